From an optimization exercise on the open Yosys and OpenROAD flow, aimed at small area; shortcuts taken in it are not production practice. RTL that was checked went through simulation tests only; none was proved equivalent to the original. Order is by start time. A run may have started before the one above it ended, and the first run may already hold edits. Some runs may be left out. An edit can pass the tests and still lose a function that they never use. Function not checked in runs 3 to 7: the RTL went through the layout flow alone. The flow treats the clock pin as an ideal source, which a real chip does not have. Power and IR drop assume default switching activity.

## config.mk

```make
export PLATFORM = sky130hd
export DESIGN_NAME = PL_Calculate
export DESIGN_NICKNAME = PL_Calculate
export VERILOG_FILES = /design/flow/design.v
export SDC_FILE = /design/flow/constraint.sdc
export NUM_CORES = 4
export LEC_CHECK = 0
export CAP_MARGIN = 20
export CORE_MARGIN = 2
export CORE_UTILIZATION = 40
export SLEW_MARGIN = 20
```

## run.sh

```bash
#!/bin/bash
# synth_recipe.tcl (not shown) runs the flow's synth.tcl, then flattens the netlist and writes it again
# the make line also repeats each setting of config.mk as NAME=value (left out here)
make -C /OpenROAD-flow-scripts/flow DESIGN_CONFIG=/design/flow/config.mk WORK_HOME=/design/flow/orfs CLKGATE_MAP_FILE= SYNTH_SCRIPT=/design/flow/synth_recipe.tcl finish
```

## constraint.sdc

```tcl
create_clock -name core_clock -period 5.0 [get_ports {clk}]
set_input_delay 1.0000 -clock core_clock [delete_from_list [all_inputs] [get_ports {clk}]]
set_output_delay 1.0000 -clock core_clock [all_outputs]
set_load 0.01 [all_outputs]
```

## design.v

```verilog
`timescale 1ns / 1ps
module PL_Calculate(
    clk,
    rst_n,
    ps_write_done,
    pl_cal_done,
    bram_addr_0b,
    bram_rddata_0b,
    bram_en_0b,
    bram_rst_0b,
    bram_we_0b,
    bram_addr_1a,
    bram_wrdata_1a,
    bram_en_1a,
    bram_rst_1a,
    bram_we_1a,
    phase_tdata,
    phase_tvalid,
    sin_tdata,
    sin_tvalid,
    cos_tdata,
    cos_tvalid
    );
    input clk;
    input rst_n;
    input ps_write_done;
    output pl_cal_done;
    output [11:0]bram_addr_0b;
    input [31:0]bram_rddata_0b;
    output bram_en_0b;
    output bram_rst_0b;
    output [3:0]bram_we_0b;
    output [11:0]bram_addr_1a;
    output [31:0]bram_wrdata_1a;
    output bram_en_1a;
    output bram_rst_1a;
    output [3:0]bram_we_1a;
    output [31:0]phase_tdata;
    output phase_tvalid;
    input [31:0]sin_tdata;
    input sin_tvalid;
    input [31:0]cos_tdata;
    input cos_tvalid;
	wire clk;
	wire rst_n;
	wire ps_write_done;
	wire pl_cal_done;
	wire [11:0]bram_addr_0b;
	wire [31:0]bram_rddata_0b;
	wire bram_en_0b;
	wire bram_rst_0b;
	wire [3:0]bram_we_0b;
	wire [11:0]bram_addr_1a;
	wire [31:0]bram_wrdata_1a;
	wire bram_en_1a;
	wire bram_rst_1a;
	wire [3:0]bram_we_1a;
	wire [31:0]phase_tdata;
	wire phase_tvalid;
	wire [31:0]sin_tdata;
	wire sin_tvalid;
	wire [31:0]cos_tdata;
	wire cos_tvalid;
	wire idle_s1_start;
	wire s1_s2_start;
	wire s2_s3_start;
	wire s3_s4_start;
	wire s4_s5_start;
	wire s4_idle_start;
	reg ps_write_done_reg_0;
	reg ps_write_done_reg_1;
	reg pl_cal_done_reg;
	reg [31:0]bram_addr_0b_reg;
	reg [31:0]bram_rddata_0b_reg;
	reg bram_en_0b_reg;
	reg [3:0]bram_we_0b_reg;
	reg [31:0]bram_addr_1a_reg;
	reg [31:0]bram_wrdata_1a_reg;
	reg bram_en_1a_reg;
	reg [3:0]bram_we_1a_reg;
	reg [2:0]state_current;
	reg [2:0]state_next;
	reg [1:0]subState1;
	reg [1:0]subState3;
	reg [31:0]phase_tdata_reg;
	reg phase_tvalid_reg;
	reg [31:0]sin_data_reg;
	reg [31:0]cos_data_reg;
	reg [1:0]phase_tvalid_cnt;
	reg phase_sincos_flag_reg;
	reg s4_idle_flag_reg;
	localparam  IDLE=3'b000,				 
				State1=3'b001,				 
				State2=3'b011,				 
				State3=3'b010,				 
				State4=3'b110,				 
				State5=3'b111;				 
	localparam	subState10=2'b00,
				subState11=2'b01,
				subState12=2'b11,
				subState13=2'b10;
	localparam	subState30=2'b00,
				subState31=2'b01,
				subState32=2'b11,
				subState33=2'b10;
	localparam  BRAM1_ADDRESS_HIGH = 32'd48 - 32'd4;
	assign pl_cal_done=pl_cal_done_reg;
	assign bram_rst_0b=~rst_n;
	assign bram_addr_0b=bram_addr_0b_reg[11:0];
	assign bram_en_0b=bram_en_0b_reg;
	assign bram_we_0b=bram_we_0b_reg;
	assign bram_rst_1a=~rst_n;
	assign bram_addr_1a=bram_addr_1a_reg[11:0];
	assign bram_wrdata_1a=bram_wrdata_1a_reg;
	assign bram_en_1a=bram_en_1a_reg;
	assign bram_we_1a=bram_we_1a_reg;
	assign phase_tdata=phase_tdata_reg;
	assign phase_tvalid=phase_tvalid_reg;
	always @ (posedge clk)
	begin
		if(!rst_n)
			ps_write_done_reg_0<=1'b0;
		else
			ps_write_done_reg_0<=ps_write_done;
	end
	always @ (posedge clk)
	begin
		if(!rst_n)
			ps_write_done_reg_1<=1'b0;
		else if ({ps_write_done_reg_0,ps_write_done}==2'b01)
			ps_write_done_reg_1<=1'b1;
		else
			ps_write_done_reg_1<=ps_write_done_reg_1;
	end	
	always@(posedge clk)
	begin
		if(!rst_n)
			state_current<=IDLE;
		else
			state_current<=state_next;
	end
	always@(*)
	begin
		case(state_current)
		IDLE:
			begin
				if(idle_s1_start)
					state_next = State1;
				else
					state_next = state_current;
			end
		State1:
			begin
				if(s1_s2_start)
					state_next = State2;
				else
					state_next = state_current;
			end
		State2:
			begin
				if(s2_s3_start)
					state_next = State3;
				else
					state_next = state_current;
			end
		State3:
			begin
				if(s3_s4_start)
					state_next = State4;
				else
					state_next = state_current;
			end
		State4:
			begin
				if(s4_s5_start)
					state_next = State5;
				else if(s4_idle_start)
					state_next = IDLE;
				else
					state_next = state_current;
			end
		State5:
			state_next = state_current;
		default:
			state_next = IDLE; 	
		endcase
	end
	assign idle_s1_start = (state_current==IDLE) && (ps_write_done_reg_1==1'b1);
	assign s1_s2_start = (state_current==State1) && (subState1==subState13);
	assign s2_s3_start = (state_current==State2) && (phase_sincos_flag_reg==1'b1);
	assign s3_s4_start = (state_current==State3) && (subState3==subState33);
	assign s4_s5_start = (state_current==State4) && (pl_cal_done_reg==1'b1);
	assign s4_idle_start = (state_current==State4) && (s4_idle_flag_reg==1'b1);
	always@(posedge clk)
	begin
		if(!rst_n)
		begin
			bram_addr_0b_reg<=32'd0;
			bram_en_0b_reg<=1'b0;
			bram_we_0b_reg<=4'd0;
			bram_rddata_0b_reg<=32'd0;
			bram_addr_1a_reg<=32'd0;
			bram_wrdata_1a_reg<=32'd0;
			bram_en_1a_reg<=1'b0;
			bram_we_1a_reg<=4'd0;
			pl_cal_done_reg<=1'b0;
			phase_sincos_flag_reg<=1'b0;
			subState1<=subState10;
			subState3<=subState30;
			phase_tvalid_cnt<=2'b0;
			s4_idle_flag_reg<=1'b0;
		end 
		else begin
			case(state_current)
			IDLE:
				begin
					subState1<=subState10;
					subState3<=subState30;
					phase_sincos_flag_reg<=1'b0;
					phase_tvalid_cnt<=2'b0;
					s4_idle_flag_reg<=1'b0;
					bram_en_0b_reg<=1'b0;
					bram_we_0b_reg<=4'd0;
				end
			State1:
				begin
					case(subState1)
					subState10:
						begin
							bram_en_0b_reg<=1'b1;
							bram_we_0b_reg<=4'd0;
							subState1 <= subState11;
						end
					subState11:
						begin
							bram_en_0b_reg<=1'b0;
							bram_we_0b_reg<=4'd0;
							subState1 <= subState12;
						end
					subState12:
						begin
							bram_rddata_0b_reg<=bram_rddata_0b;
							subState1 <= subState13;
						end
					default:
						subState1 <= subState10;
					endcase
				end
			State2:
				begin
					phase_tdata_reg <= bram_rddata_0b_reg;
					if(phase_tvalid_cnt < 2'b11)
					begin	
						phase_tvalid_reg <= 1'b1;
						phase_tvalid_cnt <= phase_tvalid_cnt+1'b1;
					end
					else
						phase_tvalid_reg <= 1'b0;
					if((sin_tvalid == 1'b1)&&(cos_tvalid == 1'b1))
					begin
						sin_data_reg <= sin_tdata;
						cos_data_reg <= cos_tdata;
						phase_sincos_flag_reg<=1'b1;
					end
				end
			State3:
				begin
					case(subState3)
					subState30: 
						begin
							bram_en_1a_reg<=1'b1;
							bram_we_1a_reg<=4'hf;
							bram_wrdata_1a_reg<=sin_data_reg;
							subState3<=subState31;
						end
					subState31:
						begin
							bram_en_1a_reg<=1'b0;
							bram_we_1a_reg<=4'h0;
							bram_addr_1a_reg<=bram_addr_1a_reg+32'd4;
							subState3<=subState32;
						end
					subState32:
						begin
							bram_en_1a_reg<=1'b1;
							bram_we_1a_reg<=4'hf;
							bram_wrdata_1a_reg<=cos_data_reg;
							subState3<=subState33;
						end
					subState33:
						begin
							bram_en_1a_reg<=1'b0;
							bram_we_1a_reg<=4'h0;
						end
					default:
						subState3<= subState30;
					endcase
				end
			State4:
				begin
					if(bram_addr_1a_reg==BRAM1_ADDRESS_HIGH)
					begin
						bram_addr_0b_reg<=32'd0;
						bram_addr_1a_reg<=32'd0;
						pl_cal_done_reg<=~pl_cal_done_reg;						
					end
					else if(s4_idle_flag_reg==1'b0)
					begin
						bram_addr_0b_reg<=bram_addr_0b_reg+32'd4;
						bram_addr_1a_reg<=bram_addr_1a_reg+32'd4;
						s4_idle_flag_reg<=1'b1;
 					end
				end
			default:;
			endcase
		end
	end
endmodule
```

==> results.ini, run 1 <==
[timing]
finalSetupViolations = 0
grt_setup_unrepaired = false
min_period_ps = 3447
worst_pin_slew_ps = 935.9
hold_viol_final = 0
max_freq_ghz = 0.2901
tns_ps = 0
fin_crit_sh = 0.6893
maxSlewViolCount = 0
finalClockSkew_ps = 9.658
slew_headroom = 0.3761
fin_ws_ps = 1553

[worst_setup_path]
required_ps = 4000
worstPathArrival_ps = 2450
setup.worst_path.end_class = output port
start_kind = primary input
critical_path_class = primary input to output port
path_max_fanout = 8

[routing]
viasPerCell = 4.896
highest_layer = met4
wl_met2_um = 8561
num_vias = 6027
drt_wl_total_um = 18820
dr_wl_met3_um = 1455
routedLengthMet1_um = 8432
first_pass_iters = 4
drt_iter0_drc = 224
remaining_drc_errors = 0
wl_per_cell_um = 15.29
ant_nets = 0

[place]
place_ws_ps = 1552
dp_hpwl_um = 12530
port_buffers = 194
gp_congestion = 0.7953

[floorplanning]
io_pins = 203
std_cell_rows = 53
start_util = 0.4057
die_w_um = 149.6
core-area_um2 = 20890
fp.dieH_um = 149.6
dieArea_um2 = 22370

[cts]
root_buffer = clkbuf_16
cts_buffer_depth = 3
hold_buffers = 0
cts_tree = yes
htree_levels = 1
cts_resized = 0
numCtsBuffers = 25
cts.reportedPaths.clkPinSlew_ps = 60
postCtsSetupRepairBufs = 0
cts_sinks = 217
insertion_delay_ps = 510

[outcome]
status = finished clean

[synth]
ys_seq_area_frac = 0.6272
netlist_area_um2 = 8474
synth-edff-count = 97
synth-seq-cells = 217
ys.flop_type = dfxtp_1
synth.distinct_cells = 53
syn-instance-count = 762
async_reset_ff_frac = 0
yosys_warnings = 1
syn_avg_cell_area_um2 = 11.12

[grt]
grt_max_degree = 83
grt_usage = 0.1645
antenna_found_initial = 0
overflow = 0
grt_pass1_vias = 5815
grt_pass1_wl_um = 29530

[layout]
synthToLayoutAreaGrowth_pct = 34.12
post_route_cells_drive_above_1_share = 0.06695
fin_nets = 1047
antenna_cells = 0
multi_input_area_um2 = 2834
n_fill_cell = 1853
seqCellArea_um2 = 5315

[power]
p_leak_nw = 3.760
cellPowerDensity_nw_per_um2 = 392.9
ir_drop_uv = 299.2

[worst_hold_path]
worstHoldPathType = flip-flop to flip-flop

[job]
maxCapViolations = 0

==> cells by family (layout without fill, tap and decap cells) <==
group / after synthesis / after routing / synth area share
buffers and inverters: 75 / 262 / 0.04415
XOR/XNOR: 20 / 20 / 0.02067
flip-flops: 217 / 217 / 0.6272
multiplexers: 35 / 35 / 0.04134
AO/OA/AOI/OAI: 136 / 136 / 0.09937
AND/OR/NAND/NOR: 270 / 270 / 0.1550
adder cells (fa/ha/maj): 8 / 8 / 0.01181
other: 1 / 8 / 0.0004425
==> power breakdown <==
group          internal [mW]  total [mW]  switching (mW)
combinational          0.353       0.664           0.311
sequential              1.96        2.05          0.0899
clock                   1.06        1.75           0.687
==> worst max-delay path: stages <==
cell and delay [ps]:
clkdlybuf4s50_1 700, inv_2 180, clkdlybuf4s50_1 560
==> layer usage <==
metal | track usage | vias up
li1 | - | 3055
met1 | 0.2121 | 2765
met2 | 0.2700 | 176
met3 | 0.05152 | 31
met4 | 0.04095 | 0
met5 | 0 | -
==> placed cells by master (no fill, tap or decap), types with 12 or more instances in the layout <==
cell,count
o21ai_0,20
clkbuf_16,25
and3_1,13
edfxtp_1,97
dfxtp_1,120
xor2_1,17
nand3_1,20
mux2i_1,35
nor2_1,72
a21oi_1,58
nand2_1,92
nand4_1,12
clkdlybuf4s50_1,194
a211oi_1,35
inv_1,13
==> metrics by stage <==
step	utilization	hold slack, ps	area, um2	power [mW]	std cells
after floorplan	-	408.1	8501	2.408	769
after global placement	0.5049	410.4	10550	2.760	1185
after detailed placement	0.5049	413.5	10550	2.762	1185
after CTS	0.5432	427.4	11350	4.529	1230
after global routing	0.5441	435.4	11370	4.671	1231
final	0.5441	426.5	11370	4.466	1231
==> synth_stat cells (all sizes together), types with 2 or more instances <==
master / number / area share
clkbuf: 32 / 0.014
o21ai: 21 / 0.013
nor4: 7 / 0.0074
or2: 3 / 0.0022
nand2: 93 / 0.041
and2: 5 / 0.0037
or3: 10 / 0.0074
nor3: 6 / 0.0035
mux2i: 35 / 0.041
ha: 8 / 0.012
a211oi: 35 / 0.031
a2bb2oi: 3 / 0.0031
a21oi: 58 / 0.034
a31oi: 6 / 0.0044
dfxtp: 120 / 0.28
nand2b: 6 / 0.0044
and3: 14 / 0.010
nand4: 14 / 0.012
nor4b: 2 / 0.0035
nor2: 75 / 0.034
inv: 14 / 0.0062
edfxtp: 97 / 0.34
nand4b: 2 / 0.0021
buf: 29 / 0.024
xor2: 17 / 0.018
nand3: 20 / 0.012
nand3b: 3 / 0.0027
nor2b: 3 / 0.0022
o211ai: 2 / 0.0024
and4: 3 / 0.0031
xnor2: 3 / 0.0031
o31ai: 5 / 0.0050
==> area by class of cell <==
type	count	area share
sequential	217	0.4676
multi-input combinational	477	0.2493
timing repair buffer	203	0.1779
clock buffer	32	0.06000
tap	275	0.03027
clock inverter	13	0.01024
inverter	14	0.004624
==> path summary, 6_finish.rpt <==
check                                      from                           endpoint  slack, ps  cells past startpoint
max                                       rst_n                        bram_rst_1a       1550                      3
min          bram_rddata_0b_reg[8]$_SDFFE_PN0P_       phase_tdata_reg[8]$_DFFE_PP_        430                      0
max reg2reg    bram_addr_1a_reg[2]$_SDFFE_PN0P_  bram_addr_1a_reg[16]$_SDFFE_PN0P_       2260                      7
min reg2reg  bram_rddata_0b_reg[8]$_SDFFE_PN0P_       phase_tdata_reg[8]$_DFFE_PP_        430                      0
==> run 2, diff against run 1 <==
==> design.v (replaced) <==
`timescale 1ns / 1ps
module PL_Calculate(
    clk,
    rst_n,
    ps_write_done,
    pl_cal_done,
    bram_addr_0b,
    bram_rddata_0b,
    bram_en_0b,
    bram_rst_0b,
    bram_we_0b,
    bram_addr_1a,
    bram_wrdata_1a,
    bram_en_1a,
    bram_rst_1a,
    bram_we_1a,
    phase_tdata,
    phase_tvalid,
    sin_tdata,
    sin_tvalid,
    cos_tdata,
    cos_tvalid
    );
    input clk;
    input rst_n;
    input ps_write_done;
    output pl_cal_done;
    output [11:0]bram_addr_0b;
    input [31:0]bram_rddata_0b;
    output bram_en_0b;
    output bram_rst_0b;
    output [3:0]bram_we_0b;
    output [11:0]bram_addr_1a;
    output [31:0]bram_wrdata_1a;
    output bram_en_1a;
    output bram_rst_1a;
    output [3:0]bram_we_1a;
    output [31:0]phase_tdata;
    output phase_tvalid;
    input [31:0]sin_tdata;
    input sin_tvalid;
    input [31:0]cos_tdata;
    input cos_tvalid;
    localparam [3:0] WAIT = 4'd0,
                     IDLE = 4'd1,
                     R0   = 4'd2,
                     R1   = 4'd3,
                     R2   = 4'd4,
                     R3   = 4'd5,
                     CW   = 4'd6,
                     CF   = 4'd7,
                     W0   = 4'd8,
                     W1   = 4'd9,
                     W2   = 4'd10,
                     W3   = 4'd11,
                     U0   = 4'd12,
                     U1   = 4'd13,
                     DONE = 4'd14;
    reg [3:0] st;
    reg [2:0] idx;           
    reg [1:0] cnt;           
    reg       tvalid;
    reg [31:0] x_reg;        
    reg [31:0] c_reg;        
    reg [31:0] p_reg;        
    reg [31:0] w_reg;        
    wire cap = sin_tvalid & cos_tvalid;
    wire in_wait = (st == CW) | (st == CF);
    wire last = (idx == 3'd5);
    always @(posedge clk) begin
        if (!rst_n)
            st <= WAIT;
        else begin
            case (st)
            WAIT: if (ps_write_done) st <= IDLE;
            CW:   if (cap) st <= CF;
            U1:   st <= (idx == 3'd0) ? DONE : IDLE;
            DONE: st <= DONE;
            default: st <= st + 4'd1;
            endcase
        end
    end
    always @(posedge clk) begin
        if (!rst_n)
            idx <= 3'd0;
        else if (st == U0)
            idx <= last ? 3'd0 : idx + 3'd1;
    end
    always @(posedge clk) begin
        if (st == IDLE)
            cnt <= 2'd0;
        else if (in_wait && cnt != 2'd3)
            cnt <= cnt + 2'd1;
    end
    always @(posedge clk) begin
        if (in_wait)
            tvalid <= (cnt != 2'd3);
    end
    always @(posedge clk) begin
        if (st == R2)
            x_reg <= bram_rddata_0b;
        else if (in_wait && cap)
            x_reg <= sin_tdata;
    end
    always @(posedge clk) begin
        if (in_wait && cap)
            c_reg <= cos_tdata;
    end
    always @(posedge clk) begin
        if (st == CW && cnt == 2'd0)
            p_reg <= x_reg;
    end
    always @(posedge clk) begin
        if (!rst_n)
            w_reg <= 32'd0;
        else if (st == W0)
            w_reg <= x_reg;
        else if (st == W2)
            w_reg <= c_reg;
    end
    wire odd = (st == W2) | (st == W3) | (st == U0) | (st == DONE);
    assign pl_cal_done    = (st == DONE) | ((st == U1) & (idx == 3'd0));
    assign bram_rst_0b    = ~rst_n;
    assign bram_addr_0b   = {7'd0, idx[2:1], idx[0] | (st == DONE), 2'b00};
    assign bram_en_0b     = (st == R1);
    assign bram_we_0b     = 4'd0;
    assign bram_rst_1a    = ~rst_n;
    assign bram_addr_1a   = {6'd0, idx, odd, 2'b00};
    assign bram_wrdata_1a = w_reg;
    assign bram_en_1a     = (st == W1) | (st == W3);
    assign bram_we_1a     = {4{bram_en_1a}};
    assign phase_tdata    = p_reg;
    assign phase_tvalid   = tvalid;
endmodule
==> results.ini, run 2 <==
[worst_setup_path]
worstPathArrival_ps = 2560
critical_path_class = primary input to output port
r2r_slack_ps = 2140
required_ps = 4000
start_kind = primary input
path_max_fanout = 37
setup.worst_path.end_class = output port

[timing]
slew_headroom = 0.3489
worst_pin_slew_ps = 974.4
hold_viol_final = 0
whs_ps = 447.5
finalSetupViolations = 0
fin_crit_sh = 0.7117
maxSlewViolCount = 0
fin_ws_ps = 1441
tns_ps = 0
min_period_ps = 3559
finalClockSkew_ps = 15.49
grt_setup_unrepaired = false
max_freq_ghz = 0.2810

[synth]
syn_avg_cell_area_um2 = 14.13
synth-seq-cells = 138
yosysMostFrequentCell = edfxtp_1
synth_common_cells = edfxtp_1 (97), dfxtp_1 (41), a21oi_1 (40)
synth_top_area_share = 0.5128
synth-edff-count = 97
netlist_area_um2 = 5680
synth_top_family_by_area = multiplexers
synth.area.mux_share = 0.1198
yosys_warnings = 1
async_reset_ff_frac = 0
syn-instance-count = 402
yosysTopAreaCell = edfxtp_1
synth_compound_area_frac = 0.1020
synthSimpleGateAreaFrac = 0.04097
yosys-top-cells-area = edfxtp_1 (51%), dfxtp_1 (14%), mux2_2 (6.3%), mux2i_1 (5.6%), a211oi_1 (4.4%)
synth.distinct_cells = 44
ys_seq_area_frac = 0.6573
ys.flop_type = edfxtp_1
synthAdderAreaFrac = 0.01322
synth-xor-area-share = 0.001542

[routing]
drt_wl_total_um = 13570
first_pass_iters = 4
wl_per_cell_um = 17.73
remaining_drc_errors = 0
viasPerCell = 5.000
ant_nets = 0
num_vias = 3825
drt_iter0_drc = 215

[cts]
cts_resized = 0
cts_tree = yes
cts_buffer_depth = 2
insertion_delay_ps = 420
root_buffer = clkbuf_16
numCtsBuffers = 17
hold_buffers = 0
postCtsSetupRepairBufs = 0
cts.reportedPaths.clkPinSlew_ps = 60
cts_sinks = 138
htree_levels = 4

[floorplanning]
std_cell_rows = 43
dieArea_um2 = 15170
die_w_um = 123.2
start_util = 0.4092
io_pins = 203
fp.dieH_um = 123.2
core-area_um2 = 13880

[place]
place_ws_ps = 1424
dp_hpwl_um = 9141
port_buffers = 181
gp_congestion = 0.8318
postPlaceCellArea_um2 = 7536

[layout]
post_route_cells_drive_above_1_share = 0.1301
n_fill_cell = 1133
synthToLayoutAreaGrowth_pct = 43.06
seqCellArea_um2 = 3734
fin_area_um2 = 8127
multi_input_area_um2 = 1682
layout_commonest_cell = clkdlybuf4s50_1
final_cell_mix = clkdlybuf4s50_1 (181), edfxtp_1 (97), dfxtp_1 (41), a21oi_1 (40), a211oi_1 (33)
fin_nets = 678

[power]
totalPowerFinal_mw = 2.757
p_leak_nw = 2.822
ir_drop_uv = 257.6
cellPowerDensity_nw_per_um2 = 339.3

[worst_hold_path]
worstHoldPathType = flip-flop to flip-flop

[grt]
grt_max_degree = 38
grt_usage = 0.1787
grt_pass1_wl_um = 19900
grt_pass1_vias = 3718
overflow = 0
antenna_found_initial = 1

[job]
maxCapViolations = 0

[outcome]
status = finished clean

run 2: critical path: stages:
cell and delay, ps:
clkdlybuf4s50_1 470, clkinv_1 70, buf_4 380, clkdlybuf4s50_1 630
run 2: final cells by class:
type	count	share of cell area
sequential	138	0.4594
tap	180	0.02771
timing repair buffer	186	0.2300
inverter	7	0.003233
clock inverter	13	0.01786
antenna	1	0.0003079
multi-input combinational	221	0.2069
clock buffer	19	0.05450
run 2: routing by layer:
| metal | share of wire | vias up | GRT usage |
|---|---|---|---|
| met1 | 0.38 | 1848 | 0.2110 |
| li1 | - | 1811 | - |
| met2 | 0.51 | 154 | 0.2964 |
| met5 | 0 | - | 0 |
| met3 | 0.094 | 12 | 0.07380 |
| met4 | 0.013 | 0 | 0.05753 |
run 2: report_power, final:
part           switching, mW  leakage (nW)  internal, mW
Clock                  0.478         0.280         0.751
Sequential            0.0114          1.20          1.23
Combinational          0.136          1.34         0.149
Total                  0.626          2.82          2.13
run 2: final timing paths:
check	from	to	depth (start not counted)
min reg2reg	x_reg[21]$_DFFE_PP_	p_reg[21]$_DFFE_PP_	0
max reg2reg	st[0]$_SDFFE_PN0P_	x_reg[30]$_DFFE_PP_	5
max	rst_n	bram_rst_0b	4
min	x_reg[21]$_DFFE_PP_	p_reg[21]$_DFFE_PP_	0
run 2: logic make-up (layout without fill, tap and decap cells):
family / count (synthesis) / in the layout
DFF: 138 / 138
AOI/OAI and AO/OA: 91 / 91
muxes: 64 / 64
buffers and inverters: 63 / 225
and+or+nand+nor: 38 / 38
adders and majority gates: 6 / 6
other: 1 / 22
xor gates and xnor gates: 1 / 1
run 2: per-stage QoR:
| stage | cells | util |
|---|---|---|
| 2_1_floorplan | 422 | - |
| 3_3_place_gp | 731 | 0.5408 |
| 3_5_place_dp | 732 | 0.5429 |
| 4_1_cts | 764 | 0.5853 |
| 5_1_grt | 764 | 0.5853 |
| 6_report | 765 | 0.5855 |
==> run 3, diff against run 2 <==
--- a/design.v
+++ b/design.v
@@ -96,27 +96,19 @@
         if (in_wait)
             tvalid <= (cnt != 2'd3);
     end
+    wire        s_rd  = (st == R2);
+    wire        s_cap = in_wait & cap;
+    wire        s_ph  = (st == CW) & (cnt == 2'd0);
+    wire        s_ws  = rst_n & (st == W0);
+    wire        s_wc  = rst_n & (st == W2);
+    wire        h_x   = ~(s_rd | s_cap);
+    wire        h_w   = rst_n & ~((st == W0) | (st == W2));
     always @(posedge clk) begin
-        if (st == R2)
-            x_reg <= bram_rddata_0b;
-        else if (in_wait && cap)
-            x_reg <= sin_tdata;
-    end
-    always @(posedge clk) begin
-        if (in_wait && cap)
-            c_reg <= cos_tdata;
-    end
-    always @(posedge clk) begin
-        if (st == CW && cnt == 2'd0)
-            p_reg <= x_reg;
-    end
-    always @(posedge clk) begin
-        if (!rst_n)
-            w_reg <= 32'd0;
-        else if (st == W0)
-            w_reg <= x_reg;
-        else if (st == W2)
-            w_reg <= c_reg;
+        x_reg <= ({32{s_rd}} & bram_rddata_0b) | ({32{s_cap}} & sin_tdata) |
+                 ({32{h_x}} & x_reg);
+        c_reg <= ({32{s_cap}} & cos_tdata) | ({32{~s_cap}} & c_reg);
+        p_reg <= ({32{s_ph}} & x_reg) | ({32{~s_ph}} & p_reg);
+        w_reg <= ({32{s_ws}} & x_reg) | ({32{s_wc}} & c_reg) | ({32{h_w}} & w_reg);
     end
     wire odd = (st == W2) | (st == W3) | (st == U0) | (st == DONE);
     assign pl_cal_done    = (st == DONE) | ((st == U1) & (idx == 3'd0));
==> flow/run.sh (new file) <==
#!/bin/bash
set -euo pipefail
bash standard.sh BUFFER_PORTS_ARGS="-buffer_cell sky130_fd_sc_hd__buf_1" finish > standard.log 2>&1
==> standard.sh (new file) <==
#!/bin/bash
# synth_recipe.tcl (not shown) runs the flow's synth.tcl, then flattens the netlist and writes it again
# the make line also repeats each setting of config.mk as NAME=value (left out here)
make -C /OpenROAD-flow-scripts/flow DESIGN_CONFIG=/design/flow/config.mk WORK_HOME=/design/flow/orfs CLKGATE_MAP_FILE= SYNTH_SCRIPT=/design/flow/synth_recipe.tcl "${@:-finish}"
--- a/config.mk
+++ b/config.mk
@@ -8,4 +8,6 @@
 export CAP_MARGIN = 20
 export CORE_MARGIN = 2
 export CORE_UTILIZATION = 40
+export CTS_BUF_LIST = sky130_fd_sc_hd__clkbuf_4
+export CTS_CLUSTER_SIZE = 30
 export SLEW_MARGIN = 20
removed: run.sh
==> results.ini, run 3 <==
[layout]
fin_area_um2 = 6231
antenna_cells = 0
fin_nets = 705
synthToLayoutAreaGrowth_pct = 14.51
n_fill_cell = 1264
final_cell_mix = buf_1 (181), dfxtp_1 (73), nand2_1 (70), edfxtp_1 (65), a21o_1 (33)
post_route_cells_drive_above_1_share = 0.08020
seqCellArea_um2 = 3413
layout_commonest_cell = buf_1
multi_input_area_um2 = 1627

[routing]
first_pass_iters = 5
remaining_drc_errors = 0
drt_wl_total_um = 12190
viasPerCell = 4.836
wl_per_cell_um = 15.49
num_vias = 3806
ant_nets = 0
drt_iter0_drc = 205

[power]
switching_share = 0.3048
ir_drop_uv = 206.4
cellPowerDensity_nw_per_um2 = 419.5
seq_power_share = 0.579
p_int_mw = 1.817
p_sw_uw = 796.6
pwr-share-comb = 0.195
p_leak_nw = 2.491
power_frac_clock = 0.226

[worst_setup_path]
path_max_fanout = 9
critical_path_class = flip-flop to output port
path_buf_inv = 2
setup.worst_path.end_class = output port
worstPathArrival_ps = 1940
required_ps = 4000
cp_slowest_cell = dfxtp_1
start_kind = flip-flop
crit_chain = inv_1, ha_1, mux2_2, o21a_1, buf_1
crit_path_max_incr_delay_ps = 430
critPathTopFamily = flip-flops

[synth]
synth_compound_area_frac = 0.1729
yosysMostFrequentCell = dfxtp_1
synth_top_area_share = 0.3587
synth-xor-area-share = 0.006438
yosysTopAreaCell = edfxtp_1
synth-seq-cells = 138
synthAdderAreaFrac = 0.01380
ys.flop_type = dfxtp_1
netlist_area_um2 = 5441
async_reset_ff_frac = 0
syn-instance-count = 429
synth.area.mux_share = 0.003909
synth_common_cells = dfxtp_1 (73), nand2_1 (70), edfxtp_1 (65)
synth-edff-count = 65
synth.distinct_cells = 43
synth_top_family_by_area = compound AO/OA/AOI/OAI gates
yosys_warnings = 1
synthSimpleGateAreaFrac = 0.08692
ys_seq_area_frac = 0.6273
syn_avg_cell_area_um2 = 12.68
yosys-top-cells-area = edfxtp_1 (36%), dfxtp_1 (27%), a22o_1 (5.2%), buf_4 (5.0%), nand2_1 (4.8%)

[cts]
insertion_delay_ps = 510
htree_levels = 4
cts_tree = yes
cts_resized = 0
cts.reportedPaths.clkPinSlew_ps = 110
hold_buffers = 0
postCtsSetupRepairBufs = 0
cts_sinks = 138
numCtsBuffers = 17
cts_buffer_depth = 2
root_buffer = clkbuf_4

[timing]
hold_viol_final = 0
grt_setup_unrepaired = false
fin_crit_sh = 0.5889
max_freq_ghz = 0.3396
tns_ps = 0
finalClockSkew_ps = 17.16
finalSetupViolations = 0
maxSlewViolCount = 0
slew_headroom = 0.3968
worst_pin_slew_ps = 904.8
min_period_ps = 2945

[grt]
grt_pass1_vias = 3592
grt_max_degree = 65
antenna_found_initial = 0
grt_usage = 0.1672
overflow = 0
grt_pass1_wl_um = 18240

[floorplanning]
die_w_um = 120.6
io_pins = 203
start_util = 0.4109
std_cell_rows = 42
fp.dieH_um = 120.6
dieArea_um2 = 14550
core-area_um2 = 13240

[place]
gp_congestion = 0.7986
port_buffers = 181
dp_hpwl_um = 7940
postPlaceCellArea_um2 = 5981

[outcome]
status = finished clean

[job]
maxCapViolations = 0

[worst_hold_path]
worstHoldPathType = flip-flop to flip-flop

## run 3: cell types whose count changed in the layout (fill, tap and decap cells not counted), moves of 17 or more
| cell | before | now |
|---|---|---|
| mux2_2 | 32 | 1 |
| mux2i_1 | 32 | 1 |
| buf_1 | 0 | 181 |
| edfxtp_1 | 97 | 65 |
| dfxtp_1 | 41 | 73 |
| nand2_1 | 6 | 70 |
| a22o_1 | 0 | 32 |
| a21oi_1 | 40 | 8 |
| a22oi_1 | 0 | 25 |
| a211oi_1 | 33 | 0 |
| clkbuf_4 | 0 | 19 |
| clkdlybuf4s50_1 | 181 | 0 |
| clkbuf_16 | 17 | 0 |
| a21o_1 | 2 | 33 |
## run 3: power by group through the flow
stage	registers, mW	logic [mW]	clock network [mW]
after floorplan	1.50	0.428	0
after global placement	1.53	0.496	0
after detailed placement	1.54	0.510	0
after CTS	1.51	0.516	0.615
after global routing	1.53	0.569	0.662
final	1.51	0.511	0.590
## run 3: per-stage QoR
stage          power, mW  hold WS (ps)  worst slack (ps)  cells  utilization
6_report           2.614         429.9              2056    787       0.4705
3_5_place_dp       2.047         415.7              2322    754       0.4516
2_1_floorplan      1.931         408.1              2630    449            -
3_3_place_gp       2.024         410.9              2395    754       0.4516
4_1_cts            2.642         431.1              1988    786       0.4684
5_1_grt            2.764         452.6              1898    787       0.4705
## run 3: worst paths after layout
check | depth (start not counted) | endpoint | start | slack (ps)
max | 5 | bram_addr_1a[2] | st[0]$_SDFFE_PN0P_ | 2060
min | 2 | w_reg[30]$_DFF_P_ | flip-flop | 430
max reg2reg | 7 | x_reg[10]$_DFF_P_ | st[0]$_SDFFE_PN0P_ | 2590
min reg2reg | 2 | w_reg[30]$_DFF_P_ | flip-flop | 430
## run 3: cells by family after synthesis
group	count (synthesis)
DFF	138
AOI/OAI and AO/OA	117
and+or+nand+nor	100
buffers and inverters	61
adders and majority gates	6
xor gates and xnor gates	4
muxes	2
other	1
## run 3: area by class of cell
class,instances,share of cell area
tap,176,0.03534
sequential,138,0.5478
multi-input combinational,250,0.2610
inverter,7,0.004217
clock buffer,19,0.02289
clock inverter,13,0.01285
timing repair buffer,184,0.1159
## run 3: worst min-delay path, stage by stage (launching register included)
cell      delay, ps
edfxtp_1        330
nand2_1          40
nand2_1          40
## run 3: metal layers
layer / share of wire / vias up / GRT usage
met3: 0.078 / 5 / 0.05802
li1: - / 1846 / -
met4: 0.0066 / 0 / 0.05669
met1: 0.42 / 1800 / 0.2004
met2: 0.49 / 155 / 0.2800
met5: 0 / - / 0
==> run 4, diff against run 3 <==
--- a/config.mk
+++ b/config.mk
@@ -8,6 +8,4 @@
 export CAP_MARGIN = 20
 export CORE_MARGIN = 2
 export CORE_UTILIZATION = 40
-export CTS_BUF_LIST = sky130_fd_sc_hd__clkbuf_4
-export CTS_CLUSTER_SIZE = 30
 export SLEW_MARGIN = 20
==> results.ini, run 4 <==
[power]
pwr-share-comb = 0.162
p_int_mw = 2.291
cellPowerDensity_nw_per_um2 = 482.2
switching_share = 0.2748
power_frac_clock = 0.359
p_sw_uw = 868.0
seq_power_share = 0.479
p_leak_nw = 2.633
ir_drop_uv = 220.5

[floorplanning]
io_pins = 203
start_util = 0.4109
std_cell_rows = 42
dieArea_um2 = 14550
die_w_um = 120.6
core-area_um2 = 13240
fp.dieH_um = 120.6

[synth]
synth-xor-area-share = 0.006438
yosysTopAreaCell = edfxtp_1
synth_top_family_by_area = compound AO/OA/AOI/OAI gates
synth.distinct_cells = 43
syn_avg_cell_area_um2 = 12.68
synthAdderAreaFrac = 0.01380
synth-seq-cells = 138
yosysMostFrequentCell = dfxtp_1
netlist_area_um2 = 5441
synth_common_cells = dfxtp_1 (73), nand2_1 (70), edfxtp_1 (65)
async_reset_ff_frac = 0
synth.area.mux_share = 0.003909
ys_seq_area_frac = 0.6273
synthSimpleGateAreaFrac = 0.08692
yosys_warnings = 1
yosys-top-cells-area = edfxtp_1 (36%), dfxtp_1 (27%), a22o_1 (5.2%), buf_4 (5.0%), nand2_1 (4.8%)
synth_compound_area_frac = 0.1729
ys.flop_type = dfxtp_1
synth-edff-count = 65
synth_top_area_share = 0.3587
syn-instance-count = 429

[timing]
fin_ws_ps = 2173
fin_crit_sh = 0.5653
grt_setup_unrepaired = false
worst_pin_slew_ps = 896.7
finalSetupViolations = 0
min_period_ps = 2827
tns_ps = 0
maxSlewViolCount = 0
hold_viol_final = 0
finalClockSkew_ps = 8.598
max_freq_ghz = 0.3538
slew_headroom = 0.4022

[worst_setup_path]
r2r-end = x_reg[10]$_DFF_P_
critPathLaunch = st[0]$_SDFFE_PN0P_
path_depth = 5
critical_path_class = flip-flop to output port
start_kind = flip-flop
path_max_fanout = 9
worstPathArrival_ps = 1830
r2r_slack_ps = 2610
setup.worst_path.end_class = output port
cp-endpoint = bram_addr_1a[2]
r2r-start = st[0]$_SDFFE_PN0P_
ff2ff_path_depth = 7
path_buf_inv = 2
crit_chain = inv_1, ha_1, mux2_2, o21a_1, buf_1
crit_path_max_incr_delay_ps = 410
critPathTopFamily = flip-flops
required_ps = 4000
cp_slowest_cell = dfxtp_1

[layout]
layout_commonest_cell = buf_1
final_cell_mix = buf_1 (181), dfxtp_1 (73), nand2_1 (70), edfxtp_1 (65), a21o_1 (33)
synthToLayoutAreaGrowth_pct = 20.40
multi_input_area_um2 = 1627
fin_nets = 705
n_fill_cell = 1227
antenna_cells = 0
seqCellArea_um2 = 3413
post_route_cells_drive_above_1_share = 0.08183

[routing]
drt_wl_total_um = 12260
first_pass_iters = 4
viasPerCell = 4.846
remaining_drc_errors = 0
ant_nets = 0
wl_per_cell_um = 15.57
drt_iter0_drc = 196
num_vias = 3814

[job]
maxCapViolations = 0

[cts]
insertion_delay_ps = 410
hold_buffers = 0
cts_buffer_depth = 2
cts_sinks = 138
numCtsBuffers = 17
cts_resized = 0
postCtsSetupRepairBufs = 0
cts.reportedPaths.clkPinSlew_ps = 60
cts_tree = yes
htree_levels = 4
root_buffer = clkbuf_16

[place]
place_ws_ps = 2322
dp_hpwl_um = 7940
gp_congestion = 0.7986
port_buffers = 181

[worst_hold_path]
worstHoldPathType = flip-flop to flip-flop
whs_path_depth = 2

[grt]
grt_pass1_wl_um = 18410
grt_max_degree = 65
overflow = 0
grt_usage = 0.1690
grt_pass1_vias = 3615
antenna_found_initial = 0

[outcome]
status = finished clean

[run 4: cell counts after synthesis]
Identical to the previous run, type by type.
[run 4: power by group through the flow]
stage | clock (mW) | sequential [mW] | combinational, mW
after floorplan | 0 | 1.50 | 0.428
after global placement | 0 | 1.53 | 0.496
after detailed placement | 0 | 1.54 | 0.510
after CTS | 1.15 | 1.51 | 0.517
after global routing | 1.21 | 1.53 | 0.570
final | 1.13 | 1.51 | 0.511
[run 4: how the worst min path moves through the flow]
stage | startpoint | endpoint | slack, ps
after global placement | flip-flop | w_reg[15]$_DFF_P_ | 410
final | flip-flop | w_reg[30]$_DFF_P_ | 430
after global routing | flip-flop | w_reg[15]$_DFF_P_ | 440
after detailed placement | flip-flop | w_reg[30]$_DFF_P_ | 420
after CTS | flip-flop | w_reg[30]$_DFF_P_ | 430
after floorplan | flip-flop | w_reg[0]$_DFF_P_ | 410
[run 4: kinds of logic after synthesis]
logic type | Yosys count
flops | 138
compound gates | 117
xor+xnor | 4
fa+ha+maj | 6
buf+inv | 61
simple gates | 100
other cells | 1
mux | 2
[run 4: stage by stage]
stage	total power, mW	cell area [um2]	hold slack [ps]	cells	utilization
final	3.159	6551	426.5	787	0.4947
after global routing	3.310	6551	442.8	787	0.4947
after CTS	3.183	6524	425.3	786	0.4926
after detailed placement	2.047	5981	415.7	754	0.4516
after global placement	2.024	5981	410.9	754	0.4516
after floorplan	1.931	5517	408.1	449	-
[run 4: layout make-up]
class / instances / share of cell area
Clock buffer: 22 / 0.07238
Tap cell: 176 / 0.03361
Inverter: 7 / 0.004011
Sequential cell: 138 / 0.5210
Multi-Input combinational cell: 250 / 0.2483
Clock inverter: 10 / 0.01050
Timing Repair Buffer: 184 / 0.1102
[run 4: routing by layer]
metal / global-route usage / up-vias / routed length [um]
met5: 0 / - / 0
met4: 0.05887 / 0 / 131
met3: 0.05660 / 15 / 891
met2: 0.2839 / 147 / 5959
met1: 0.2026 / 1808 / 5274
li1: - / 1844 / -
[run 4: tightest hold or removal path: cells and delay by family, from the launching register on]
kind,cells,cell delay [ps]
flip-flops,1,310
AND/OR/NAND/NOR,2,80
==> run 5, diff against run 4 <==
--- a/config.mk
+++ b/config.mk
@@ -7,5 +7,8 @@
 export LEC_CHECK = 0
 export CAP_MARGIN = 20
 export CORE_MARGIN = 2
-export CORE_UTILIZATION = 40
+export CORE_UTILIZATION = 60
+export CTS_BUF_LIST = sky130_fd_sc_hd__clkbuf_2 sky130_fd_sc_hd__clkbuf_4 sky130_fd_sc_hd__clkbuf_8
+export CTS_CLUSTER_DIAMETER = 200
+export CTS_CLUSTER_SIZE = 40
 export SLEW_MARGIN = 20
==> results.ini, run 5 <==
[worst_setup_path]
r2r-start = st[0]$_SDFFE_PN0P_
path_max_fanout = 9
required_ps = 4000
start_kind = flip-flop
critical_path_class = flip-flop to output port
worstPathArrival_ps = 1850
critPathLaunch = st[0]$_SDFFE_PN0P_
setup.worst_path.end_class = output port

[routing]
ant_nets = 0
viasPerCell = 5.255
wl_per_cell_um = 16.16
first_pass_iters = 4
num_vias = 3778
remaining_drc_errors = 0
drt_wl_total_um = 11620
drt_iter0_drc = 133

[floorplanning]
start_util = 0.6209
io_pins = 203
std_cell_rows = 34
die_w_um = 99.23
dieArea_um2 = 9847
fp.dieH_um = 99.23
core-area_um2 = 8763

[grt]
grt_pass1_wl_um = 17910
grt_pass1_vias = 3716
grt_usage = 0.2361
antenna_found_initial = 0
grt_max_degree = 66
overflow = 0

[place]
dp_hpwl_um = 7634
gp_congestion = 0.8039
port_buffers = 181

[cts]
cts_resized = 0
postCtsSetupRepairBufs = 0
cts_tree = yes
cts_buffer_depth = 2
htree_levels = 4
cts_sinks = 138
hold_buffers = 0
numCtsBuffers = 17
cts.reportedPaths.clkPinSlew_ps = 80
insertion_delay_ps = 410
root_buffer = clkbuf_8

[layout]
synthToLayoutAreaGrowth_pct = 15.73
post_route_cells_drive_above_1_share = 0.08347
antenna_cells = 0
n_fill_cell = 694
fin_nets = 705
final_cell_mix = buf_1 (181), dfxtp_1 (73), nand2_1 (70), edfxtp_1 (65), a21o_1 (33)
finish.utilization = 0.7186
layout_commonest_cell = buf_1

[synth]
syn-instance-count = 429
yosysTopAreaCell = edfxtp_1
yosysMostFrequentCell = dfxtp_1
synth_top_area_share = 0.3587
synth-edff-count = 65
netlist_area_um2 = 5441
yosys-top-cells-area = edfxtp_1 (36%), dfxtp_1 (27%), a22o_1 (5.2%), buf_4 (5.0%), nand2_1 (4.8%)
synth_common_cells = dfxtp_1 (73), nand2_1 (70), edfxtp_1 (65)
syn_avg_cell_area_um2 = 12.68
yosys_warnings = 1
synth.distinct_cells = 43
synth-seq-cells = 138
async_reset_ff_frac = 0
ys_seq_area_frac = 0.6273
ys.flop_type = dfxtp_1

[power]
p_sw_uw = 850.6
pwr-share-comb = 0.175
switching_share = 0.2934
p_int_mw = 2.049
power_frac_clock = 0.304
ir_drop_uv = 229.4
p_leak_nw = 2.554
cellPowerDensity_nw_per_um2 = 460.4
seq_power_share = 0.522

[timing]
whs_ps = 418.9
slew_headroom = 0.2757
finalSetupViolations = 0
min_period_ps = 2847
fin_crit_sh = 0.5694
worst_pin_slew_ps = 1084
finalClockSkew_ps = 13.62
grt_setup_unrepaired = false
hold_viol_final = 0
maxSlewViolCount = 0
tns_ps = 0
max_freq_ghz = 0.3512

[worst_hold_path]
worstHoldPathType = flip-flop to flip-flop

[outcome]
status = finished clean

[job]
maxCapViolations = 0

-- run 5: critical path, stage by stage (launching register included) --
cell and delay, ps:
dfxtp_1 400, inv_1 100, ha_1 330, mux2_2 310, o21a_1 160, buf_1 120
-- run 5: power by group through the flow --
stage                     combinational (mW)  sequential (mW)  clock (mW)
after floorplan                        0.428             1.50           0
after global placement                 0.483             1.52           0
after detailed placement               0.508             1.54           0
after CTS                              0.512             1.51       0.891
after global routing                   0.562             1.53       0.940
final                                  0.507             1.51       0.880
-- run 5: per-stage QoR --
stage | cells | area, um2 | power (mW) | worst slack (ps)
finish | 719 | 6297 | 2.899 | 2153
global route | 719 | 6297 | 3.034 | 2068
CTS | 719 | 6297 | 2.913 | 2132
detailed placement | 687 | 5902 | 2.044 | 2309
global placement | 687 | 5902 | 2.008 | 2348
floorplan | 449 | 5517 | 1.931 | 2630
-- run 5: path summary, 6_finish.rpt --
| kind | slack, ps | cells after the start | end |
|---|---|---|---|
| worst max-delay path | 2150 | 5 | bram_addr_1a[2] |
| worst min-delay path | 420 | 2 | w_reg[11]$_DFF_P_ |
| worst max register to register | 2380 | 7 | x_reg[24]$_DFF_P_ |
| worst min register to register | 420 | 2 | w_reg[11]$_DFF_P_ |
-- run 5: logic make-up (layout without fill, tap and decap cells) --
kind of cell,after synthesis,after routing,synth area share
buffers and inverters,61,223,0.08807
DFF,138,138,0.6273
adders and majority gates,6,6,0.01380
muxes,2,2,0.003909
xor gates and xnor gates,4,4,0.006439
other,1,21,0.0006892
AOI/OAI and AO/OA,117,117,0.1729
and+or+nand+nor,100,100,0.08692
-- run 5: per-layer routing --
metal	vias to the layer above	share of wire	GRT usage
met3	18	0.073	0.07098
met4	0	0.024	0.09694
met1	1770	0.40	0.2801
met5	-	0	0
met2	156	0.51	0.4023
li1	1834	-	-
-- run 5: final cells by class --
| cell class | count | area, um2 | area share |
|---|---|---|---|
| Multi-Input combinational cell | 250 | 1625 | 0.2581 |
| Sequential cell | 138 | 3413 | 0.5420 |
| Tap cell | 108 | 135.1 | 0.02146 |
| Clock inverter | 13 | 133.9 | 0.02126 |
| Inverter | 7 | 26.28 | 0.004172 |
| Timing Repair Buffer | 184 | 701.9 | 0.1115 |
| Clock buffer | 19 | 261.5 | 0.04153 |
==> run 6, diff against run 5 <==
==> flow/run.sh (replaced) <==
#!/bin/bash
# Layout flow: the standard flow (standard.sh) with three changes:
#  - synthesis maps logic with ABC's area mapper (flow/area.abc) instead of
#    ORFS's speed script; everything else in synth_recipe.tcl is unchanged;
#  - ports are buffered with sky130_fd_sc_hd__buf_1;
#  - clock tree: clkbuf_4 buffers, no dummy loads.
set -euo pipefail
here=$PWD
{
  head -n 1 synth_recipe.tcl
  cat <<EOT
proc abc {args} {
  set i [lsearch -exact \$args -script]
  if {\$i >= 0} { lset args [expr {\$i + 1}] $here/flow/area.abc }
  yosys abc {*}\$args
}
EOT
  tail -n +2 synth_recipe.tcl
} > my_synth.tcl
bash standard.sh SYNTH_SCRIPT=$here/my_synth.tcl \
  BUFFER_PORTS_ARGS="-buffer_cell sky130_fd_sc_hd__buf_1" \
  CTS_ARGS="-sink_clustering_enable -repair_clock_nets -dont_use_dummy_load -buf_list sky130_fd_sc_hd__clkbuf_4" \
  finish > standard.log 2>&1
==> flow/area.abc (new file) <==
strash
dch
amap
topo
==> config.mk (replaced) <==
export PLATFORM = sky130hd
export DESIGN_NAME = PL_Calculate
export DESIGN_NICKNAME = PL_Calculate
export VERILOG_FILES = /design/flow/design.v
export SDC_FILE = /design/flow/constraint.sdc
export NUM_CORES = 4
export LEC_CHECK = 0
export CAP_MARGIN = 20
export CORE_MARGIN = 2
export CORE_UTILIZATION = 40
export SLEW_MARGIN = 20
==> results.ini, run 6 <==
[outcome]
status = finished clean

[timing]
max_freq_ghz = 0.3495
worst_pin_slew_ps = 1011
min_period_ps = 2861
maxSlewViolCount = 0
tns_ps = 0
finalClockSkew_ps = 21.66
finalSetupViolations = 0
slew_headroom = 0.3241
fin_crit_sh = 0.5723
grt_setup_unrepaired = false
hold_viol_final = 0

[synth]
yosysMostFrequentCell = clkinv_1
synth_top_area_share = 0.3945
yosys-top-cells-area = edfxtp_1 (39%), dfxtp_1 (30%), a222oi_1 (13%), clkinv_1 (6.4%), buf_4 (4.4%)
synth-edff-count = 65
syn_avg_cell_area_um2 = 13.02
ys.flop_type = dfxtp_1
synth-seq-cells = 138
syn-instance-count = 380
synth.distinct_cells = 21
yosysTopAreaCell = edfxtp_1
netlist_area_um2 = 4947
ys_seq_area_frac = 0.6899
synth_common_cells = clkinv_1 (85), dfxtp_1 (73), edfxtp_1 (65)
async_reset_ff_frac = 0
yosys_warnings = 1

[worst_setup_path]
r2r-start = st[2]$_SDFFE_PN0P_
setup.worst_path.end_class = flip-flop
required_ps = 5390
path_buf_inv = 3
cp_slowest_cell = nor2_4
r2r-end = x_reg[10]$_DFF_P_
r2r_slack_ps = 2140
path_max_fanout = 33
cpMostUsedCell = clkinv_1
start_kind = flip-flop
critical_path_class = flip-flop to flip-flop
crit_chain = clkinv_1, nor2_1, clkinv_1, nor2_4, nor2_4, a222oi_1, clkinv_1
critPathTopFamily = simple AND/OR/NAND/NOR gates
crit_path_max_incr_delay_ps = 780
cp-endpoint = x_reg[10]$_DFF_P_
path_depth = 7
critPathLaunch = st[2]$_SDFFE_PN0P_
ff2ff_path_depth = 7
worstPathArrival_ps = 3250

[layout]
final_cells = 741
synthToLayoutAreaGrowth_pct = 19.09
final_cell_mix = buf_1 (181), clkinv_1 (85), dfxtp_1 (73), edfxtp_1 (65), a222oi_1 (64)
fin_nets = 681
n_fill_cell = 1161
post_route_cells_drive_above_1_share = 0.04720
layout_commonest_cell = buf_1

[routing]
first_pass_iters = 8
ant_nets = 0
remaining_drc_errors = 0
viasPerCell = 5.136
num_vias = 3806
drt_wl_total_um = 12270
wl_per_cell_um = 16.56
drt_iter0_drc = 545

[grt]
antenna_found_initial = 1
grt_pass1_wl_um = 18490
grt_pass1_vias = 3657
grt_max_degree = 65
overflow = 0
grt_usage = 0.1862

[worst_hold_path]
whs_path_depth = 2
worstHoldPathType = flip-flop to flip-flop

[cts]
cts_resized = 0
cts_tree = yes
htree_levels = 4
cts_buffer_depth = 2
insertion_delay_ps = 520
postCtsSetupRepairBufs = 0
hold_buffers = 0
numCtsBuffers = 17
cts_sinks = 138
root_buffer = clkbuf_4
cts.reportedPaths.clkPinSlew_ps = 100

[floorplanning]
dieArea_um2 = 13270
start_util = 0.4102
die_w_um = 115.2
io_pins = 203
core-area_um2 = 12060
fp.dieH_um = 115.2
std_cell_rows = 40

[power]
p_leak_nw = 1.994
ir_drop_uv = 201.3
cellPowerDensity_nw_per_um2 = 376.6

[place]
gp_congestion = 0.8025
place_inst = 723
dp_hpwl_um = 7958
port_buffers = 181

[job]
maxCapViolations = 0

## run 6: cell count changes after synthesis, moves of 12 or more
| cell | before | now |
|---|---|---|
| a22oi_1 | 25 | 1 |
| buf_6 | 15 | 0 |
| a21o_1 | 33 | 0 |
| nor2_1 | 8 | 20 |
| a222oi_1 | 0 | 64 |
| clkinv_1 | 0 | 85 |
| a22o_1 | 32 | 0 |
| nand2_1 | 70 | 6 |
## run 6: through the flow
step           area [um2]  worst slack [ps]  power (mW)  hold slack (ps)  utilization
5_1_grt              5892              1830       2.336            467.7       0.4885
3_3_place_gp         5762              2209       1.741            424.9       0.4777
2_1_floorplan        5034             996.4       1.660            424.1            -
6_report             5892              2139       2.219            432.9       0.4885
4_1_cts              5889              2098       2.241            433.8       0.4883
3_5_place_dp         5762              2159       1.760            434.3       0.4777
## run 6: power breakdown
group / internal [mW] / switching, mW
registers: 1.33 / 0.0913
clock network: 0.155 / 0.329
logic: 0.149 / 0.167
## run 6: metal layers
layer | global-route usage | vias up | part of all wire
li1 | - | 1773 | -
met1 | 0.2212 | 1798 | 0.41
met2 | 0.3094 | 229 | 0.47
met3 | 0.07011 | 6 | 0.11
met4 | 0.06827 | 0 | 0.0063
met5 | 0 | - | 0
## run 6: how the worst min path moves through the flow
stage                    from  slack (ps)                 to
floorplan           flip-flop         420   w_reg[0]$_DFF_P_
global placement    flip-flop         420  w_reg[23]$_DFF_P_
detailed placement  flip-flop         430  w_reg[29]$_DFF_P_
CTS                 flip-flop         430  w_reg[29]$_DFF_P_
global route        flip-flop         470  w_reg[29]$_DFF_P_
finish              flip-flop         430  w_reg[29]$_DFF_P_
## run 6: cells by family (layout without fill, tap and decap cells)
logic type | Yosys count | count (layout) | synth area share
adder cells (fa/ha/maj) | 6 | 6 | 0.01517
other | 1 | 22 | 0.0007580
flip-flops | 138 | 138 | 0.6899
AO/OA/AOI/OAI | 82 | 82 | 0.1523
AND/OR/NAND/NOR | 39 | 39 | 0.03338
buffers and inverters | 114 | 286 | 0.1085
## run 6: area by class of cell
| class | count | area, um2 | area share |
|---|---|---|---|
| sequential | 138 | 3413 | 0.5793 |
| multi-input combinational | 148 | 1117 | 0.1896 |
| timing repair buffer | 184 | 701.9 | 0.1191 |
| inverter | 85 | 319.1 | 0.05415 |
| tap | 168 | 210.2 | 0.03568 |
| clock buffer | 17 | 127.6 | 0.02166 |
| antenna | 1 | 2.502 | 0.0004247 |
## run 6: tightest hold or removal path: cells and delay by family, from the launching register on
| kind | cells | cell delay, ps |
|---|---|---|
| DFF | 1 | 330 |
| buffers and inverters | 1 | 40 |
| AOI/OAI and AO/OA | 1 | 60 |
==> run 7, diff against run 6 <==
--- a/flow/run.sh
+++ b/flow/run.sh
@@ -3,7 +3,7 @@
 #  - synthesis maps logic with ABC's area mapper (flow/area.abc) instead of
 #    ORFS's speed script; everything else in synth_recipe.tcl is unchanged;
 #  - ports are buffered with sky130_fd_sc_hd__buf_1;
-#  - clock tree: clkbuf_4 buffers, no dummy loads.
+#  - clock tree: clkbuf_8 buffers, no dummy loads.
 set -euo pipefail
 here=$PWD
 {
@@ -19,5 +19,5 @@
 } > my_synth.tcl
 bash standard.sh SYNTH_SCRIPT=$here/my_synth.tcl \
   BUFFER_PORTS_ARGS="-buffer_cell sky130_fd_sc_hd__buf_1" \
-  CTS_ARGS="-sink_clustering_enable -repair_clock_nets -dont_use_dummy_load -buf_list sky130_fd_sc_hd__clkbuf_4" \
+  CTS_ARGS="-sink_clustering_enable -repair_clock_nets -dont_use_dummy_load -buf_list sky130_fd_sc_hd__clkbuf_8" \
   finish > standard.log 2>&1
==> results.ini, run 7 <==
[synth]
yosys-top-cells-area = edfxtp_1 (39%), dfxtp_1 (30%), a222oi_1 (13%), clkinv_1 (6.4%), buf_4 (4.4%)
netlist_area_um2 = 4947
synth-edff-count = 65
synth_top_area_share = 0.3945
synth_common_cells = clkinv_1 (85), dfxtp_1 (73), edfxtp_1 (65)
ys_seq_area_frac = 0.6899
ys.flop_type = dfxtp_1
synth.distinct_cells = 21
syn-instance-count = 380
synth-seq-cells = 138
yosys_warnings = 1
yosysTopAreaCell = edfxtp_1
yosysMostFrequentCell = clkinv_1
syn_avg_cell_area_um2 = 13.02
async_reset_ff_frac = 0

[cts]
postCtsSetupRepairBufs = 0
cts_sinks = 138
htree_levels = 4
cts_buffer_depth = 2
cts.reportedPaths.clkPinSlew_ps = 70
cts_resized = 0
root_buffer = clkbuf_8
hold_buffers = 0
numCtsBuffers = 17
cts_tree = yes
insertion_delay_ps = 430

[grt]
grt_pass1_vias = 3686
antenna_found_initial = 0
grt_max_degree = 65
grt_pass1_wl_um = 18460
grt_usage = 0.1854
overflow = 0

[timing]
grt_setup_unrepaired = false
finalSetupViolations = 0
maxSlewViolCount = 0
finalClockSkew_ps = 14.30
max_freq_ghz = 0.3472
min_period_ps = 2880
worst_pin_slew_ps = 1049
tns_ps = 0
fin_ws_ps = 2120
slew_headroom = 0.2991
hold_viol_final = 0
fin_crit_sh = 0.5760

[layout]
seqCellArea_um2 = 3413
post_route_cells_drive_above_1_share = 0.04720
antenna_cells = 0
final_cell_mix = buf_1 (181), clkinv_1 (85), dfxtp_1 (73), edfxtp_1 (65), a222oi_1 (64)
multi_input_area_um2 = 1117
layout_commonest_cell = buf_1
n_fill_cell = 1143
finish.utilization = 0.4971
fin_nets = 681
synthToLayoutAreaGrowth_pct = 21.19

[power]
cellPowerDensity_nw_per_um2 = 397.4
p_leak_nw = 2.038
ir_drop_uv = 205.6

[floorplanning]
io_pins = 203
core-area_um2 = 12060
fp.dieH_um = 115.2
dieArea_um2 = 13270
std_cell_rows = 40
die_w_um = 115.2
start_util = 0.4102

[place]
gp_congestion = 0.8025
place_ws_ps = 2159
port_buffers = 181
dp_hpwl_um = 7958

[job]
maxCapViolations = 0

[worst_setup_path]
worstPathArrival_ps = 3180
critical_path_class = flip-flop to flip-flop
setup.worst_path.end_class = flip-flop
start_kind = flip-flop
path_max_fanout = 33
required_ps = 5300

[worst_hold_path]
worstHoldPathType = flip-flop to flip-flop

[outcome]
status = finished clean

[routing]
viasPerCell = 5.122
first_pass_iters = 7
wl_per_cell_um = 16.55
remaining_drc_errors = 0
num_vias = 3790
drt_wl_total_um = 12250
ant_nets = 0
drt_iter0_drc = 506

[run 7: cell counts after synthesis]
No cell type changed its count.
[run 7: cell families after synthesis]
kind of cell               share of synthesized area
other                                      0.0007580
adders and majority gates                    0.01517
AOI/OAI and AO/OA                             0.1523
DFF                                           0.6899
and+or+nand+nor                              0.03338
buffers and inverters                         0.1085
[run 7: through the flow]
| step | hold slack, ps | std cells | cell area [um2] | power (mW) |
|---|---|---|---|---|
| floorplan | 424.1 | 400 | 5034 | 1.660 |
| global placement | 424.9 | 723 | 5762 | 1.741 |
| detailed placement | 434.3 | 723 | 5762 | 1.760 |
| CTS | 436.2 | 740 | 5996 | 2.407 |
| global route | 468.2 | 740 | 5996 | 2.498 |
| finish | 435.9 | 740 | 5996 | 2.382 |
[run 7: path summary, 6_finish.rpt]
check	end	slack [ps]	cells after the start	start
max	x_reg[3]$_DFF_P_	2120	7	st[2]$_SDFFE_PN0P_
min	w_reg[29]$_DFF_P_	440	2	flip-flop
max reg2reg	x_reg[3]$_DFF_P_	2120	7	st[2]$_SDFFE_PN0P_
min reg2reg	w_reg[29]$_DFF_P_	440	2	flip-flop
[run 7: final cells by class]
cell class / count / share of cell area
Sequential cell: 138 / 0.5693
Multi-Input combinational cell: 148 / 0.1864
Timing Repair Buffer: 184 / 0.1171
Inverter: 85 / 0.05321
Clock buffer: 17 / 0.03902
Tap cell: 168 / 0.03506
[run 7: report_power, final]
part	internal, mW	switching [mW]	leakage [nW]
Sequential	1.33	0.0917	1.18
Combinational	0.149	0.167	0.732
Clock	0.299	0.347	0.122
[run 7: routing by layer]
layer / global-route usage / share of wire / vias up
met1: 0.2208 / 0.41 / 1789
li1: - / - / 1771
met5: 0 / 0 / -
met4: 0.07550 / 0.017 / 0
met3: 0.06062 / 0.10 / 18
met2: 0.3106 / 0.47 / 212
[run 7: worst max-delay path, stage by stage, from the launching register on]
cell	delay, ps
dfxtp_1	410
clkinv_1	170
nor2_1	210
clkinv_1	150
nor2_4	810
nor2_4	380
a222oi_1	480
clkinv_1	120
==> run 8, diff against run 7 <==
==> design.v (replaced) <==
`timescale 1ns / 1ps
module PL_Calculate(
    clk, rst_n, ps_write_done, pl_cal_done,
    bram_addr_0b, bram_rddata_0b, bram_en_0b, bram_rst_0b, bram_we_0b,
    bram_addr_1a, bram_wrdata_1a, bram_en_1a, bram_rst_1a, bram_we_1a,
    phase_tdata, phase_tvalid, sin_tdata, sin_tvalid, cos_tdata, cos_tvalid
    );
    input clk;
    input rst_n;
    input ps_write_done;
    output pl_cal_done;
    output [11:0]bram_addr_0b;
    input [31:0]bram_rddata_0b;
    output bram_en_0b;
    output bram_rst_0b;
    output [3:0]bram_we_0b;
    output [11:0]bram_addr_1a;
    output [31:0]bram_wrdata_1a;
    output bram_en_1a;
    output bram_rst_1a;
    output [3:0]bram_we_1a;
    output [31:0]phase_tdata;
    output phase_tvalid;
    input [31:0]sin_tdata;
    input sin_tvalid;
    input [31:0]cos_tdata;
    input cos_tvalid;
    localparam [3:0] WAIT = 4'd8,
                     IDLE = 4'd4,
                     R0   = 4'd11,
                     R1   = 4'd3,
                     R2   = 4'd6,
                     R3   = 4'd2,
                     CW   = 4'd10,
                     CF   = 4'd14,
                     W0   = 4'd12,
                     W1   = 4'd7,
                     W2   = 4'd15,
                     W3   = 4'd5,
                     U0   = 4'd0,
                     U1   = 4'd9,
                     DONE = 4'd13;
    reg [3:0] st;
    reg [2:0] idx;           
    reg [1:0] cnt;           
    reg       tvalid;        
    reg [31:0] x_reg;        
    reg [31:0] c_reg;        
    reg [31:0] p_reg;        
    reg [31:0] w_reg;        
    wire cap = sin_tvalid & cos_tvalid;
    wire in_wait = (st == CW) | (st == CF);
    always @(posedge clk) begin
        if (!rst_n)
            st <= WAIT;
        else begin
            case (st)
            WAIT: st <= ps_write_done ? IDLE : WAIT;
            IDLE: st <= R0;
            R0:   st <= R1;
            R1:   st <= R2;
            R2:   st <= R3;
            R3:   st <= CW;
            CW:   st <= cap ? CF : CW;
            CF:   st <= W0;
            W0:   st <= W1;
            W1:   st <= W2;
            W2:   st <= W3;
            W3:   st <= U0;
            U0:   st <= U1;
            U1:   st <= (idx == 3'd0) ? DONE : IDLE;
            DONE: st <= DONE;
            default: st <= WAIT;
            endcase
        end
    end
    always @(posedge clk) begin
        if (!rst_n)
            idx <= 3'd0;
        else if (st == U0)
            idx <= (idx == 3'd5) ? 3'd0 : idx + 3'd1;
    end
    always @(posedge clk) begin
        if (!in_wait)
            cnt <= 2'd0;
        else if (cnt != 2'd3)
            cnt <= cnt + 2'd1;
    end
    always @(posedge clk) begin
        if (in_wait)
            tvalid <= (cnt != 2'd3);
    end
    wire        s_rd  = (st == R2);
    wire        s_cap = in_wait & cap;
    wire        s_ph  = (st == CW) & (cnt == 2'd0);
    wire        s_ws  = rst_n & (st == W0);
    wire        s_wc  = rst_n & (st == W2);
    wire        h_x   = ~(s_rd | s_cap);
    wire        unused = (st == 4'd1);
    wire        h_c   = ~(s_cap | unused);
    wire        h_p   = ~(s_ph | unused);
    wire        h_w   = rst_n & ~((st == W0) | (st == W2));
    always @(posedge clk) begin
        x_reg <= ({32{s_rd}} & bram_rddata_0b) | ({32{s_cap}} & sin_tdata) |
                 ({32{h_x}} & x_reg);
        c_reg <= ({32{s_cap}} & cos_tdata) | ({32{h_c}} & c_reg);
        p_reg <= ({32{s_ph}} & x_reg) | ({32{h_p}} & p_reg);
        w_reg <= ({32{s_ws}} & x_reg) | ({32{s_wc}} & c_reg) | ({32{h_w}} & w_reg);
    end
    wire odd = (st == W2) | (st == W3) | (st == U0) | (st == DONE);
    assign pl_cal_done    = (st == DONE) | ((st == U1) & (idx == 3'd0));
    assign bram_rst_0b    = ~rst_n;
    assign bram_addr_0b   = {7'd0, idx[2:1], idx[0] | (st == DONE), 2'b00};
    assign bram_en_0b     = (st == R1);
    assign bram_we_0b     = 4'd0;
    assign bram_rst_1a    = ~rst_n;
    assign bram_addr_1a   = {6'd0, idx, odd, 2'b00};
    assign bram_wrdata_1a = w_reg;
    assign bram_en_1a     = (st == W1) | (st == W3);
    assign bram_we_1a     = {4{bram_en_1a}};
    assign phase_tdata    = p_reg;
    assign phase_tvalid   = tvalid;
endmodule
==> flow/run.sh (replaced) <==
#!/bin/bash
# Layout flow: the standard flow (standard.sh) with these changes:
#  - synthesis maps logic with ABC's area mapper (flow/area.abc) instead of
#    ORFS's speed script; everything else in synth_recipe.tcl is unchanged;
#  - ports are buffered with sky130_fd_sc_hd__buf_1;
#  - clock tree: clkbuf_4 buffers, no dummy loads;
#  - one tie cell drives all constant outputs (no tie fanout repair).
set -euo pipefail
here=$PWD
{
  head -n 1 synth_recipe.tcl
  cat <<EOT
proc abc {args} {
  set i [lsearch -exact \$args -script]
  if {\$i >= 0} { lset args [expr {\$i + 1}] $here/flow/area.abc }
  yosys abc {*}\$args
}
EOT
  tail -n +2 synth_recipe.tcl
} > my_synth.tcl
bash standard.sh SYNTH_SCRIPT=$here/my_synth.tcl \
  BUFFER_PORTS_ARGS="-buffer_cell sky130_fd_sc_hd__buf_1" \
  SKIP_REPAIR_TIE_FANOUT=1 \
  CTS_ARGS="-sink_clustering_enable -repair_clock_nets -dont_use_dummy_load -buf_list sky130_fd_sc_hd__clkbuf_4" \
  finish > standard.log 2>&1
==> results.ini, run 8 <==
[timing]
finalSetupViolations = 0
fin_crit_sh = 0.6312
max_freq_ghz = 0.3168
grt_setup_unrepaired = false
slew_headroom = 0.2475
hold_viol_final = 0
tns_ps = 0
worst_pin_slew_ps = 1124
maxSlewViolCount = 0
finalClockSkew_ps = 37.15
min_period_ps = 3156

[layout]
fin_area_um2 = 5866
synthToLayoutAreaGrowth_pct = 18.15
finish.utilization = 0.4863
final_cell_mix = buf_1 (181), clkinv_1 (145), dfxtp_1 (137), a222oi_1 (64), o22ai_1 (33)
final_cells = 840
post_route_cells_drive_above_1_share = 0.04471
fin_nets = 776
layout_commonest_cell = buf_1
n_fill_cell = 1192

[synth]
yosysMostFrequentCell = clkinv_1
async_reset_ff_frac = 0
ys.flop_type = dfxtp_1
syn_avg_cell_area_um2 = 9.969
yosys_warnings = 1
synth_common_cells = clkinv_1 (145), dfxtp_1 (137), a222oi_1 (64)
synth.distinct_cells = 25
synth_top_area_share = 0.5524
netlist_area_um2 = 4965
ys_seq_area_frac = 0.5585
synth-edff-count = 1
syn-instance-count = 498
yosysTopAreaCell = dfxtp_1
yosys-top-cells-area = dfxtp_1 (55%), a222oi_1 (13%), clkinv_1 (11%), a22o_1 (5.6%), buf_4 (4.4%)
synth-seq-cells = 138

[worst_setup_path]
path_max_fanout = 7
setup.worst_path.end_class = output port
worstPathArrival_ps = 2160
r2r-start = st[1]$_SDFF_PN0_
required_ps = 4000
critical_path_class = flip-flop to output port
r2r_slack_ps = 2100
start_kind = flip-flop
ff2ff_path_depth = 8
r2r-end = x_reg[15]$_DFF_P_

[place]
gp_congestion = 0.7908
postPlaceCellArea_um2 = 5736
dp_hpwl_um = 8453
place_inst = 822
port_buffers = 181

[routing]
wl_per_cell_um = 15.78
drt_iter0_drc = 536
first_pass_iters = 6
drt_wl_total_um = 13250
viasPerCell = 5.204
remaining_drc_errors = 0
num_vias = 4371
ant_nets = 0

[floorplanning]
die_w_um = 115.4
fp.dieH_um = 115.4
core-area_um2 = 12060
io_pins = 203
dieArea_um2 = 13320
std_cell_rows = 40
start_util = 0.4116

[power]
totalPowerFinal_mw = 3.307
cellPowerDensity_nw_per_um2 = 563.9
p_leak_nw = 2.043
ir_drop_uv = 234.3

[cts]
numCtsBuffers = 17
cts.reportedPaths.clkPinSlew_ps = 110
cts_sinks = 138
cts_tree = yes
cts_resized = 0
hold_buffers = 0
postCtsSetupRepairBufs = 0
root_buffer = clkbuf_4
insertion_delay_ps = 530
htree_levels = 4
cts_buffer_depth = 2

[worst_hold_path]
min_to = p_reg[15]$_DFF_P_
whs_path_depth = 2
worstHoldPathType = flip-flop to flip-flop
hp-start = x_reg[15]$_DFF_P_

[grt]
grt_pass1_wl_um = 20290
grt_usage = 0.1975
grt_pass1_vias = 4137
overflow = 0
antenna_found_initial = 0
grt_max_degree = 67

[outcome]
status = finished clean

[job]
maxCapViolations = 0

run 8: critical path, stage by stage, from the launching register on:
cell and delay [ps]:
dfxtp_1 400, nor2_1 320, clkinv_1 230, nor2_1 260, clkinv_1 150, o221ai_1 90
buf_1 170
run 8: cell type report:
class | count | area, um2 | share of cell area
well taps | 168 | 210.2 | 0.03584
repair buffers | 185 | 709.4 | 0.1209
inverters | 145 | 544.3 | 0.09279
diodes | 1 | 2.502 | 0.0004266
flip-flops and latches | 138 | 2773 | 0.4727
clock buffers | 17 | 127.6 | 0.02176
multi-input cells | 186 | 1499 | 0.2555
run 8: kinds of logic (layout without fill, tap and decap cells):
group | after synthesis | in the layout | share of synthesized area
other cells | 1 | 2 | 0.0007553
flops | 138 | 138 | 0.5585
compound gates | 146 | 146 | 0.2505
buf+inv | 174 | 347 | 0.1535
fa+ha+maj | 2 | 2 | 0.005040
simple gates | 37 | 37 | 0.03175
run 8: through the flow:
step	worst slack (ps)	hold slack, ps
finish	1844	442.9
global route	1572	465.3
CTS	1778	439.3
detailed placement	1918	449.3
global placement	1992	444.1
floorplan	306.4	432.3
run 8: per-layer routing:
layer  track usage  up-vias  part of all wire
met4       0.06988        0            0.0093
met1        0.2488     2063              0.44
li1              -     2123                 -
met5             0        -                 0
met2        0.3212      175              0.48
met3       0.06119       10             0.080
run 8: worst max path at each step:
stage,startpoint,end,cells past startpoint
finish,st[2]$_SDFF_PN0_,bram_addr_1a[2],6
global route,st[2]$_SDFF_PN0_,bram_addr_1a[2],6
CTS,st[2]$_SDFF_PN0_,bram_addr_1a[2],6
detailed placement,cos_tvalid,x_reg[27]$_DFF_P_,7
global placement,cos_tvalid,x_reg[23]$_DFF_P_,7
floorplan,cos_tvalid,x_reg[0]$_DFF_P_,5
run 8: report_power, final:
group          internal [mW]  switching, mW  total (mW)
Clock                  0.155          0.324       0.479
Combinational          0.468          0.598        1.07
Sequential              1.51          0.256        1.76
==> run 9, diff against run 8 <==
--- a/design.v
+++ b/design.v
@@ -41,13 +41,11 @@
                      U1   = 4'd9,
                      DONE = 4'd13;
     reg [3:0] st;
-    reg [2:0] idx;           
-    reg [1:0] cnt;           
-    reg       tvalid;        
-    reg [31:0] x_reg;        
-    reg [31:0] c_reg;        
-    reg [31:0] p_reg;        
-    reg [31:0] w_reg;        
+    reg [2:0] idx;
+    reg [1:0] cnt;
+    reg       tvalid;
+    wire [31:0] p_reg;
+    wire [31:0] w_reg;
     wire cap = sin_tvalid & cos_tvalid;
     wire in_wait = (st == CW) | (st == CF);
     always @(posedge clk) begin
@@ -96,17 +94,13 @@
     wire        s_ws  = rst_n & (st == W0);
     wire        s_wc  = rst_n & (st == W2);
     wire        h_x   = ~(s_rd | s_cap);
-    wire        unused = (st == 4'd1);
-    wire        h_c   = ~(s_cap | unused);
-    wire        h_p   = ~(s_ph | unused);
     wire        h_w   = rst_n & ~((st == W0) | (st == W2));
-    always @(posedge clk) begin
-        x_reg <= ({32{s_rd}} & bram_rddata_0b) | ({32{s_cap}} & sin_tdata) |
-                 ({32{h_x}} & x_reg);
-        c_reg <= ({32{s_cap}} & cos_tdata) | ({32{h_c}} & c_reg);
-        p_reg <= ({32{s_ph}} & x_reg) | ({32{h_p}} & p_reg);
-        w_reg <= ({32{s_ws}} & x_reg) | ({32{s_wc}} & c_reg) | ({32{h_w}} & w_reg);
-    end
+    PL_Calculate_data u_data (
+        .clk(clk),
+        .s_rd(s_rd), .s_cap(s_cap), .s_ph(s_ph), .s_ws(s_ws), .s_wc(s_wc),
+        .h_x(h_x), .h_c(~s_cap), .h_p(~s_ph), .h_w(h_w),
+        .rddata(bram_rddata_0b), .sin(sin_tdata), .cos(cos_tdata),
+        .p(p_reg), .w(w_reg));
     wire odd = (st == W2) | (st == W3) | (st == U0) | (st == DONE);
     assign pl_cal_done    = (st == DONE) | ((st == U1) & (idx == 3'd0));
     assign bram_rst_0b    = ~rst_n;
@@ -121,3 +115,19 @@
     assign phase_tdata    = p_reg;
     assign phase_tvalid   = tvalid;
 endmodule
+module PL_Calculate_data(
+    input clk,
+    input s_rd, input s_cap, input s_ph, input s_ws, input s_wc,
+    input h_x, input h_c, input h_p, input h_w,
+    input [31:0] rddata, input [31:0] sin, input [31:0] cos,
+    output reg [31:0] p, output reg [31:0] w
+    );
+    reg [31:0] x;    
+    reg [31:0] c;    
+    always @(posedge clk) begin
+        x <= ({32{s_rd}} & rddata) | ({32{s_cap}} & sin) | ({32{h_x}} & x);
+        c <= ({32{s_cap}} & cos) | ({32{h_c}} & c);
+        p <= ({32{s_ph}} & x) | ({32{h_p}} & p);
+        w <= ({32{s_ws}} & x) | ({32{s_wc}} & c) | ({32{h_w}} & w);
+    end
+endmodule
--- a/config.mk
+++ b/config.mk
@@ -9,3 +9,4 @@
 export CORE_MARGIN = 2
 export CORE_UTILIZATION = 40
 export SLEW_MARGIN = 20
+export SYNTH_HIERARCHICAL = 1
==> results.ini, run 9 <==
[cts]
root_buffer = clkbuf_4
cts.reportedPaths.clkPinSlew_ps = 120
htree_levels = 4
cts_tree = yes
cts_buffer_depth = 2
cts_resized = 0
insertion_delay_ps = 500
cts_sinks = 138
hold_buffers = 0
postCtsSetupRepairBufs = 0
numCtsBuffers = 17

[routing]
first_pass_iters = 6
remaining_drc_errors = 0
ant_nets = 0
drt_iter0_drc = 387
drt_wl_total_um = 12910
num_vias = 4167
wl_per_cell_um = 17.30
viasPerCell = 5.586

[timing]
fin_ws_ps = 1954
max_freq_ghz = 0.3283
fin_crit_sh = 0.6092
worst_pin_slew_ps = 935.1
min_period_ps = 3046
finalClockSkew_ps = 35.22
maxSlewViolCount = 0
hold_viol_final = 0
slew_headroom = 0.3751
grt_setup_unrepaired = false
finalSetupViolations = 0
tns_ps = 0

[worst_setup_path]
start_kind = flip-flop
r2r-start = st[1]$_SDFF_PN0_
critical_path_class = flip-flop to flip-flop
cp-endpoint = u_data.x[11]$_DFF_P_
critPathLaunch = st[1]$_SDFF_PN0_
r2r_slack_ps = 1950
path_max_fanout = 65
required_ps = 5410
setup.worst_path.end_class = flip-flop
r2r-end = u_data.x[11]$_DFF_P_
ff2ff_path_depth = 9
worstPathArrival_ps = 3460

[synth]
synth_common_cells = dfxtp_1 (137), clkinv_1 (82), a222oi_1 (64), a22o_1 (64), buf_4 (29)
synth-edff-count = 1
synth_top_area_share = 0.5738
yosysTopAreaCell = dfxtp_1
yosys-top-cells-area = dfxtp_1 (57%), a222oi_1 (13%), a22o_1 (12%), clkinv_1 (6.4%), buf_4 (4.6%)
ys.flop_type = dfxtp_1
yosys_warnings = 8
syn-instance-count = 428
netlist_area_um2 = 4780
ys_seq_area_frac = 0.5801
async_reset_ff_frac = 0
syn_avg_cell_area_um2 = 11.17
synth-seq-cells = 138
synth.distinct_cells = 24
yosysMostFrequentCell = dfxtp_1

[outcome]
status = finished clean

[layout]
antenna_cells = 0
n_fill_cell = 1126
layout_commonest_cell = buf_1
final_cell_mix = buf_1 (181), dfxtp_1 (137), clkinv_1 (80), a222oi_1 (64), a22o_1 (64)
post_route_cells_drive_above_1_share = 0.05141
synthToLayoutAreaGrowth_pct = 17.83
fin_nets = 708

[grt]
met3_usage = 0.07177
grt_pass1_wl_um = 20690
antenna_found_initial = 0
grt_usage = 0.2027
grt_pass1_vias = 4057
grt_max_degree = 66
grt-busiest-layer = met2
use_met1 = 0.2593
use_met2 = 0.3257
overflow = 0

[floorplanning]
die_w_um = 113.3
start_util = 0.4150
core-area_um2 = 11520
io_pins = 203
fp.dieH_um = 113.3
dieArea_um2 = 12840
std_cell_rows = 39

[power]
switching_share = 0.3453
p_int_mw = 2.174
cellPowerDensity_nw_per_um2 = 589.7
p_leak_nw = 2.050
p_sw_mw = 1.147
ir_drop_uv = 283.2
power_frac_clock = 0.144
seq_power_share = 0.544
pwr-share-comb = 0.312

[worst_hold_path]
worstHoldPathType = flip-flop to flip-flop

[place]
gp_congestion = 0.9016
port_buffers = 181
place_ws_ps = 1900
dp_hpwl_um = 8600

[job]
maxCapViolations = 0

[run 9: cell count changes after synthesis, moves of 2 or more]
cell / previous run / this run
a22o_1: 32 / 64
clkinv_1: 145 / 82
nor2_1: 20 / 17
o21a_1: 3 / 1
a21oi_1: 4 / 2
o22ai_1: 33 / 2
[run 9: how the worst min path moves through the flow]
stage | end | slack, ps | start | cells after the start
after floorplan | u_data.w[29]$_DFF_P_ | 430 | u_data.c[29]$_DFF_P_ | 2
after global placement | u_data.w[17]$_DFF_P_ | 440 | u_data.c[17]$_DFF_P_ | 2
after detailed placement | u_data.w[4]$_DFF_P_ | 450 | u_data.c[4]$_DFF_P_ | 2
after CTS | u_data.w[2]$_DFF_P_ | 440 | u_data.c[2]$_DFF_P_ | 2
after global routing | u_data.w[2]$_DFF_P_ | 470 | u_data.c[2]$_DFF_P_ | 2
final | u_data.w[2]$_DFF_P_ | 440 | u_data.c[2]$_DFF_P_ | 2
[run 9: kinds of logic (layout without fill, tap and decap cells)]
logic type	count (synthesis)	after routing	share of synthesized area
flip-flops	138	138	0.5801
other	1	1	0.0007846
AO/OA/AOI/OAI	143	143	0.2741
AND/OR/NAND/NOR	33	33	0.02984
adder cells (fa/ha/maj)	2	2	0.005235
buffers and inverters	111	286	0.1099
[run 9: metal layers]
metal | wire (um) | vias to the layer above
met2 | 6041 | 187
met5 | 0 | -
met1 | 5597 | 1988
met3 | 1153 | 11
met4 | 114 | 0
li1 | - | 1981
[run 9: critical path, cell delays in order, from the launching register on]
cell and delay, ps:
dfxtp_1 410, clkinv_1 130, nor2_1 150, clkinv_1 190, nor2_1 230, nand3_2 660
inv_2 290, buf_4 590, a222oi_1 160, clkinv_1 80
[run 9: layout make-up]
class | count | area [um2] | area share
Timing Repair Buffer | 187 | 724.4 | 0.1286
Tap cell | 143 | 178.9 | 0.03177
Sequential cell | 138 | 2773 | 0.4923
Inverter | 82 | 307.8 | 0.05465
Multi-Input combinational cell | 179 | 1520 | 0.2699
Clock buffer | 17 | 127.6 | 0.02266
[run 9: metrics by stage]
step                      total power, mW  hold slack [ps]  cells  area, um2    util
after floorplan                     2.508            432.3    428       4780       -
after global placement              2.823            442.1    728       5490  0.4767
after detailed placement            2.864            450.8    729       5498  0.4774
after CTS                           3.348            439.2    746       5625  0.4885
after global routing                3.555            466.7    746       5632  0.4890
final                               3.321            439.5    746       5632  0.4890
[run 9: power groups by stage]
stage               Combinational, mW  Sequential (mW)  Clock [mW]
finish                           1.04             1.81       0.479
CTS                              1.04             1.80       0.501
detailed placement               1.04             1.82           0
global route                     1.16             1.86       0.539
floorplan                       0.690             1.82           0
global placement                 1.01             1.81           0
[run 9: modules after synthesis (local to each module, per instance)]
module / cell area, um2 / copies in the design
PL_Calculate: 775.7 / 1
PL_Calculate_data: 4004 / 1
==> run 10, diff against run 9 <==
--- a/config.mk
+++ b/config.mk
@@ -5,8 +5,8 @@
 export SDC_FILE = /design/flow/constraint.sdc
 export NUM_CORES = 4
 export LEC_CHECK = 0
-export CAP_MARGIN = 20
+export CAP_MARGIN = 0
 export CORE_MARGIN = 2
 export CORE_UTILIZATION = 40
-export SLEW_MARGIN = 20
+export SLEW_MARGIN = 0
 export SYNTH_HIERARCHICAL = 1
==> results.ini, run 10 <==
[outcome]
status = finished clean

[floorplanning]
core-area_um2 = 11520
std_cell_rows = 39
start_util = 0.4150
io_pins = 203
die_w_um = 113.3
dieArea_um2 = 12840
fp.dieH_um = 113.3

[layout]
finish.utilization = 0.4878
final_cell_mix = buf_1 (181), dfxtp_1 (137), clkinv_1 (81), a222oi_1 (64), a22o_1 (64)
post_route_cells_drive_above_1_share = 0.04817
layout_commonest_cell = buf_1
antenna_cells = 0
synthToLayoutAreaGrowth_pct = 17.54
fin_nets = 707

[power]
p_sw_mw = 1.148
cellPowerDensity_nw_per_um2 = 591.4
p_leak_nw = 2.038
power_frac_clock = 0.145
p_int_mw = 2.174
seq_power_share = 0.543
switching_share = 0.3455
ir_drop_uv = 277.2
pwr-share-comb = 0.312

[worst_setup_path]
worstPathArrival_ps = 3480
start_kind = flip-flop
setup.worst_path.end_class = flip-flop
cp_slowest_cell = nand3_2
crit_chain = clkinv_1, nor2_1, clkinv_1, nor2_1, nand3_2, inv_2, buf_4, a221oi_1, nor2_1
crit_path_max_incr_delay_ps = 660
critical_path_class = flip-flop to flip-flop
required_ps = 5420
cpMostUsedCell = nor2_1
path_max_fanout = 65

[synth]
synth_common_cells = dfxtp_1 (137), clkinv_1 (82), a222oi_1 (64), a22o_1 (64), buf_4 (29)
yosysTopAreaCell = dfxtp_1
ys_seq_area_frac = 0.5801
async_reset_ff_frac = 0
synth-seq-cells = 138
yosys_warnings = 8
syn-instance-count = 428
synth-edff-count = 1
synth_top_area_share = 0.5738
ys.flop_type = dfxtp_1
synth.distinct_cells = 24
yosys-top-cells-area = dfxtp_1 (57%), a222oi_1 (13%), a22o_1 (12%), clkinv_1 (6.4%), buf_4 (4.6%)
yosysMostFrequentCell = dfxtp_1
netlist_area_um2 = 4780
syn_avg_cell_area_um2 = 11.17

[cts]
cts_buffer_depth = 2
postCtsSetupRepairBufs = 0
cts_resized = 0
cts_sinks = 138
hold_buffers = 0
insertion_delay_ps = 500
htree_levels = 4
cts.reportedPaths.clkPinSlew_ps = 100
root_buffer = clkbuf_4
cts_tree = yes
numCtsBuffers = 17

[timing]
worst_pin_slew_ps = 1205
finalClockSkew_ps = 31.41
tns_ps = 0
finalSetupViolations = 0
whs_ps = 455.2
maxSlewViolCount = 0
fin_ws_ps = 1938
fin_crit_sh = 0.6124
min_period_ps = 3062
max_freq_ghz = 0.3266
hold_viol_final = 0
slew_headroom = 0.1923
grt_setup_unrepaired = false

[grt]
overflow = 0
grt_pass1_wl_um = 20620
grt_usage = 0.2023
antenna_found_initial = 0
grt_max_degree = 66
grt_pass1_vias = 4072

[job]
maxCapViolations = 0

[place]
place_ws_ps = 1888
port_buffers = 181
gp_congestion = 0.9016
dp_hpwl_um = 8561

[routing]
drt_wl_total_um = 12990
first_pass_iters = 7
num_vias = 4148
remaining_drc_errors = 0
wl_per_cell_um = 17.44
drt_iter0_drc = 487
viasPerCell = 5.568
ant_nets = 0

[worst_hold_path]
worstHoldPathType = flip-flop to flip-flop

-- run 10: changes by cell type in the layout (fill, tap and decap cells not counted) --
| cell | previous run | this run |
|---|---|---|
| clkinv_1 | 80 | 81 |
| inv_2 | 2 | 1 |
| nor3_2 | 1 | 2 |
| buf_4 | 6 | 5 |
| nor3_4 | 1 | 0 |
-- run 10: metrics by stage --
| stage | total power, mW | instances | cell area [um2] |
|---|---|---|---|
| floorplan | 2.508 | 428 | 4780 |
| global placement | 2.823 | 728 | 5490 |
| detailed placement | 2.868 | 728 | 5490 |
| CTS | 3.346 | 745 | 5618 |
| global route | 3.552 | 745 | 5618 |
| finish | 3.322 | 745 | 5618 |
-- run 10: path summary, 6_finish.rpt --
| check | startpoint | cells past startpoint | slack [ps] | end |
|---|---|---|---|---|
| worst max register to register | st[1]$_SDFF_PN0_ | 9 | 1940 | st[2]$_SDFF_PN0_ |
| worst min register to register | u_data.c[29]$_DFF_P_ | 2 | 460 | u_data.w[29]$_DFF_P_ |
| worst min-delay path | u_data.c[29]$_DFF_P_ | 2 | 460 | u_data.w[29]$_DFF_P_ |
| worst max-delay path | st[1]$_SDFF_PN0_ | 9 | 1940 | st[2]$_SDFF_PN0_ |
-- run 10: per-layer routing --
| metal | wire [um] | GRT usage | share of wire | up-vias |
|---|---|---|---|---|
| li1 | - | - | - | 1973 |
| met1 | 5620 | 0.2494 | 0.43 | 1984 |
| met2 | 6120 | 0.3357 | 0.47 | 183 |
| met3 | 1160 | 0.06856 | 0.089 | 8 |
| met4 | 91 | 0.06179 | 0.0070 | 0 |
| met5 | 0 | 0 | 0 | - |
-- run 10: modules after synthesis, one instance, submodules excluded --
module	times used	cell area, um2	cells	flip-flops and latches
PL_Calculate_data	1	4004	320	128
PL_Calculate	1	775.7	108	10
-- run 10: layout make-up --
| cell class | instances | area, um2 |
|---|---|---|
| repair buffers | 186 | 716.9 |
| fillers | 1126 | 5898 |
| inverters | 82 | 307.8 |
| clock buffers | 17 | 127.6 |
| flip-flops and latches | 138 | 2773 |
| multi-input cells | 179 | 1514 |
| well taps | 143 | 178.9 |
-- run 10: critical path, delay by kind of cell, from the launching register on --
kind                   cells  cell delay (ps)
buffers and inverters      4             1210
AND/OR/NAND/NOR            4             1160
flip-flops                 1              410
AO/OA/AOI/OAI              1              210
-- run 10: cells by family after synthesis --
group           Yosys count  synth area share
compound gates          143            0.2741
fa+ha+maj                 2          0.005235
buf+inv                 111            0.1099
flops                   138            0.5801
other cells               1         0.0007846
simple gates             33           0.02984
-- run 10: power by group through the flow --
| stage | clock [mW] | sequential, mW | combinational, mW |
|---|---|---|---|
| after global routing | 0.538 | 1.85 | 1.16 |
| after global placement | 0 | 1.81 | 1.01 |
| after detailed placement | 0 | 1.82 | 1.05 |
| after CTS | 0.498 | 1.80 | 1.05 |
| final | 0.482 | 1.80 | 1.04 |
| after floorplan | 0 | 1.82 | 0.690 |
==> run 11, diff against run 10 <==
--- a/config.mk
+++ b/config.mk
@@ -7,6 +7,6 @@
 export LEC_CHECK = 0
 export CAP_MARGIN = 0
 export CORE_MARGIN = 2
-export CORE_UTILIZATION = 40
+export CORE_UTILIZATION = 55
 export SLEW_MARGIN = 0
 export SYNTH_HIERARCHICAL = 1
==> results.ini, run 11 <==
[timing]
whs_ps = 444.2
tns_ps = 0
slew_headroom = 0.2496
min_period_ps = 3127
hold_viol_final = 0
grt_setup_unrepaired = false
maxSlewViolCount = 0
finalSetupViolations = 0
fin_crit_sh = 0.6253
max_freq_ghz = 0.3198
worst_pin_slew_ps = 1119
finalClockSkew_ps = 46.60

[cts]
cts_tree = yes
cts.reportedPaths.clkPinSlew_ps = 100
postCtsSetupRepairBufs = 0
numCtsBuffers = 17
root_buffer = clkbuf_4
cts_resized = 0
hold_buffers = 0
insertion_delay_ps = 490
cts_sinks = 138
cts_buffer_depth = 2
htree_levels = 4

[synth]
syn_avg_cell_area_um2 = 11.17
async_reset_ff_frac = 0
syn-instance-count = 428
synth_top_area_share = 0.5738
synth-edff-count = 1
synth.distinct_cells = 24
yosysTopAreaCell = dfxtp_1
synth-seq-cells = 138
ys_seq_area_frac = 0.5801
yosysMostFrequentCell = dfxtp_1
yosys_warnings = 8
ys.flop_type = dfxtp_1
yosys-top-cells-area = dfxtp_1 (57%), a222oi_1 (13%), a22o_1 (12%), clkinv_1 (6.4%), buf_4 (4.6%)
netlist_area_um2 = 4780
synth_common_cells = dfxtp_1 (137), clkinv_1 (82), a222oi_1 (64), a22o_1 (64), buf_4 (29)

[worst_hold_path]
whs_path_depth = 2
worstHoldPathType = flip-flop to flip-flop
min_to = u_data.w[6]$_DFF_P_
hp-start = u_data.c[6]$_DFF_P_

[layout]
fin_area_um2 = 5577
layout_commonest_cell = buf_1
final_cell_mix = buf_1 (181), dfxtp_1 (137), clkinv_1 (81), a222oi_1 (64), a22o_1 (64)
fin_nets = 708
synthToLayoutAreaGrowth_pct = 16.68
post_route_cells_drive_above_1_share = 0.04975
antenna_cells = 0
finish.utilization = 0.6490

[floorplanning]
io_pins = 203
fp.dieH_um = 97.22
dieArea_um2 = 9452
start_util = 0.5562
die_w_um = 97.22
std_cell_rows = 34
core-area_um2 = 8593

[place]
dp_hpwl_um = 8186
postPlaceCellArea_um2 = 5449
port_buffers = 181
gp_congestion = 0.7915

[routing]
ant_nets = 0
first_pass_iters = 10
wl_per_cell_um = 17.33
num_vias = 4163
remaining_drc_errors = 0
drt_iter0_drc = 444
drt_wl_total_um = 12320
viasPerCell = 5.855

[power]
p_leak_nw = 2.040
ir_drop_uv = 313.9
totalPowerFinal_mw = 3.308
cellPowerDensity_nw_per_um2 = 593.1

[outcome]
status = finished clean

[worst_setup_path]
worstPathArrival_ps = 3470
r2r-end = u_data.x[17]$_DFF_P_
start_kind = flip-flop
ff2ff_path_depth = 10
r2r-start = st[1]$_SDFF_PN0_
r2r_slack_ps = 1870
path_max_fanout = 33
setup.worst_path.end_class = flip-flop
required_ps = 5350
critical_path_class = flip-flop to flip-flop

[grt]
grt_pass1_vias = 3978
antenna_found_initial = 0
grt_usage = 0.2642
overflow = 0
grt_pass1_wl_um = 19950
grt_max_degree = 66

[job]
maxCapViolations = 0

run 11: per-module statistics from Yosys, one instance, submodules excluded:
module / times used / flip-flops and latches / cell area (um2) / cells inside
PL_Calculate: 1 / 10 / 775.7 / 108
PL_Calculate_data: 1 / 128 / 4004 / 320
run 11: layout make-up:
| cell class | count | area (um2) |
|---|---|---|
| Clock buffer | 17 | 127.6 |
| Fill cell | 741 | 3017 |
| Inverter | 82 | 307.8 |
| Multi-Input combinational cell | 179 | 1509 |
| Sequential cell | 138 | 2773 |
| Tap cell | 108 | 135.1 |
| Timing Repair Buffer | 187 | 724.4 |
run 11: where the power goes:
part	switching (mW)	internal, mW	leakage [nW]
Combinational	0.543	0.494	0.822
Sequential	0.272	1.53	1.14
Clock	0.317	0.156	0.0782
Total	1.13	2.18	2.04
run 11: stage by stage:
step | setup slack [ps] | std cells
CTS | 1907 | 711
finish | 1873 | 711
detailed placement | 1944 | 694
global placement | 2013 | 694
floorplan | 368.7 | 428
global route | 1571 | 711
run 11: kinds of logic (layout without fill, tap and decap cells):
logic type      Yosys count  after routing  synth area share
compound gates          143            143            0.2741
simple gates             33             33           0.02984
other cells               1              1         0.0007846
flops                   138            138            0.5801
buf+inv                 111            286            0.1099
fa+ha+maj                 2              2          0.005235
run 11: critical path, stage by stage, from the launching register on:
cell and delay (ps):
dfxtp_1 410, clkinv_1 130, nor2_1 160, clkinv_1 210
nor2_1 220, nand3_2 640, inv_2 230, nor2_2 150
buf_4 320, a222oi_1 400, clkinv_1 110
run 11: worst max-delay path by stage:
stage                     slack [ps]              from                   end  cells past startpoint
after global placement          2010        sin_tvalid  u_data.x[26]$_DFF_P_                      7
after CTS                       1910  st[1]$_SDFF_PN0_   u_data.x[1]$_DFF_P_                     10
after detailed placement        1940        sin_tvalid  u_data.x[17]$_DFF_P_                      7
final                           1870  st[1]$_SDFF_PN0_  u_data.x[17]$_DFF_P_                     10
after floorplan                  370        sin_tvalid   u_data.x[0]$_DFF_P_                      5
after global routing            1570  st[1]$_SDFF_PN0_  u_data.x[17]$_DFF_P_                     10
run 11: routing by layer:
layer,GRT usage,share of wire
met5,0,0
met4,0.1004,0.014
met3,0.08201,0.096
met2,0.4231,0.48
met1,0.3374,0.41
==> run 12, diff against run 11 <==
--- a/design.v
+++ b/design.v
@@ -25,25 +25,25 @@
     input sin_tvalid;
     input [31:0]cos_tdata;
     input cos_tvalid;
-    localparam [3:0] WAIT = 4'd8,
-                     IDLE = 4'd4,
+    localparam [3:0] WAIT = 4'd5,
+                     IDLE = 4'd0,
                      R0   = 4'd11,
-                     R1   = 4'd3,
-                     R2   = 4'd6,
-                     R3   = 4'd2,
-                     CW   = 4'd10,
-                     CF   = 4'd14,
-                     W0   = 4'd12,
-                     W1   = 4'd7,
-                     W2   = 4'd15,
-                     W3   = 4'd5,
-                     U0   = 4'd0,
-                     U1   = 4'd9,
-                     DONE = 4'd13;
+                     R1   = 4'd15,
+                     R2   = 4'd7,
+                     R3   = 4'd13,
+                     CW   = 4'd2,
+                     CF   = 4'd10,
+                     W0   = 4'd14,
+                     W1   = 4'd9,
+                     W2   = 4'd12,
+                     W3   = 4'd8,
+                     U0   = 4'd1,
+                     U1   = 4'd6,
+                     DONE = 4'd4;
     reg [3:0] st;
-    reg [2:0] idx;
-    reg [1:0] cnt;
-    reg       tvalid;
+    reg [2:0] idx;           
+    reg [1:0] cnt;           
+    reg       tvalid;        
     wire [31:0] p_reg;
     wire [31:0] w_reg;
     wire cap = sin_tvalid & cos_tvalid;
--- a/flow/run.sh
+++ b/flow/run.sh
@@ -4,7 +4,9 @@
 #    ORFS's speed script; everything else in synth_recipe.tcl is unchanged;
 #  - ports are buffered with sky130_fd_sc_hd__buf_1;
 #  - clock tree: clkbuf_4 buffers, no dummy loads;
-#  - one tie cell drives all constant outputs (no tie fanout repair).
+#  - one tie cell drives all constant outputs (no tie fanout repair);
+#  - after CTS, clock leaf buffers whose flip-flops see a slew above
+#    115 ps are upsized to clkbuf_8 (flow/clk_fix.tcl).
 set -euo pipefail
 here=$PWD
 {
@@ -21,5 +23,6 @@
 bash standard.sh SYNTH_SCRIPT=$here/my_synth.tcl \
   BUFFER_PORTS_ARGS="-buffer_cell sky130_fd_sc_hd__buf_1" \
   SKIP_REPAIR_TIE_FANOUT=1 \
+  POST_CTS_TCL=$here/flow/clk_fix.tcl \
   CTS_ARGS="-sink_clustering_enable -repair_clock_nets -dont_use_dummy_load -buf_list sky130_fd_sc_hd__clkbuf_4" \
   finish > standard.log 2>&1
==> flow/clk_fix.tcl (new file) <==
set clk_slew_limit 0.115
estimate_parasitics -placement
foreach inst [get_cells clkbuf_*] {
  set worst 0
  foreach pin [get_pins -of_objects [get_nets -of_objects [get_pins [get_full_name $inst]/X]]] {
    if {[get_property $pin direction] ne "input" || [get_property $pin lib_pin_name] ne "CLK"} continue
    set s [get_property $pin slew_max]
    if {$s > $worst} { set worst $s }
  }
  if {$worst > $clk_slew_limit && [get_property $inst ref_name] ne "sky130_fd_sc_hd__clkbuf_8"} {
    puts "clk_fix: [get_full_name $inst] load slew $worst, upsized to clkbuf_8"
    replace_cell $inst sky130_fd_sc_hd__clkbuf_8
  }
}
estimate_parasitics -placement
set ms 0
foreach pin [get_pins -hierarchical */CLK] { set s [get_property $pin slew_max]; if {$s > $ms} { set ms $s } }
puts "clk_fix: max flip-flop clock slew $ms"
--- a/config.mk
+++ b/config.mk
@@ -7,6 +7,6 @@
 export LEC_CHECK = 0
 export CAP_MARGIN = 0
 export CORE_MARGIN = 2
-export CORE_UTILIZATION = 55
+export CORE_UTILIZATION = 45
 export SLEW_MARGIN = 0
 export SYNTH_HIERARCHICAL = 1
==> results.ini, run 12 <==
[outcome]
status = finished clean

[layout]
antenna_cells = 0
fin_nets = 702
final_cells = 733
post_route_cells_drive_above_1_share = 0.05025
n_fill_cell = 1013
final_cell_mix = buf_1 (181), dfxtp_1 (137), clkinv_1 (76), a222oi_1 (64), a22o_1 (64)
synthToLayoutAreaGrowth_pct = 17.97
layout_commonest_cell = buf_1
fin_area_um2 = 5610

[synth]
yosysMostFrequentCell = dfxtp_1
async_reset_ff_frac = 0
yosys-top-cells-area = dfxtp_1 (58%), a222oi_1 (13%), a22o_1 (12%), clkinv_1 (6.1%), buf_4 (4.6%)
ys.flop_type = dfxtp_1
synth-xor-area-share = 0
synth_common_cells = dfxtp_1 (137), clkinv_1 (77), a222oi_1 (64), a22o_1 (64), buf_4 (29)
synthSimpleGateAreaFrac = 0.03210
yosys_warnings = 8
syn_avg_cell_area_um2 = 11.27
yosysTopAreaCell = dfxtp_1
synth_top_family_by_area = compound AO/OA/AOI/OAI gates
syn-instance-count = 422
ys_seq_area_frac = 0.5830
synth_top_area_share = 0.5767
synthAdderAreaFrac = 0.005262
synth.area.mux_share = 0
synth.distinct_cells = 25
synth_compound_area_frac = 0.2723
netlist_area_um2 = 4756
synth-seq-cells = 138
synth-edff-count = 1

[floorplanning]
core-area_um2 = 10280
dieArea_um2 = 11410
start_util = 0.4627
die_w_um = 106.8
std_cell_rows = 37
io_pins = 203
fp.dieH_um = 106.8

[worst_setup_path]
cp_slowest_cell = nor2_4
required_ps = 5340
worstPathArrival_ps = 3520
path_max_fanout = 33
start_kind = flip-flop
setup.worst_path.end_class = flip-flop
crit_path_max_incr_delay_ps = 810
crit_chain = clkinv_1, or2_0, nor2_4, nor2_2, buf_4, a222oi_1, clkinv_1
critical_path_class = flip-flop to flip-flop
cpMostUsedCell = clkinv_1
critPathTopFamily = simple AND/OR/NAND/NOR gates
path_buf_inv = 3

[power]
p_leak_nw = 2.018
ir_drop_uv = 221.3
cellPowerDensity_nw_per_um2 = 483.5

[timing]
fin_crit_sh = 0.6348
grt_setup_unrepaired = false
tns_ps = 0
worst_pin_slew_ps = 1091
max_freq_ghz = 0.3150
finalClockSkew_ps = 33.44
slew_headroom = 0.2684
hold_viol_final = 0
maxSlewViolCount = 0
finalSetupViolations = 0
min_period_ps = 3174

[place]
postPlaceCellArea_um2 = 5470
port_buffers = 181
dp_hpwl_um = 8501
place_inst = 716
gp_congestion = 0.8535

[routing]
wl_per_cell_um = 17.88
remaining_drc_errors = 0
first_pass_iters = 9
ant_nets = 0
num_vias = 4183
viasPerCell = 5.707
drt_iter0_drc = 480
drt_wl_total_um = 13110

[cts]
cts_tree = yes
cts_sinks = 138
cts.reportedPaths.clkPinSlew_ps = 100
insertion_delay_ps = 480

[grt]
grt_usage = 0.2280
antenna_found_initial = 0
overflow = 0
grt_pass1_wl_um = 20240
grt_pass1_vias = 4030
grt_max_degree = 65

[worst_hold_path]
worstHoldPathType = flip-flop to flip-flop

[job]
maxCapViolations = 0

[run 12: cell types whose count changed after synthesis, moves of 2 or more]
cell	before	now
o221ai_1	2	0
nor2_1	17	15
or2_0	0	3
clkinv_1	82	77
nor3_1	8	4
o22ai_1	2	4
nor4_1	0	2
[run 12: path summary, 6_finish.rpt]
kind | from | endpoint | slack, ps | cells after the start
max | st[2]$_SDFF_PN1_ | u_data.x[0]$_DFF_P_ | 1830 | 7
min | u_data.c[27]$_DFF_P_ | u_data.w[27]$_DFF_P_ | 450 | 2
max reg2reg | st[2]$_SDFF_PN1_ | u_data.x[0]$_DFF_P_ | 1830 | 7
min reg2reg | u_data.c[27]$_DFF_P_ | u_data.w[27]$_DFF_P_ | 450 | 2
[run 12: per-stage QoR]
step / power [mW] / setup WS [ps] / utilization / hold WS, ps
2_1_floorplan: 2.019 / 360.5 / - / 432.3
3_3_place_gp: 2.217 / 1896 / 0.5323 / 443.4
3_5_place_dp: 2.246 / 1806 / 0.5323 / 448.5
5_1_grt: 2.887 / 1655 / 0.5459 / 488.2
6_report: 2.712 / 1826 / 0.5459 / 451.4
[run 12: layout make-up]
cell class	instances	area, um2	share of cell area
inverters	77	289.0	0.05152
repair buffers	187	724.4	0.1291
well taps	136	170.2	0.03033
flip-flops and latches	138	2773	0.4942
clock buffers	17	140.1	0.02498
multi-input cells	178	1514	0.2698
[run 12: worst reg2reg max path, cell delays in order, from the launching register on]
cell and delay, ps:
dfxtp_1 540, clkinv_1 130, or2_0 330, nor2_4 810, nor2_2 390, buf_4 330
a222oi_1 400, clkinv_1 100
[run 12: cell families after synthesis]
family          count (synthesis)
other cells                     1
buf+inv                       106
fa+ha+maj                       2
simple gates                   33
compound gates                142
flops                         138
[run 12: Yosys stat by module (local to each module, per instance)]
module,cells inside,copies in the design,flops+latches,area [um2]
PL_Calculate,102,1,10,752.0
PL_Calculate_data,320,1,128,4004
[run 12: power breakdown]
group / switching (mW) / internal [mW] / leakage [nW]
Clock: 0.315 / 0.173 / 0.0834
Sequential: 0.190 / 1.37 / 1.12
Combinational: 0.347 / 0.318 / 0.810
[run 12: per-layer routing]
metal | global-route usage | wire length [um]
met3 | 0.07295 | 1177
met2 | 0.3712 | 6385
met4 | 0.07978 | 124
met1 | 0.2851 | 5417
met5 | 0 | 0
==> run 13, diff against run 12 <==
--- a/design.v
+++ b/design.v
@@ -81,8 +81,8 @@
     always @(posedge clk) begin
         if (!in_wait)
             cnt <= 2'd0;
-        else if (cnt != 2'd3)
-            cnt <= cnt + 2'd1;
+        else
+            cnt <= {cnt[1] | cnt[0], cnt[1] | ~cnt[0]};    
     end
     always @(posedge clk) begin
         if (in_wait)
==> results.ini, run 13 <==
[cts]
insertion_delay_ps = 500
cts.reportedPaths.clkPinSlew_ps = 100
cts_tree = yes
cts_sinks = 138

[synth]
syn_avg_cell_area_um2 = 11.22
ys_seq_area_frac = 0.5870
ys.flop_type = dfxtp_1
yosys_warnings = 8
yosysTopAreaCell = dfxtp_1
synth_common_cells = dfxtp_1 (137), clkinv_1 (76), a222oi_1 (64), a22o_1 (64), buf_4 (29)
async_reset_ff_frac = 0
synth-edff-count = 1
yosys-top-cells-area = dfxtp_1 (58%), a222oi_1 (14%), a22o_1 (12%), clkinv_1 (6.0%), buf_4 (4.6%)
synth-seq-cells = 138
synth.distinct_cells = 23
netlist_area_um2 = 4723
syn-instance-count = 421
synth_top_area_share = 0.5807
yosysMostFrequentCell = dfxtp_1

[timing]
finalClockSkew_ps = 36.80
grt_setup_unrepaired = false
whs_ps = 459.6
slew_headroom = 0.2066
maxSlewViolCount = 0
hold_viol_final = 0
worst_pin_slew_ps = 1183
tns_ps = 0
min_period_ps = 2950
finalSetupViolations = 0
max_freq_ghz = 0.3390
fin_crit_sh = 0.5900

[layout]
final_cells = 733
final_cell_mix = buf_1 (181), dfxtp_1 (137), clkinv_1 (75), a222oi_1 (64), a22o_1 (64)
fin_nets = 700
synthToLayoutAreaGrowth_pct = 17.99
post_route_cells_drive_above_1_share = 0.05193
layout_commonest_cell = buf_1
finish.utilization = 0.5422
antenna_cells = 0

[routing]
drt_iter0_drc = 455
wl_per_cell_um = 17.51
first_pass_iters = 7
num_vias = 4112
drt_wl_total_um = 12840
remaining_drc_errors = 0
viasPerCell = 5.610
ant_nets = 0

[power]
ir_drop_uv = 225.5
totalPowerFinal_mw = 2.927
p_leak_nw = 1.999
cellPowerDensity_nw_per_um2 = 525.3

[floorplanning]
die_w_um = 106.5
std_cell_rows = 37
start_util = 0.4596
dieArea_um2 = 11330
fp.dieH_um = 106.5
io_pins = 203
core-area_um2 = 10280

[job]
maxCapViolations = 0

[worst_setup_path]
path_max_fanout = 34
critical_path_class = flip-flop to flip-flop
r2r-end = u_data.x[22]$_DFF_P_
setup.worst_path.end_class = flip-flop
worstPathArrival_ps = 3300
required_ps = 5350
ff2ff_path_depth = 8
start_kind = flip-flop
r2r_slack_ps = 2050
r2r-start = st[2]$_SDFF_PN1_

[outcome]
status = finished clean

[worst_hold_path]
min_to = u_data.w[17]$_DFF_P_
hp-start = u_data.c[17]$_DFF_P_
worstHoldPathType = flip-flop to flip-flop
whs_path_depth = 2

[grt]
grt_pass1_wl_um = 19880
grt_pass1_vias = 3941
grt_usage = 0.2255
antenna_found_initial = 0
grt_max_degree = 65
overflow = 0

[place]
port_buffers = 181
gp_congestion = 0.8363
place_inst = 716
dp_hpwl_um = 8254

[run 13: worst max-delay path by stage]
| stage | start | end | slack (ps) | depth (start not counted) |
|---|---|---|---|---|
| 2_1_floorplan | sin_tvalid | u_data.x[0]$_DFF_P_ | 360 | 5 |
| 3_3_place_gp | sin_tvalid | u_data.x[27]$_DFF_P_ | 2130 | 8 |
| 3_5_place_dp | sin_tvalid | u_data.x[9]$_DFF_P_ | 2100 | 8 |
| 5_1_grt | st[2]$_SDFF_PN1_ | u_data.x[11]$_DFF_P_ | 1790 | 8 |
| 6_report | st[2]$_SDFF_PN1_ | u_data.x[22]$_DFF_P_ | 2050 | 8 |
[run 13: per-stage QoR]
stage               area (um2)  setup WS [ps]
global placement          5433           2126
detailed placement        5433           2097
floorplan                 4723          358.7
finish                    5573           2050
global route              5573           1791
[run 13: modules after synthesis, one instance, submodules excluded]
module	flip-flops and latches	cell area, um2	cells
PL_Calculate	10	719.4	101
PL_Calculate_data	128	4004	320
[run 13: cell families (layout without fill, tap and decap cells)]
| family | after synthesis | count (layout) | share of synthesized area |
|---|---|---|---|
| flip-flops | 138 | 138 | 0.5870 |
| AND/OR/NAND/NOR | 35 | 35 | 0.03152 |
| other | 1 | 1 | 0.0007939 |
| buffers and inverters | 105 | 281 | 0.1065 |
| AO/OA/AOI/OAI | 142 | 142 | 0.2742 |
[run 13: where the power goes]
part / switching [mW] / internal [mW]
clock network: 0.322 / 0.173
registers: 0.215 / 1.43
logic: 0.400 / 0.388
[run 13: final cells by class]
type	instances	area [um2]
repair buffers	188	732.0
clock buffers	17	140.1
fillers	977	4705
flip-flops and latches	138	2773
inverters	76	285.3
well taps	136	170.2
multi-input cells	178	1473
[run 13: per-layer routing]
layer | track usage | share of wire
met3 | 0.06990 | 0.089
met4 | 0.06494 | 0.0043
met1 | 0.2966 | 0.43
met2 | 0.3585 | 0.48
met5 | 0 | 0
[run 13: critical path, cell delays in order (launching register included)]
cell and delay (ps):
dfxtp_1 440, clkinv_1 110, nor2_1 150, clkinv_1 160
nor2_4 760, nor2_2 380, buf_4 320, a222oi_1 360
clkinv_1 110
==> run 14, diff against run 13 <==
--- a/config.mk
+++ b/config.mk
@@ -7,6 +7,6 @@
 export LEC_CHECK = 0
 export CAP_MARGIN = 0
 export CORE_MARGIN = 2
-export CORE_UTILIZATION = 45
+export CORE_UTILIZATION = 40
 export SLEW_MARGIN = 0
 export SYNTH_HIERARCHICAL = 1
==> results.ini, run 14 <==
[worst_hold_path]
worstHoldPathType = flip-flop to flip-flop
whs_path_depth = 2
hp-start = u_data.c[24]$_DFF_P_
min_to = u_data.w[24]$_DFF_P_

[cts]
cts_sinks = 138
cts_tree = yes
cts.reportedPaths.clkPinSlew_ps = 100
insertion_delay_ps = 540

[routing]
first_pass_iters = 11
remaining_drc_errors = 0
viasPerCell = 5.559
drt_wl_total_um = 12930
highest_layer = met4
routedLengthMet1_um = 5542
num_vias = 4097
drt_iter0_drc = 459
dr_wl_met3_um = 1037
wl_per_cell_um = 17.55
ant_nets = 0
wl_met2_um = 6148

[synth]
yosysTopAreaCell = dfxtp_1
netlist_area_um2 = 4723
syn-instance-count = 421
syn_avg_cell_area_um2 = 11.22
yosys_warnings = 8
ys.flop_type = dfxtp_1
yosys-top-cells-area = dfxtp_1 (58%), a222oi_1 (14%), a22o_1 (12%), clkinv_1 (6.0%), buf_4 (4.6%)
synth_top_area_share = 0.5807
yosysMostFrequentCell = dfxtp_1
synth.distinct_cells = 23
synth_common_cells = dfxtp_1 (137), clkinv_1 (76), a222oi_1 (64), a22o_1 (64), buf_4 (29)
ys_seq_area_frac = 0.5870
synth-seq-cells = 138
async_reset_ff_frac = 0
synth-edff-count = 1

[timing]
maxSlewViolCount = 0
fin_crit_sh = 0.5808
max_freq_ghz = 0.3443
grt_setup_unrepaired = false
worst_pin_slew_ps = 1178
hold_viol_final = 0
tns_ps = 0
finalSetupViolations = 0
finalClockSkew_ps = 29.31
slew_headroom = 0.2096
min_period_ps = 2904

[place]
postPlaceCellArea_um2 = 5429
gp_congestion = 0.8424
dp_hpwl_um = 8209
port_buffers = 181

[floorplanning]
core-area_um2 = 11470
dieArea_um2 = 12690
start_util = 0.4119
die_w_um = 112.7
io_pins = 203
std_cell_rows = 39
fp.dieH_um = 112.7

[worst_setup_path]
start_kind = flip-flop
critical_path_class = flip-flop to output port
required_ps = 4000
worstPathArrival_ps = 1900
ff2ff_path_depth = 7
crit_chain = nor2_1, clkinv_1, nor2_1, clkinv_1, o21ai_0, buf_1
r2r-start = st[1]$_SDFF_PN0_
path_max_fanout = 6
cp_slowest_cell = dfxtp_1
setup.worst_path.end_class = output port
r2r-end = u_data.x[27]$_DFF_P_
crit_path_max_incr_delay_ps = 370
r2r_slack_ps = 2200

[grt]
overflow = 0
grt_pass1_vias = 4122
grt_pass1_wl_um = 20950
grt_usage = 0.2103
grt_max_degree = 65
antenna_found_initial = 0

[power]
power_frac_clock = 0.171
totalPowerFinal_mw = 2.934
seq_power_share = 0.560
p_sw_uw = 947.1
switching_share = 0.3228
p_leak_nw = 1.988
pwr-share-comb = 0.268
p_int_mw = 1.987
ir_drop_uv = 216.6
cellPowerDensity_nw_per_um2 = 526.9

[layout]
final_cell_mix = buf_1 (181), dfxtp_1 (137), clkinv_1 (75), a222oi_1 (64), a22o_1 (64)
n_fill_cell = 1122
layout_commonest_cell = buf_1
synthToLayoutAreaGrowth_pct = 17.91
post_route_cells_drive_above_1_share = 0.04714
antenna_cells = 0
finish.utilization = 0.4857
fin_nets = 697
fin_area_um2 = 5569

[job]
maxCapViolations = 0

[outcome]
status = finished clean

run 14: cell counts after synthesis:
No cell type changed its count.
run 14: worst max-delay path by stage:
| stage | startpoint | endpoint | slack (ps) | cells past startpoint |
|---|---|---|---|---|
| floorplan | sin_tvalid | u_data.x[0]$_DFF_P_ | 360 | 5 |
| global placement | sin_tvalid | u_data.x[22]$_DFF_P_ | 2030 | 6 |
| detailed placement | sin_tvalid | u_data.x[3]$_DFF_P_ | 1970 | 6 |
| global route | st[0]$_SDFF_PN1_ | bram_addr_1a[2] | 1850 | 6 |
| finish | st[2]$_SDFF_PN1_ | bram_addr_1a[2] | 2100 | 6 |
run 14: routing by layer:
layer,vias to the layer above,track usage
met3,13,0.06587
li1,1943,-
met4,0,0.09268
met5,-,0
met2,197,0.3357
met1,1944,0.2620
run 14: worst max-delay path, delay by kind of cell (launching register included):
family / cells / cell delay [ps]
buf+inv: 3 / 460
simple gates: 2 / 460
flops: 1 / 370
compound gates: 1 / 90
run 14: final cells by class:
class | instances | area [um2] | area share
sequential | 138 | 2773 | 0.4979
multi-input combinational | 178 | 1483 | 0.2662
timing repair buffer | 185 | 709.4 | 0.1274
inverter | 76 | 285.3 | 0.05122
tap | 143 | 178.9 | 0.03213
clock buffer | 17 | 140.1 | 0.02516
run 14: through the flow:
| stage | hold slack, ps | worst slack [ps] | instances |
|---|---|---|---|
| after global routing | 475.6 | 1846 | 737 |
| after floorplan | 429.6 | 358.7 | 421 |
| after global placement | 439.2 | 2026 | 720 |
| final | 460.0 | 2096 | 737 |
| after detailed placement | 449.0 | 1969 | 720 |
run 14: power by group through the flow:
stage | sequential (mW) | clock (mW) | combinational [mW]
after floorplan | 1.68 | 0 | 0.507
after global placement | 1.65 | 0 | 0.773
after detailed placement | 1.66 | 0 | 0.792
after global routing | 1.68 | 0.574 | 0.876
final | 1.64 | 0.503 | 0.787
run 14: logic make-up (layout without fill, tap and decap cells):
family,count (synthesis),after routing,share of synthesized area
AO/OA/AOI/OAI,142,142,0.2742
flip-flops,138,138,0.5870
other,1,1,0.0007939
buffers and inverters,105,278,0.1065
AND/OR/NAND/NOR,35,35,0.03152
run 14: modules after synthesis (local to each module, per instance):
module             flops+latches  area [um2]  cells  times used
PL_Calculate                  10       719.4    101           1
PL_Calculate_data            128        4004    320           1

[port drivers added, routing unchanged]
No port has a modelled driver above. Below, the same layouts with a new extraction and two added sets of constraints. Step 1, drivers: a clkbuf_16 drives clk and a buf_2 each remaining input, both assumed. Step 2, shift: input delay + t, output delay - t, t = (earliest + latest rising clock arrival at the registers) / 2. This alone moves slack from input paths to output paths. a / b / c = no drivers / after step 1 / after step 2; a / b = the first two.
| run | shift t [ns] | setup slack, ns | worst setup path at the end | worst register clock-pin slew, ns | pins driven straight from the clock port |
|---|---|---|---|---|---|
| run 1 | 0.552 | 1.553 / 1.513 / 1.513 | input to output | 0.06 / 0.06 | 1 |
| run 2 | 0.449 | 1.441 / 1.418 / 1.418 | input to output | 0.06 / 0.06 | 1 |
| run 3 | 0.539 | 2.055 / 2.022 / 2.416 | input to output | 0.12 / 0.12 | 1 |
| run 4 | 0.449 | 2.173 / 2.134 / 2.419 | input to output | 0.06 / 0.06 | 1 |
| run 5 | 0.442 | 2.153 / 2.121 / 2.316 | input to register | 0.09 / 0.09 | 1 |
| run 6 | 0.549 | 2.139 / 2.123 / 2.139 | register to register | 0.10 / 0.10 | 1 |
| run 7 | 0.455 | 2.120 / 2.120 / 2.120 | register to register | 0.07 / 0.07 | 1 |
| run 8 | 0.542 | 1.844 / 1.809 / 1.882 | input to register | 0.12 / 0.12 | 1 |
| run 9 | 0.510 | 1.954 / 1.934 / 1.954 | register to register | 0.12 / 0.12 | 1 |
| run 10 | 0.514 | 1.938 / 1.938 / 1.879 | input to register | 0.12 / 0.12 | 1 |
| run 11 | 0.499 | 1.873 / 1.873 / 1.873 | register to register | 0.12 / 0.12 | 1 |
| run 12 | 0.502 | 1.826 / 1.826 / 1.792 | input to register | 0.11 / 0.11 | 1 |
| run 13 | 0.512 | 2.050 / 2.050 / 2.050 | register to register | 0.11 / 0.11 | 1 |
| run 14 | 0.557 | 2.096 / 2.065 / 1.956 | input to register | 0.10 / 0.10 | 1 |
After both steps every run listed still meets setup and hold. The setup slack of run 14, which loses most, moves by -0.031 ns with the drivers and by -0.140 ns with both steps.
